This is an optimization exercise on Yosys and OpenROAD, whose aim is small area, not a production implementation.
The RTL was checked by simulation tests, not by an equivalence proof against the original design.
Order is by start time. A run may have started before the one above it ended, and the first run may already hold edits.
Not every run is shown, and edits may drop behaviour that the tests do not exercise.
Power and IR drop assume default switching activity.

### flow/design.v
module PC (
    input wire clk,              
    input wire rst,               
    input wire hold,              
    input wire [31:0] next_pc,    
    input wire pc_sel,            
    output reg [31:0] pc          
);
    always @(posedge clk or posedge rst) begin
        if (rst) begin
            pc <= 32'b0;                      
        end 
        else if (!hold) begin                 
            if (pc_sel)
                pc <= next_pc;                
            else if (pc == 32'hFFFFFFFC)      
                pc <= 32'b0;                  
            else
                pc <= pc + 4;                 
        end
    end
endmodule
`timescale 1ns/1ps
module decoder (
    input  wire [31:0] instr,
    output wire [6:0]  opcode,
    output wire [4:0]  rd,
    output wire [2:0]  funct3,
    output wire [4:0]  rs1,
    output wire [4:0]  rs2,
    output wire [6:0]  funct7
);
    assign opcode = instr[6:0];
    assign rd     = instr[11:7];
    assign funct3 = instr[14:12];
    assign rs1    = instr[19:15];
    assign rs2    = instr[24:20];
    assign funct7 = instr[31:25];
endmodule
`timescale 1ns / 1ps
module imgen (
    input  [31:0] instr,       
    output reg [31:0] imm_out  
);
    wire [6:0] opcode = instr[6:0];
    always @(*) begin
        case (opcode)
            7'b0000011,  
            7'b0010011,  
            7'b1100111:  
                imm_out = {{20{instr[31]}}, instr[31:20]};
            7'b0100011:  
                imm_out = {{20{instr[31]}}, instr[31:25], instr[11:7]};
            7'b1100011:  
                imm_out = {{19{instr[31]}}, instr[31], instr[7],
                           instr[30:25], instr[11:8], 1'b0};
            7'b0110111,  
            7'b0010111:  
                imm_out = {instr[31:12], 12'b0};
            7'b1101111:  
                imm_out = {{11{instr[31]}}, instr[31],
                           instr[19:12], instr[20], instr[30:21], 1'b0};
            default:
                imm_out = 32'b0;
        endcase
    end
endmodule
`timescale 1ns / 1ps
module control (
    input  [6:0] opcode,      
    output reg Branch,
    output reg MemRead,
    output reg MemtoReg,
    output reg [1:0] ALUOp,
    output reg MemWrite,
    output reg ALUSrc,
    output reg RegWrite
);
    always @(*) begin
        Branch   = 0;
        MemRead  = 0;
        MemtoReg = 0;
        ALUOp    = 2'b00;
        MemWrite = 0;
        ALUSrc   = 0;
        RegWrite = 0;
        case (opcode)
            7'b0110011: begin  
                RegWrite = 1;
                ALUSrc   = 0;
                ALUOp    = 2'b10;
            end
            7'b0010011: begin  
                RegWrite = 1;
                ALUSrc   = 1;
                ALUOp    = 2'b11;
            end
            7'b0000011: begin  
                RegWrite = 1;
                ALUSrc   = 1;
                MemRead  = 1;
                MemtoReg = 1;
                ALUOp    = 2'b00;
            end
            7'b0100011: begin  
                ALUSrc   = 1;
                MemWrite = 1;
                ALUOp    = 2'b00;
            end
            7'b1100011: begin  
                Branch   = 1;
                ALUOp    = 2'b01;
            end
            7'b1101111: begin  
                RegWrite = 1;
                Branch   = 1;
                ALUOp    = 2'b00;
            end
            7'b0110111: begin  
                RegWrite = 1;
                ALUSrc   = 1;
                ALUOp    = 2'b00;
            end
            default: begin
                Branch   = 0;
                MemRead  = 0;
                MemtoReg = 0;
                ALUOp    = 2'b00;
                MemWrite = 0;
                ALUSrc   = 0;
                RegWrite = 0;
            end
        endcase
    end
endmodule
`timescale 1ns / 1ps
module register (
    input wire clk,
    input wire rst,
    input wire RegWrite,            
    input wire [4:0] rs1,           
    input wire [4:0] rs2,           
    input wire [4:0] rd,            
    input wire [31:0] write_data,   
    output wire [31:0] rdata1,      
    output wire [31:0] rdata2       
);
    reg [31:0] registers [31:0];
    integer i;
    always @(posedge clk or posedge rst) begin
        if (rst) begin
            for (i = 0; i < 32; i = i + 1)
                registers[i] <= 32'b0;
        end
        else if (RegWrite && rd != 0) begin
            registers[rd] <= write_data;
        end
    end
    assign rdata1 = (rs1 == 0) ? 32'b0 : registers[rs1];
    assign rdata2 = (rs2 == 0) ? 32'b0 : registers[rs2];
endmodule
`timescale 1ns / 1ps
module ID_stage (
    input wire clk,
    input wire rst,
    input wire [31:0] instr,         
    input wire [31:0] write_data,    
    output wire [31:0] rdata1,       
    output wire [31:0] rdata2,       
    output wire [31:0] imm_out,      
    output wire RegWrite,            
    output wire MemRead,
    output wire MemWrite,
    output wire Branch,
    output wire MemtoReg,
    output wire ALUSrc,
    output wire [1:0] ALUOp,         
    output wire [6:0] opcode,
    output wire [2:0] funct3,
    output wire [6:0] funct7,
    output wire [4:0] rs1,
    output wire [4:0] rs2,
    output wire [4:0] rd
);
    wire [6:0] opcode_w;
    wire [2:0] funct3_w;
    wire [6:0] funct7_w;
    wire [4:0] rs1_w, rs2_w, rd_w;
    decoder dec_inst (
        .instr(instr),
        .opcode(opcode_w),
        .funct3(funct3_w),
        .funct7(funct7_w),
        .rs1(rs1_w),
        .rs2(rs2_w),
        .rd(rd_w)
    );
    imgen imm_inst (
        .instr(instr),
        .imm_out(imm_out)
    );
    control ctrl_inst (
        .opcode(opcode),
        .Branch(Branch),
        .MemRead(MemRead),
        .MemtoReg(MemtoReg),
        .ALUOp(ALUOp),
        .MemWrite(MemWrite),
        .ALUSrc(ALUSrc),
        .RegWrite(RegWrite)
    );
    register reg_inst (
            .clk(clk),
            .rst(rst),
            .RegWrite(RegWrite),
            .rs1(rs1_w),
            .rs2(rs2_w),
            .rd(rd_w),
            .write_data(write_data),
            .rdata1(rdata1),
            .rdata2(rdata2)
        );
    assign opcode = opcode_w;
    assign funct3 = funct3_w;
    assign funct7 = funct7_w;
    assign rs1 = rs1_w;
    assign rs2 = rs2_w;
    assign rd  = rd_w;
endmodule
`timescale 1ns / 1ps
module ALU_control (
    input wire [1:0] ALUOp,      
    input wire [2:0] funct3,     
    input wire [6:0] funct7,     
    output reg [3:0] alu_ctrl    
);
    always @(*) begin
        case (ALUOp)
            2'b00: alu_ctrl = 4'b0010;  
            2'b01: alu_ctrl = 4'b0110;  
            2'b10: begin                
                case (funct3)
                    3'b000: alu_ctrl = (funct7[5]) ? 4'b0110 : 4'b0010;  
                    3'b111: alu_ctrl = 4'b0000;  
                    3'b110: alu_ctrl = 4'b0001;  
                    3'b010: alu_ctrl = 4'b0111;  
                    default: alu_ctrl = 4'b1111;  
                endcase
            end
            2'b11: begin                
                case (funct3)
                    3'b000: alu_ctrl = 4'b0010;  
                    3'b111: alu_ctrl = 4'b0000;  
                    3'b110: alu_ctrl = 4'b0001;  
                    3'b010: alu_ctrl = 4'b0111;  
                    default: alu_ctrl = 4'b1111;  
                endcase
            end
            default: alu_ctrl = 4'b1111;
        endcase
    end
endmodule
`timescale 1ns / 1ps
module alu (
    input  wire [31:0] A,           
    input  wire [31:0] B,           
    input  wire [3:0]  ALU_Ctrl,    
    output reg  [31:0] ALU_Result,  
    output wire Zero                 
);
    always @(*) begin
        case (ALU_Ctrl)
            4'b0010: ALU_Result = A + B;       
            4'b0110: ALU_Result = A - B;       
            4'b0000: ALU_Result = A & B;       
            4'b0001: ALU_Result = A | B;       
            4'b0111: ALU_Result = (A < B) ? 32'b1 : 32'b0;  
            4'b0011: ALU_Result = A ^ B;       
            4'b0100: ALU_Result = A << B[4:0];  
            4'b0101: ALU_Result = A >> B[4:0];  
            default: ALU_Result = 32'b0;
        endcase
    end
    assign Zero = (ALU_Result == 32'b0) ? 1'b1 : 1'b0;
endmodule
`timescale 1ns / 1ps
module Branch_unit (
    input wire [31:0] PC,           
    input wire [31:0] imm,          
    input wire Branch,              
    input wire Zero,                
    output reg [31:0] PC_next,      
    output reg branch_taken         
);
always @(*) begin
    if (Branch && Zero) begin
        branch_taken = 1'b1;
        PC_next = PC + imm;         
    end
    else begin
        branch_taken = 1'b0;
        PC_next = PC + 4;           
    end
end
endmodule
`timescale 1ns / 1ps
module EX_stage (
    input  wire [31:0] pc_in,           
    input  wire [31:0] rdata1,          
    input  wire [31:0] rdata2,          
    input  wire [31:0] imm_out,         
    input  wire [6:0] funct7,           
    input  wire [2:0] funct3,           
    input  wire [1:0] ALUOp,            
    input  wire        ALUSrc,          
    input  wire        Branch,          
    output wire [31:0] ALU_result,      
    output wire        Zero,            
    output wire [31:0] PC_next,         
    output wire        branch_taken     
);
    wire [3:0] ALU_Ctrl;
    wire [31:0] ALU_input2;
    ALU_control alu_ctrl_inst (
        .ALUOp(ALUOp),
        .funct3(funct3),
        .funct7(funct7),
        .alu_ctrl(ALU_Ctrl)
    );
    assign ALU_input2 = (ALUSrc) ? imm_out : rdata2;
    alu alu_inst (
        .A(rdata1),
        .B(ALU_input2),
        .ALU_Ctrl(ALU_Ctrl),
        .ALU_Result(ALU_result),
        .Zero(Zero)
    );
    Branch_unit branch_inst (
        .PC(pc_in),
        .imm(imm_out),
        .Branch(Branch),
        .Zero(Zero),
        .PC_next(PC_next),
        .branch_taken(branch_taken)
    );
endmodule
`timescale 1ns / 1ps
module WB_stage (
    input  wire [31:0] read_data,      
    input  wire [31:0] ALU_result,     
    input  wire        MemtoReg,       
    output wire [31:0] write_data      
);
    assign write_data = (MemtoReg) ? read_data : ALU_result;
endmodule
module riscv_core (
    input  wire        clk,
    input  wire        rst,           
    output wire [31:0] imem_addr,     
    input  wire [31:0] imem_rdata,    
    output wire [31:0] dmem_addr,     
    output wire [31:0] dmem_wdata,    
    output wire        dmem_we,       
    output wire        dmem_re,       
    input  wire [31:0] dmem_rdata     
);
    wire [31:0] pc;
    wire [31:0] rdata1, rdata2, imm;
    wire        RegWrite, MemRead, MemWrite, Branch, MemtoReg, ALUSrc;
    wire [1:0]  ALUOp;
    wire [6:0]  opcode, funct7;
    wire [2:0]  funct3;
    wire [4:0]  rs1, rs2, rd;
    wire [31:0] alu_result, pc_next;
    wire        zero, branch_taken;
    wire [31:0] wb_data;
    wire is_jal = (opcode == 7'b1101111);
    wire is_lui = (opcode == 7'b0110111);
    PC pc_inst (
        .clk(clk),
        .rst(rst),
        .hold(1'b0),
        .next_pc(pc_next),
        .pc_sel(branch_taken),
        .pc(pc)
    );
    ID_stage id_inst (
        .clk(clk),
        .rst(rst),
        .instr(imem_rdata),
        .write_data(wb_data),
        .rdata1(rdata1),
        .rdata2(rdata2),
        .imm_out(imm),
        .RegWrite(RegWrite),
        .MemRead(MemRead),
        .MemWrite(MemWrite),
        .Branch(Branch),
        .MemtoReg(MemtoReg),
        .ALUSrc(ALUSrc),
        .ALUOp(ALUOp),
        .opcode(opcode),
        .funct3(funct3),
        .funct7(funct7),
        .rs1(rs1),
        .rs2(rs2),
        .rd(rd)
    );
    EX_stage ex_inst (
        .pc_in(pc),
        .rdata1(rdata1),
        .rdata2(rdata2),
        .imm_out(imm),
        .funct7(funct7),
        .funct3(funct3),
        .ALUOp(ALUOp),
        .ALUSrc(ALUSrc),
        .Branch(Branch),
        .ALU_result(alu_result),
        .Zero(zero),
        .PC_next(),
        .branch_taken()
    );
    Branch_unit br_inst (
        .PC(pc),
        .imm(imm),
        .Branch(Branch),
        .Zero(zero | is_jal),
        .PC_next(pc_next),
        .branch_taken(branch_taken)
    );
    wire [31:0] ex_result = is_jal ? (pc + 32'd4) :
                            is_lui ? imm : alu_result;
    WB_stage wb_inst (
        .read_data(MemRead ? dmem_rdata : 32'b0),
        .ALU_result(ex_result),
        .MemtoReg(MemtoReg),
        .write_data(wb_data)
    );
    assign imem_addr  = pc;
    assign dmem_addr  = alu_result;
    assign dmem_wdata = rdata2;
    assign dmem_we    = MemWrite;
    assign dmem_re    = MemRead;
endmodule
### flow/run.sh
#!/bin/bash
# synth_recipe.tcl (not shown) runs the flow's synth.tcl, then flattens the netlist and writes it again
# the make line also repeats each setting of config.mk as NAME=value (left out here)
make -C /OpenROAD-flow-scripts/flow DESIGN_CONFIG=/design/flow/config.mk WORK_HOME=/design/flow/orfs CLKGATE_MAP_FILE= SYNTH_SCRIPT=/design/flow/synth_recipe.tcl finish
### flow/config.mk
export PLATFORM = sky130hd
export DESIGN_NAME = riscv_core
export DESIGN_NICKNAME = riscv_core
export VERILOG_FILES = /design/flow/design.v
export SDC_FILE = /design/flow/constraint.sdc
export NUM_CORES = 8
export LEC_CHECK = 0
export CAP_MARGIN = 20
export CORE_MARGIN = 2
export CORE_UTILIZATION = 35
export PLACE_DENSITY = 0.6
export SETUP_SLACK_MARGIN = 0.5
export SLEW_MARGIN = 20
### flow/constraint.sdc
create_clock -name core_clock -period 11.0 [get_ports {clk}]
set_input_delay 2.2000 -clock core_clock [delete_from_list [all_inputs] [get_ports {clk}]]
set_output_delay 2.2000 -clock core_clock [all_outputs]
set_load 0.01 [all_outputs]
==> run notes, run 1 <==
final std cells w/o fill between 8000 and 9000; max_slew headroom 18.1%; dpl cell area around 0.062 mm2; DRT iter0 DRCs about 9800; number of global-route vias before repair roughly 55000; TritonCTS Sinks 1024; WL final 315000 um; worst reg2reg startpoint id_inst.reg_inst.registers[16][0]; first-pass GRT wire length 436000 um; critical path launch point type input port; Synth Warn # 8; total grt overflow 0; Row Count approximately 150; CTS tree done; complex-gate fraction of the synthesized area between 20% and 30%; worst r2r path cells 29; Pre-antenna DRT Iters 13; H-tree level count 3; number of synthesized flops with an enable pin 0; Ports ~160; share of layout cells above drive strength 1 between 10% and 20%; Synth Net Count 6667; Leak ~29 nW; CTS Root Cell clkbuf_16; clk_skew between 40 and 50 ps; hold slack ~510 ps; post-synthesis mux area share 0.768%; r2r endpoint pc_inst.pc[13]; Final Max Slew Viols 0; simple-gate portion of the synthesized area approximately 16%; Vias roughly 59000; Worst-path clk slew approximately 60 ps; Slew @ Worst Pin 1230 ps; antenna violations before repair 18; die area 0.163 mm2; # port buffers around 160; maximum vdd drop about 0.13 mV; dpl ws 214 ps; Post-Synth XOR/XNOR Area less than 1%; Via density between 6 and 7; sequential area share after synthesis a little under half; commonest non-fill, non-tap cell in the layout nand2_1; post-detail-place hpwl between 150000 and 200000 um; most frequent cells in the layout nand2_1 (1229), o21ai_0 (1054), dfrtp_1 (1024), a22oi_1 (481), buf_4 (384); Residual DRC 0; setup slack, reg-to-reg between 4000 and 5000 ps; drt wl/cell 35.8 um; RSZ-0062 raised after global routing yes; WP data arrival 8250 ps; Avg Cell Area, Syn roughly 8.6 um2; min Tclk post-route roughly 10000 ps; Hold Path Sink id_inst.reg_inst.registers[1][21]; dpl cells 8533; Syn Inst Count 6468; Worst Setup Slack, final roughly 550 ps; Tot Pwr between 0.009 and 0.01 W; Tot GR Track Use 37.7%; Yosys cell types between 80 and 90; pin count of the biggest net entering global routing 170; post-route cell area about 0.067 mm2; adder-cell area share of the yosys netlist around 3.0%; period utilisation layout 95.0%; Hold Crit Depth 2; Main synth FF type dfrtp_1; max-cap viol count 0; ys async rst share between 90% and 100%; crit end category output pin; routability cong. ~1.0; CORE AREA approximately 0.16 mm2; Worst Path Required ~9000 ps; Final ANT Viol Nets 0; die height a little over 400 um; worst hold path startpoint id_inst.reg_inst.registers[1][21]; area grow syn2layout 19.6%; Clock Path Buffers 3; hold crit path type reg -> reg; Nets just under 7000; Final Setup Violations 0; largest family of logic cells by synthesized area compound AO/OA/AOI/OAI gates; WS Path Type in -> out; Num CTS Buffers between 100 and 150; crit-path max FO 13; Fmax achieved approximately 0.096 GHz; Final Hold Fails 0; power per cell area about 140 mW/mm2; #FFs+latches synth approximately 1000; Clock Latency Late Sink 800 ps; Die W slightly above 400 um; Initial Utilization around a third; status finished clean; synthesized cell area 0.0559 mm2
==> cell families after synthesis <==
| kind of cell | Yosys count |
|---|---|
| adder cells (fa/ha/maj) | 133 |
| XOR/XNOR | 63 |
| multiplexers | 42 |
| flip-flops | 1024 |
| buffers and inverters | 696 |
| AND/OR/NAND/NOR | 2030 |
| AO/OA/AOI/OAI | 2480 |
==> sequential cells by signal (all words and copies together) (netlist names) <==
| name | cells |
|---|---|
| id_inst.reg_inst.registers | 992 |
| pc_inst.pc | 32 |
==> synth_stat cells (all sizes together), types with 20 or more instances <==
master	n	share of area [%]
inv	113	0.76
a22oi	484	6.5
a222oi	66	1.2
a21oi	205	1.8
a21o	44	0.59
nand2	1253	8.4
and2	20	0.22
xnor2	38	0.60
o22ai	21	0.24
a221oi	214	3.4
nor2	269	1.8
ha	130	2.9
and3	24	0.27
nand3	169	1.5
nor3	70	0.63
xor2	25	0.39
dfrtp	1024	46
nand4	109	1.2
a22o	198	3.1
nand2b	27	0.30
clkbuf	536	3.6
o211ai	23	0.32
nor2b	20	0.22
mux2i	35	0.63
o21ai	1086	9.8
buf	46	0.39
==> through the flow <==
| stage | utilization (%) | setup TNS, ps |
|---|---|---|
| detailed placement | 39.3 | 0 |
| floorplan | - | -5441470 |
| global route | 42.1 | 0 |
| global placement | 39.3 | 0 |
| finish | 42.2 | 0 |
| CTS | 42.0 | 0 |
==> where the power goes <==
group          internal, W  leakage [nW]  total [W]  switching (W)
combinational     0.000405          12.7    0.00121       0.000808
sequential         0.00385          14.2    0.00398       0.000128
clock              0.00230          1.91    0.00406        0.00176
==> metal layers <==
layer | track usage, % | share of wire (%) | wire [um] | vias to the layer above
met2 | 54.1 | 41 | 127000 | 5198
met4 | 24.4 | 8.5 | 26800 | 16
met1 | 46.1 | 36 | 113000 | 28600
met3 | 16.0 | 15 | 46500 | 1661
li1 | - | - | - | 24000
met5 | 0.684 | 0.16 | 503 | -
==> critical path, stage by stage <==
cell	delay [ps]
clkdlybuf4s50_1	450
nand2b_2	280
buf_4	250
nor2_4	70
buf_4	280
buf_4	310
a22o_1	270
a221oi_1	220
nand4_1	130
nor3_1	300
a21oi_1	100
buf_4	200
nand2_1	60
o21ai_0	160
ha_2	470
inv_1	150
o41ai_4	440
nand2_1	100
a31oi_1	180
a21oi_2	90
a21oi_2	280
a21boi_2	120
o21ai_1	150
a2bb2oi_1	340
clkdlybuf4s50_1	610
==> layout make-up <==
class	instances	area (um2)
fill	15600	91700
multi-input combinational	4748	28700
sequential	1024	25600
timing repair buffer	601	5560
clock buffer	145	3130
tap	2072	2590
clock inverter	61	776
inverter	114	432
antenna	24	60.1
==> worst max path at each step <==
stage | from | endpoint | slack [ps]
after detailed placement | imem_rdata[23] | dmem_addr[30] | 210
final | imem_rdata[24] | dmem_addr[29] | 550
after floorplan | rst | id_inst.reg_inst.registers[10][0] | -5310
after CTS | imem_rdata[24] | dmem_addr[30] | 510
after global routing | imem_rdata[24] | dmem_addr[29] | 370
after global placement | imem_rdata[23] | dmem_addr[30] | 180
==> repair_timing <==
item,4_1_cts,5_1_grt
endpoints found under the hold margin,0,0
pin swaps,8,4
hold buffers,0,0
cloned,1,0
buffers inserted,17,6
setup endpoints to repair,13,14
gates resized for setup,15,33
==> inputs of run 2 (changes only) <==
==> flow/design.v (replaced) <==
module control (
    input  wire [31:0] ins,
    output wire        is_load,
    output wire        is_store,
    output wire        is_br,
    output wire        is_jal,
    output wire        reg_write,
    output wire        en1,         
    output wire        selR,        
    output wire        isI,
    output wire        isS,
    output wire        isIS,
    output wire        isU,
    output wire        isISU,
    output wire        sub,
    output wire        s_sum,
    output wire        s_or,
    output wire        s_ao,
    output wire        s_slt,
    output wire        s_ld
);
    wire [6:0] op = ins[6:0];
    wire [2:0] f3 = ins[14:12];
    wire is_op  = (op == 7'b0110011);
    wire is_opi = (op == 7'b0010011);
    wire is_lui = (op == 7'b0110111);
    wire is_alu = is_op | is_opi;
    assign is_load   = (op == 7'b0000011);
    assign is_store  = (op == 7'b0100011);
    assign is_br     = (op == 7'b1100011);
    assign is_jal    = (op == 7'b1101111);
    assign reg_write = is_alu | is_load | is_jal | is_lui;
    assign en1       = ~(is_jal | is_lui);
    assign selR  = is_op | is_br;
    assign isI   = is_opi | is_load;
    assign isS   = is_store;
    assign isIS  = isI | isS;
    assign isU   = is_lui;
    assign isISU = isIS | isU;
    assign sub   = is_br | (is_op & (f3 == 3'b000) & ins[30]) | (is_alu & (f3 == 3'b010));
    assign s_sum = (is_alu & (f3 == 3'b000)) | is_jal | is_lui;
    assign s_or  = is_alu & (f3 == 3'b110);
    assign s_ao  = is_alu & (f3[2:1] == 2'b11);
    assign s_slt = is_alu & (f3 == 3'b010);
    assign s_ld  = is_load;
endmodule
module rf_rbit #(
    parameter N = 31
) (
    input  wire [N-1:0] d,
    input  wire [N-1:0] s,
    output wire         y
);
    localparam NA = N / 3;           
    localparam NR = N - 3 * NA;      
    wire [NA+NR-1:0] t;              
    genvar k;
    generate
        for (k = 0; k < NA; k = k + 1) begin : a
            g_a222oi u (.a1(d[3*k]), .a2(s[3*k]), .b1(d[3*k+1]), .b2(s[3*k+1]),
                        .c1(d[3*k+2]), .c2(s[3*k+2]), .y(t[k]));
        end
        for (k = 0; k < NR; k = k + 1) begin : r
            g_nand2 u (.a(d[3*NA+k]), .b(s[3*NA+k]), .y(t[NA+k]));
        end
    endgenerate
    localparam NT = NA + NR;
    wire o0, o1, o2;
    g_nand4 n0 (.a(t[0]), .b(t[1]), .c(t[2]), .d(t[3]), .y(o0));
    g_nand4 n1 (.a(t[4]), .b(t[5]), .c(t[6]), .d(t[7]), .y(o1));
    generate
        if (NT == 12) begin : c12
            g_nand4 n2 (.a(t[8]), .b(t[9]), .c(t[10]), .d(t[11]), .y(o2));
        end else if (NT == 11) begin : c11
            g_nand3 n2 (.a(t[8]), .b(t[9]), .c(t[10]), .y(o2));
        end else begin : c10
            g_nand2 n2 (.a(t[8]), .b(t[9]), .y(o2));
        end
    endgenerate
    g_or3 o (.a(o0), .b(o1), .c(o2), .y(y));
endmodule
module rf_pre2 (
    input  wire [1:0] a,
    output wire [3:0] y
);
    assign y[0] = ~a[1] & ~a[0];
    assign y[1] = ~a[1] &  a[0];
    assign y[2] =  a[1] & ~a[0];
    assign y[3] =  a[1] &  a[0];
endmodule
module rf_pre3 (
    input  wire [2:0] a,
    output wire [7:0] y
);
    genvar k;
    generate
        for (k = 0; k < 8; k = k + 1) begin : g
            assign y[k] = (a == k);
        end
    endgenerate
endmodule
module rf_pre3e (
    input  wire [2:0] a,
    input  wire       en,
    output wire [7:0] y
);
    genvar k;
    generate
        for (k = 0; k < 8; k = k + 1) begin : g
            assign y[k] = en & (a == k);
        end
    endgenerate
endmodule
module rf_rdec #(
    parameter EN = 1     
) (
    input  wire [4:0]  rs,
    input  wire        en,
    input  wire [31:1] valid,
    output wire [31:1] sel,
    output wire [31:1] sel_b
);
    wire [3:0] lo;
    wire [7:0] hi;
    rf_pre2 p2 (.a(rs[1:0]), .y(lo));
    generate
        if (EN) begin : e
            rf_pre3e p3 (.a(rs[4:2]), .en(en), .y(hi));
        end else begin : n
            rf_pre3  p3 (.a(rs[4:2]), .y(hi));
        end
    endgenerate
    genvar i;
    generate
        for (i = 1; i < 32; i = i + 1) begin : g
            g_and3 u (.a(lo[i % 4]), .b(hi[i / 4]), .c(valid[i]), .y(sel[i]));
            g_and3 v (.a(lo[i % 4]), .b(hi[i / 4]), .c(valid[i]), .y(sel_b[i]));
        end
    endgenerate
endmodule
module rf_wdec (
    input  wire [4:0]  rd,
    input  wire        en,
    output wire [31:1] we,
    output wire [31:1] hold,
    output wire [31:1] we_b,
    output wire [31:1] hold_b
);
    wire [3:0] lo;
    wire [7:0] hi;
    rf_pre2  p2 (.a(rd[1:0]), .y(lo));
    rf_pre3e p3 (.a(rd[4:2]), .en(en), .y(hi));
    genvar i;
    generate
        for (i = 1; i < 32; i = i + 1) begin : g
            g_and2  a (.a(lo[i % 4]), .b(hi[i / 4]), .y(we[i]));
            g_nand2 n (.a(lo[i % 4]), .b(hi[i / 4]), .y(hold[i]));
            g_and2  c (.a(lo[i % 4]), .b(hi[i / 4]), .y(we_b[i]));
            g_nand2 m (.a(lo[i % 4]), .b(hi[i / 4]), .y(hold_b[i]));
        end
    endgenerate
endmodule
module g_inv   (input a, output y);                   assign y = ~a;                                  endmodule
module g_nand2 (input a, b, output y);                assign y = ~(a & b);                            endmodule
module g_nor2  (input a, b, output y);                assign y = ~(a | b);                            endmodule
module g_and2  (input a, b, output y);                assign y = a & b;                               endmodule
module g_or2   (input a, b, output y);                assign y = a | b;                               endmodule
module g_and3  (input a, b, c, output y);             assign y = a & b & c;                           endmodule
module g_or3   (input a, b, c, output y);             assign y = a | b | c;                           endmodule
module g_nand3 (input a, b, c, output y);             assign y = ~(a & b & c);                        endmodule
module g_nand4 (input a, b, c, d, output y);          assign y = ~(a & b & c & d);                    endmodule
module g_and4  (input a, b, c, d, output y);          assign y = a & b & c & d;                       endmodule
module g_or4   (input a, b, c, d, output y);          assign y = a | b | c | d;                       endmodule
module g_xor2  (input a, b, output y);                assign y = a ^ b;                               endmodule
module g_xnor2 (input a, b, output y);                assign y = ~(a ^ b);                            endmodule
module g_nand2b(input an, b, output y);               assign y = ~(~an & b);                          endmodule
module g_a21o  (input a1, a2, b1, output y);          assign y = (a1 & a2) | b1;                      endmodule
module g_a22o  (input a1, a2, b1, b2, output y);      assign y = (a1 & a2) | (b1 & b2);               endmodule
module g_a222oi(input a1, a2, b1, b2, c1, c2, output y);
    assign y = ~((a1 & a2) | (b1 & b2) | (c1 & c2));
endmodule
module g_ha    (input a, b, output s, output c);     assign s = a ^ b; assign c = a & b;            endmodule
module add_cla #(
    parameter N    = 32,
    parameter CIN  = 1,      
    parameter COUT = 1       
) (
    input  wire [N-1:0] a,
    input  wire [N-1:0] b,
    input  wire         ci,
    output wire [N-1:0] s,
    output wire [N-1:0] p,
    output wire [N-1:0] g,
    output wire         co
);
    localparam NB = (N + 3) / 4;
    wire [N:0] c;
    genvar i, k;
    generate
        for (i = 0; i < N; i = i + 1) begin : pg
            g_ha h (.a(a[i]), .b(b[i]), .s(p[i]), .c(g[i]));
        end
        if (CIN) begin : with_cin
            assign c[0] = ci;
            g_a21o c1 (.a1(p[0]), .a2(c[0]), .b1(g[0]), .y(c[1]));
            g_xor2 s0 (.a(p[0]), .b(c[0]), .y(s[0]));
        end else begin : no_cin
            assign c[0] = 1'b0;
            assign c[1] = g[0];
            assign s[0] = p[0];
        end
        for (i = 1; i < N; i = i + 1) begin : sx
            g_xor2 u (.a(p[i]), .b(c[i]), .y(s[i]));
        end
        for (k = 0; k < NB; k = k + 1) begin : blk
            localparam LO = 4 * k;
            localparam HI = (4 * k + 3 < N - 1) ? 4 * k + 3 : N - 1;
            for (i = LO + 1; i <= HI; i = i + 1) begin : rip
                if (i > 1) begin : r
                    g_a21o u (.a1(p[i-1]), .a2(c[i-1]), .b1(g[i-1]), .y(c[i]));
                end
            end
            if (k == 0 && NB > 1) begin : first
                g_a21o u (.a1(p[HI]), .a2(c[HI]), .b1(g[HI]), .y(c[HI+1]));
            end else if (k == NB - 1) begin : last
                if (COUT) begin : co_g
                    g_a21o u (.a1(p[HI]), .a2(c[HI]), .b1(g[HI]), .y(c[HI+1]));
                end else begin : co_n
                    assign c[HI+1] = 1'b0;
                end
            end else begin : mid
                wire G1, G2, G3, P;
                g_a21o x1 (.a1(p[LO+1]), .a2(g[LO]),   .b1(g[LO+1]), .y(G1));
                g_a21o x2 (.a1(p[LO+2]), .a2(G1),      .b1(g[LO+2]), .y(G2));
                g_a21o x3 (.a1(p[LO+3]), .a2(G2),      .b1(g[LO+3]), .y(G3));
                g_and4 pp (.a(p[LO]), .b(p[LO+1]), .c(p[LO+2]), .d(p[LO+3]), .y(P));
                g_a21o cc (.a1(P), .a2(c[LO]), .b1(G3), .y(c[HI+1]));
            end
        end
    endgenerate
    assign co = c[N];
endmodule
module alu (
    input  wire [31:0] A,           
    input  wire [31:0] r2,          
    input  wire [31:0] ins,
    input  wire [31:0] dmem_rdata,
    input  wire        selR,        
    input  wire        isI,         
    input  wire        isS,         
    input  wire        isIS,        
    input  wire        isU,         
    input  wire        isISU,       
    input  wire        is_jal,      
    input  wire        sub,
    input  wire        s_sum,
    input  wire        s_or,
    input  wire        s_ao,
    input  wire        s_slt,
    input  wire        s_ld,
    output wire [31:0] sum,
    output wire [31:0] wb,
    output wire [31:0] wb_b,        
    output wire        eq           
);
    wire [31:0] Bx;    
    genvar b;
    generate
        for (b = 0; b < 32; b = b + 1) begin : bs
            if (b < 5) begin : lo
                wire bn;
                g_a222oi m (.a1(r2[b]), .a2(selR), .b1(ins[20+b]), .b2(isI),
                            .c1(ins[7+b]), .c2(isS), .y(bn));
                if (b == 2) begin : four
                    wire bp;
                    g_nand2b j (.an(is_jal), .b(bn), .y(bp));
                    g_xor2   x (.a(bp), .b(sub), .y(Bx[b]));
                end else begin : n
                    g_xnor2  x (.a(bn), .b(sub), .y(Bx[b]));
                end
            end else if (b < 11) begin : mid
                wire bp;
                g_a22o  m (.a1(r2[b]), .a2(selR), .b1(ins[20+b]), .b2(isIS), .y(bp));
                g_xor2  x (.a(bp), .b(sub), .y(Bx[b]));
            end else if (b == 11) begin : b11
                wire bp;
                g_a22o  m (.a1(r2[b]), .a2(selR), .b1(ins[31]), .b2(isIS), .y(bp));
                g_xor2  x (.a(bp), .b(sub), .y(Bx[b]));
            end else if (b < 31) begin : up
                wire bn;
                g_a222oi m (.a1(r2[b]), .a2(selR), .b1(ins[31]), .b2(isIS),
                            .c1(ins[b]), .c2(isU), .y(bn));
                g_xnor2  x (.a(bn), .b(sub), .y(Bx[b]));
            end else begin : top
                wire bp;
                g_a22o  m (.a1(r2[b]), .a2(selR), .b1(ins[31]), .b2(isISU), .y(bp));
                g_xor2  x (.a(bp), .b(sub), .y(Bx[b]));
            end
        end
    endgenerate
    wire [31:0] p, g;
    wire        co;
    add_cla #(.N(32), .CIN(1), .COUT(1)) add (
        .a(A), .b(Bx), .ci(sub), .s(sum), .p(p), .g(g), .co(co)
    );
    wire [7:0] ne;
    wire [1:0] ne2;
    genvar k;
    generate
        for (k = 0; k < 8; k = k + 1) begin : e
            g_nand4 u (.a(p[4*k]), .b(p[4*k+1]), .c(p[4*k+2]), .d(p[4*k+3]), .y(ne[k]));
        end
    endgenerate
    g_or4 e0 (.a(ne[0]), .b(ne[1]), .c(ne[2]), .d(ne[3]), .y(ne2[0]));
    g_or4 e1 (.a(ne[4]), .b(ne[5]), .c(ne[6]), .d(ne[7]), .y(ne2[1]));
    g_nor2 e2 (.a(ne2[0]), .b(ne2[1]), .y(eq));
    generate
        for (b = 0; b < 32; b = b + 1) begin : w
            wire y1, y2;
            g_a222oi r (.a1(sum[b]), .a2(s_sum), .b1(p[b]), .b2(s_or), .c1(g[b]), .c2(s_ao), .y(y1));
            g_nand2  l (.a(dmem_rdata[b]), .b(s_ld), .y(y2));
            if (b == 0) begin : slt
                wire y3;
                g_nand2b t (.an(co), .b(s_slt), .y(y3));    
                g_nand3  o (.a(y1), .b(y2), .c(y3), .y(wb[b]));
                g_nand3  c (.a(y1), .b(y2), .c(y3), .y(wb_b[b]));
            end else begin : n
                g_nand2  o (.a(y1), .b(y2), .y(wb[b]));
                g_nand2  c (.a(y1), .b(y2), .y(wb_b[b]));
            end
        end
    endgenerate
endmodule
module pcu (
    input  wire [31:1] pc,
    input  wire [31:0] ins,
    input  wire        is_br,
    input  wire        is_jal,
    input  wire        eq,
    output wire [31:1] npc
);
    wire bt, taken, ntaken;
    g_and2 t0 (.a(is_br), .b(eq), .y(bt));           
    g_or2  t1 (.a(bt), .b(is_jal), .y(taken));
    g_inv  t2 (.a(taken), .y(ntaken));
    wire [31:1] off;
    genvar b;
    generate
        for (b = 1; b < 32; b = b + 1) begin : o
            if (b < 5) begin : lo           
                if (b == 2) begin : four
                    wire x;
                    g_a22o m (.a1(bt), .a2(ins[7+b]), .b1(is_jal), .b2(ins[20+b]), .y(x));
                    g_or2  f (.a(x), .b(ntaken), .y(off[b]));
                end else begin : n
                    g_a22o m (.a1(bt), .a2(ins[7+b]), .b1(is_jal), .b2(ins[20+b]), .y(off[b]));
                end
            end else if (b < 11) begin : mid    
                g_and2 m (.a(taken), .b(ins[20+b]), .y(off[b]));
            end else if (b == 11) begin : b11    
                g_a22o m (.a1(bt), .a2(ins[7]), .b1(is_jal), .b2(ins[20]), .y(off[b]));
            end else if (b < 20) begin : j       
                g_a22o m (.a1(bt), .a2(ins[31]), .b1(is_jal), .b2(ins[b]), .y(off[b]));
            end else begin : sgn                 
                g_and2 m (.a(taken), .b(ins[31]), .y(off[b]));
            end
        end
    endgenerate
    wire [30:0] s, p, g;
    wire        co;
    add_cla #(.N(31), .CIN(0), .COUT(0)) add (
        .a(pc), .b(off), .ci(1'b0), .s(s), .p(p), .g(g), .co(co)
    );
    assign npc = s;
endmodule
module riscv_core (
    input  wire        clk,
    input  wire        rst,           
    output wire [31:0] imem_addr,     
    input  wire [31:0] imem_rdata,    
    output wire [31:0] dmem_addr,     
    output wire [31:0] dmem_wdata,    
    output wire        dmem_we,       
    output wire        dmem_re,       
    input  wire [31:0] dmem_rdata     
);
    wire [31:0] ins = imem_rdata;
    reg  [31:1] pc_q;         
    reg  [31:1] valid;
    wire [31:1] npc;
    wire [31:0] wb, wb_b;
    wire [31:1] we, hold, we_b, hold_b, valid_n;
    wire [31:0] q [1:31];
    genvar i, b;
    generate
        for (i = 1; i < 32; i = i + 1) begin : r
            reg  [31:0] x;
            wire [31:0] xn;
            for (b = 0; b < 32; b = b + 1) begin : w
                if (b < 16) begin : a
                    g_a22o u (.a1(wb[b]),   .a2(we[i]),   .b1(x[b]), .b2(hold[i]),   .y(xn[b]));
                end else begin : c
                    g_a22o u (.a1(wb_b[b]), .a2(we_b[i]), .b1(x[b]), .b2(hold_b[i]), .y(xn[b]));
                end
            end
            always @(posedge clk)
                x <= xn;
            assign q[i] = x;
            g_or2 v (.a(valid[i]), .b(we[i]), .y(valid_n[i]));
        end
    endgenerate
    always @(posedge clk or posedge rst)
        if (rst)
            valid <= 31'b0;
        else
            valid <= valid_n;
    always @(posedge clk or posedge rst)
        if (rst)
            pc_q <= 31'b0;
        else
            pc_q <= npc;
    wire is_load, is_store, is_br, is_jal, reg_write, en1;
    wire selR, isI, isS, isIS, isU, isISU, sub, s_sum, s_or, s_ao, s_slt, s_ld;
    control ctl (
        .ins(ins), .is_load(is_load), .is_store(is_store), .is_br(is_br), .is_jal(is_jal),
        .reg_write(reg_write), .en1(en1), .selR(selR), .isI(isI), .isS(isS), .isIS(isIS),
        .isU(isU), .isISU(isISU), .sub(sub), .s_sum(s_sum), .s_or(s_or), .s_ao(s_ao),
        .s_slt(s_slt), .s_ld(s_ld)
    );
    wire [31:1] sel1, sel2, sel1_b, sel2_b;
    rf_rdec d1 (.rs(ins[19:15]), .en(en1),  .valid(valid), .sel(sel1), .sel_b(sel1_b));
    rf_rdec #(.EN(0)) d2 (.rs(ins[24:20]), .en(1'b0), .valid(valid), .sel(sel2), .sel_b(sel2_b));
    rf_wdec dw (.rd(ins[11:7]), .en(reg_write), .we(we), .hold(hold), .we_b(we_b), .hold_b(hold_b));
    wire [31:0] pc = {pc_q, 1'b0};
    wire [31:0] A, r2;
    generate
        for (b = 0; b < 32; b = b + 1) begin : rp
            wire [30:0] col;
            for (i = 1; i < 32; i = i + 1) begin : c
                assign col[i-1] = q[i][b];
            end
            wire [31:1] s1 = (b < 16) ? sel1 : sel1_b;
            wire [31:1] s2 = (b < 16) ? sel2 : sel2_b;
            if (b == 0) begin : b0       
                rf_rbit #(.N(31)) p1 (.d(col), .s(s1), .y(A[b]));
            end else begin : bn
                rf_rbit #(.N(32)) p1 (.d({pc[b], col}), .s({is_jal, s1}), .y(A[b]));
            end
            rf_rbit #(.N(31)) p2 (.d(col), .s(s2), .y(r2[b]));
        end
    endgenerate
    wire eq;
    alu ex (
        .A(A), .r2(r2), .ins(ins), .dmem_rdata(dmem_rdata),
        .selR(selR), .isI(isI), .isS(isS), .isIS(isIS), .isU(isU), .isISU(isISU),
        .is_jal(is_jal), .sub(sub), .s_sum(s_sum), .s_or(s_or), .s_ao(s_ao),
        .s_slt(s_slt), .s_ld(s_ld), .sum(dmem_addr), .wb(wb), .wb_b(wb_b), .eq(eq)
    );
    pcu nx (.pc(pc_q), .ins(ins), .is_br(is_br), .is_jal(is_jal), .eq(eq), .npc(npc));
    assign imem_addr  = pc;
    assign dmem_wdata = r2;
    assign dmem_we    = is_store;
    assign dmem_re    = is_load;
endmodule
==> flow/flow/run.sh (new file) <==
#!/bin/bash
# Layout flow: the standard synthesis and layout (standard.sh), with
# these changes to how the layout is made:
#   - the port buffers are the smallest buffer cell (sky130 buf_1)
#     instead of the flow's default pick;
#   - clock tree: sinks clustered by 25 within 70 um, and no dummy
#     loads added to the clock tree;
#   - after global routing, gates with timing slack to spare are sized
#     down (ORFS RECOVER_POWER).
# Each step's full output goes to its own log file here; ORFS writes
# its per-stage logs under orfs/logs/.
set -euo pipefail

bash standard.sh synth > synth.log 2>&1

bash standard.sh \
    "BUFFER_PORTS_ARGS=-buffer_cell sky130_fd_sc_hd__buf_1" \
    "CTS_ARGS=-sink_clustering_enable -repair_clock_nets -dont_use_dummy_load -sink_clustering_size 25 -sink_clustering_max_diameter 70" \
    "RECOVER_POWER=100" \
    finish > layout.log 2>&1
==> flow/standard.sh (new file) <==
#!/bin/bash
# synth_recipe.tcl (not shown) runs the flow's synth.tcl, then flattens the netlist and writes it again
# the make line also repeats each setting of config.mk as NAME=value (left out here)
make -C /OpenROAD-flow-scripts/flow DESIGN_CONFIG=/design/flow/config.mk WORK_HOME=/design/flow/orfs CLKGATE_MAP_FILE= SYNTH_SCRIPT=/design/flow/synth_recipe.tcl "${@:-finish}"
--- a/flow/config.mk
+++ b/flow/config.mk
@@ -7,7 +7,9 @@
 export LEC_CHECK = 0
 export CAP_MARGIN = 20
 export CORE_MARGIN = 2
-export CORE_UTILIZATION = 35
+export CORE_UTILIZATION = 55
 export PLACE_DENSITY = 0.6
-export SETUP_SLACK_MARGIN = 0.5
+export SETUP_SLACK_MARGIN = 0.2
 export SLEW_MARGIN = 20
+export SYNTH_HIERARCHICAL = 1
+export SYNTH_MINIMUM_KEEP_SIZE = 0
removed: flow/run.sh
==> run 2 against run 1 <==
Compared with the run above: now fails the layout checks on max-capacitance violations, max-slew violations; synthesized cell count shrank 41%; fmax shrank 3.6%; register-to-register slack worse by 2100 ps; combinational power is 79% lower.
==> run notes, run 2 <==
period utilisation layout 98.5% (+3.5 points); hold crit path type reg -> reg; Tot GR Track Use 47.0% (+9.3 points); area grow syn2layout 9.58%; crit-path max FO 16 (+3); number of global-route vias before repair 40300 (-27%); max_slew headroom -157% (-180 points); clk_skew 65.0 ps (+15.8 ps); power per cell area 130 mW/mm2 (-6.1%); setup slack, reg-to-reg 2390 ps (-2110 ps); Leak 19.5 nW (-32%); Initial Utilization 55.3% (+20 points); max-cap viol count 30 (+30); Clock Latency Late Sink 680 ps (-120 ps); Avg Cell Area, Syn 11.5 um2 (+34%); Final Max Slew Viols 949 (+949); die height 288 um (-29%); setup_tns 0 ps (unchanged); CP peak stage delay 720 ps (+110 ps); worst reg2reg startpoint valid[19]; Cell Chain, Critical Path clkbuf_1, and2_2, and3_1, a222oi_1, nand4_1, or3_1, a22o_1, xor2_1, ha_1, and4_1, a21o_1, a21o_1, a21o_1, a21o_1, a21o_1, a21o_1, a21o_1, a21o_1, a21o_1, xor2_1, buf_1; Pre-antenna DRT Iters 15 (+2); Synth Net Count 3969 (-40%); met3 usage 21.0% (+5.0 points); r2r endpoint pc_q[28]; TritonCTS Sinks 1054 (+2.9%); Final ANT Viol Nets 0 (unchanged); Num CTS Buffers 54 (-50%); commonest non-fill, non-tap cell in the layout a22o_1; Slew @ Worst Pin 3860 ps (+2630 ps); Ports 164 (unchanged); Fmax achieved 0.0922 GHz (-3.6%); worst r2r path cells 28 (-3.4%); Fill cells 6799 (-56%); RSZ-0062 raised after global routing no; CTS tree done; WP data arrival 8640 ps (+390 ps); crit end category output pin; WL final 205000 um (-35%); met1 usage 62.0% (+16 points); most frequent cells in the layout a22o_1 (1013), dfxtp_1 (992), a222oi_1 (696), nand2_1 (224), nand4_1 (167); Worst Path Required 8800 ps (about the same); Clock Path Buffers 3 (unchanged); critical path launch point type input port; min Tclk post-route 10840 ps (+386 ps); layout check failures max-capacitance violations, max-slew violations; maximum vdd drop 0.155 mV (+20%); synthesized cell area 0.0443 mm2 (-21%); Via density 8.53 (+26%); routability cong. 1.04 (+1.7%); Largest regs r.x: 992 flops, pc_q: 31 flops, valid: 31 flops; first-pass GRT wire length 288000 um (-34%); post-detail-place hpwl 139000 um (-30%); CTS Root Cell clkbuf_16; CORE AREA 0.0802 mm2 (-49%); dpl cells 5194 (-39%); # port buffers 162 (-0.61%); Most flops, register r.x; H-tree level count 2 (-1); Largest register FFs 992 (unchanged); Row Count 104 (-29%); die area 0.0828 mm2 (-49%); DRT iter0 DRCs 12000 (+23%); Worst path slowest cell a222oi_1; pin count of the biggest net entering global routing 63 (-63%); final std cells w/o fill 5257 (-40%); crit path launch imem_rdata[20]; Vias 44800 (-25%); status complete, but fails checks; Syn Inst Count 3840 (-41%); Worst-path clk slew 80 ps (+20 ps); total grt overflow 0 (unchanged); met2 usage 66.6% (+13 points); Final Setup Violations 0 (unchanged); Final Hold Fails 0 (unchanged); share of layout cells above drive strength 1 4.91% (-7.5 points); drt wl/cell 39.1 um (+9.1%); WS Path Type in -> out; Synth Warn # 7 (-1); Residual DRC 0 (unchanged); antenna violations before repair 16 (-2); Worst Setup EP dmem_addr[31]; CTS Hold Bufs 0 (unchanged); grt peak-use layer met2; Nets 4323 (-36%); Die W 288 um (-29%); most frequent CP cell a21o_1
run 2: changes by cell type in the layout (fill, tap and decap cells not counted), moves of 151 or more:
cell and change:
a221oi_1 -211, dfrtp_1 -962, a222oi_1 +630, buf_4 -280, nand2_1 -1005, o21ai_0 -1054, a21oi_1 -202, a22oi_1 -481
dfxtp_1 +992, nor2_1 -198, a22o_1 +815, clkdlybuf4s50_1 -151
run 2: critical path: cells and delay by family:
family	cells	cell delay [ps]
XOR/XNOR	2	440
AO/OA/AOI/OAI	11	2970
buffers and inverters	2	410
adder cells (fa/ha/maj)	1	330
AND/OR/NAND/NOR	5	2270
run 2: worst min-delay path by stage:
stage           startpoint           to  slack [ps]  cells past startpoint
2_1_floorplan   r[10].x[0]   r[10].x[0]         460                      1
3_3_place_gp   r[19].x[15]  r[19].x[15]         480                      1
3_5_place_dp    r[1].x[18]   r[1].x[18]         480                      1
4_1_cts        r[25].x[30]  r[25].x[30]         500                      1
5_1_grt        r[24].x[18]  r[24].x[18]         510                      1
6_report       r[28].x[21]  r[28].x[21]         510                      1
run 2: cell type report:
class	instances	area, um2	share of cell area [%]
Multi-Input combinational cell	2777	22900	47.2
Sequential cell	1054	21400	44.1
Timing Repair Buffer	304	1540	3.16
Clock buffer	54	1350	2.78
Tap cell	1060	1330	2.73
Antenna cell	5	12.5	0.0258
Inverter	3	11.3	0.0232
run 2: timing repair:
item,in CTS,in global routing
setup buffers,0,3
setup endpoints to repair,0,3
resized for setup,0,6
run 2: layer usage:
metal / routed length, um / vias to the layer above
met5: 250 / -
met3: 36500 / 755
met2: 82200 / 4244
met1: 75000 / 21800
li1: - / 18000
met4: 11400 / 20
run 2: through the flow:
step                      power [W]  utilization, %  hold WS (ps)  setup WS (ps)  cell area [um2]
final                       0.00631            60.6           505            160            48600
after global routing        0.00645            60.6           515            143            48500
after CTS                   0.00629            60.7           503            350            48600
after detailed placement    0.00425            59.0           477            373            47300
after global placement      0.00425            59.0           478            472            47300
after floorplan             0.00411               -           464            485            44300
run 2: report_power, final:
group | switching [W] | total (W) | internal [W]
sequential | 0.0000634 | 0.00392 | 0.00386
clock | 0.00126 | 0.00213 | 0.000873
combinational | 0.000181 | 0.000258 | 0.0000777
==> inputs of run 3 (changes only) <==
--- a/flow/flow/run.sh
+++ b/flow/flow/run.sh
@@ -5,8 +5,6 @@
 #     instead of the flow's default pick;
 #   - clock tree: sinks clustered by 25 within 70 um, and no dummy
 #     loads added to the clock tree;
-#   - after global routing, gates with timing slack to spare are sized
-#     down (ORFS RECOVER_POWER).
 # Each step's full output goes to its own log file here; ORFS writes
 # its per-stage logs under orfs/logs/.
 set -euo pipefail
@@ -16,5 +14,4 @@
 bash standard.sh \
     "BUFFER_PORTS_ARGS=-buffer_cell sky130_fd_sc_hd__buf_1" \
     "CTS_ARGS=-sink_clustering_enable -repair_clock_nets -dont_use_dummy_load -sink_clustering_size 25 -sink_clustering_max_diameter 70" \
-    "RECOVER_POWER=100" \
     finish > layout.log 2>&1
==> run 3 against run 2 <==
Compared with the run above: the run now finishes clean; area after synthesis unchanged; routed wire length about the same; cell count about the same; sequential share of layout area down 0.14 points; clock skew up 5.3 ps; hold slack worse by 1.4 ps; critical endpoint unchanged; largest cell class unchanged; largest power group unchanged.
==> run notes, run 3 <==
status finished clean; Largest register FFs 992 (unchanged); Comb pwr share 4.1% (about the same); Final Setup Violations 0 (unchanged); number of global-route vias before repair 40300 (unchanged); crit-path leading delay family compound AO/OA/AOI/OAI gates; most frequent cells in the layout a22o_1 (1013), dfxtp_1 (992), a222oi_1 (696), nand2_1 (224), nand4_1 (167); Synth Net Count 3969 (unchanged); Cell Chain, Critical Path clkbuf_2, and2_2, and3_1, a222oi_1, nand4_1, or3_1, a22o_1, xor2_1, ha_1, and4_1, a21o_1, a21o_1, a21o_1, a21o_1, a21o_1, a21o_1, a21o_1, a21o_1, a21o_1, xor2_1, buf_1; RSZ-0062 raised after global routing no; # port buffers 162 (unchanged); Tot Pwr 0.00632 W (about the same); Avg Cell Area, Syn 11.5 um2 (unchanged); Die W 288 um (unchanged); Clock power frac 33.8% (about the same); Sw Pwr 0.00151 W (+0.26%); Pint 0.00481 W (about the same); Worst Path Required 8800 ps (about the same); Pre-antenna DRT Iters 19 (+4); Clock Path Buffers 3 (unchanged); hold crit path type reg -> reg; Vias 44800 (-0.11%); max-cap viol count 0 (-100%); area grow syn2layout 9.94%; sw frac 23.9% (+0.043 points); post-detail-place hpwl 139000 um (unchanged); min Tclk post-route 10790 ps (-50.5 ps); most frequent CP cell a21o_1; routability cong. 1.04 (unchanged); dpl ws 373 ps (unchanged); drt wl/cell 39.0 um (about the same); Num CTS Buffers 54 (unchanged); WL final 205000 um (about the same); first-pass GRT wire length 288000 um (unchanged); pin count of the biggest net entering global routing 63 (unchanged); WP data arrival 8590 ps (-50 ps); synthesized cell area 0.0443 mm2 (unchanged); Clock Latency Late Sink 680 ps (about the same); Tot GR Track Use 47.0% (unchanged); Final Max Slew Viols 0 (-100%); Worst path slowest cell a222oi_1; CORE AREA 0.0802 mm2 (unchanged); hold slack 504 ps (-1.39 ps); Largest regs r.x: 992 flops, pc_q: 31 flops, valid: 31 flops; Worst Setup Slack, final 210 ps (+50.5 ps); Row Count 104 (unchanged); critical path launch point type input port; Nets 4323 (unchanged); Initial Utilization 55.3% (unchanged); Leak 19.7 nW (+1.1%); Fill cells 6758 (-0.60%); share of layout cells above drive strength 1 5.92% (+1.0 points); DRT iter0 DRCs 12100 (+0.96%); die height 288 um (unchanged); Worst Path Buf+Inv 2 (unchanged); period utilisation layout 98.1% (-0.46 points); CTS Root Cell clkbuf_16; power per cell area 130 mW/mm2 (-0.25%); Final Hold Fails 0 (unchanged); clk_skew 70.3 ps (+5.27 ps); CTS tree done; H-tree level count 2 (unchanged); TritonCTS Sinks 1054 (unchanged); total grt overflow 0 (unchanged); setup_tns 0 ps (unchanged); Fmax achieved 0.0927 GHz (+0.47%); max_slew headroom 22.6% (+180 points); crit end category output pin; sequential power share 62.1% (about the same); Worst-path clk slew 70 ps (about the same); Most flops, register r.x; antenna violations before repair 16 (unchanged); Slew @ Worst Pin 1160 ps (-2700 ps); Residual DRC 0 (unchanged); Via density 8.51 (-0.17%); Syn Inst Count 3840 (unchanged); Synth Warn # 7 (unchanged); CP peak stage delay 730 ps (about the same); Ports 164 (unchanged); die area 0.0828 mm2 (unchanged); maximum vdd drop 0.156 mV (+0.62%); Final ANT Viol Nets 0 (unchanged); WS Path Type in -> out; commonest non-fill, non-tap cell in the layout a22o_1; crit-path max FO 16 (unchanged)
-- run 3: repair_timing --
action                     4_1_cts  5_1_grt
hold buffers                     0        0
buffers inserted                 0        3
setup endpoints to repair        0        3
resized for setup                0        6
-- run 3: path summary, 6_finish.rpt --
| kind | end | slack [ps] | start | cells past startpoint |
|---|---|---|---|---|
| setup reg to reg | pc_q[28] | 2580 | valid[19] | 28 |
| min in group asynchronous | pc_q[8] | 1780 | rst | 3 |
| setup / recovery | dmem_addr[31] | 210 | imem_rdata[21] | 21 |
| max in group asynchronous | valid[27] | 8580 | rst | 3 |
| hold reg to reg | r[19].x[10] | 500 | r[19].x[10] | 1 |
| hold / removal | r[19].x[10] | 500 | r[19].x[10] | 1 |
-- run 3: through the flow --
step / util, % / instances / cell area (um2)
6_report: 60.8 / 5260 / 48700
4_1_cts: 60.7 / 5248 / 48600
3_5_place_dp: 59.0 / 5194 / 47300
3_3_place_gp: 59.0 / 5194 / 47300
2_1_floorplan: - / 3840 / 44300
5_1_grt: 60.7 / 5252 / 48700
-- run 3: cell type report --
cell class / count / area [um2] / area share, %
Timing Repair Buffer: 304 / 1680 / 3.45
Sequential cell: 1054 / 21400 / 44.0
Antenna cell: 8 / 20.0 / 0.0411
Tap cell: 1060 / 1330 / 2.72
Inverter: 3 / 11.3 / 0.0231
Clock buffer: 54 / 1350 / 2.77
Multi-Input combinational cell: 2777 / 22900 / 47.0
-- run 3: metal layers --
| metal | GRT usage, % | wire [um] | up-vias | part of all wire (%) |
|---|---|---|---|---|
| met5 | 1.05 | 241 | - | 0.12 |
| met4 | 18.7 | 10700 | 18 | 5.2 |
| met3 | 21.0 | 36300 | 693 | 18 |
| met2 | 66.6 | 82800 | 4304 | 40 |
| met1 | 62.0 | 75400 | 21800 | 37 |
| li1 | - | - | 18000 | - |
-- run 3: power groups by stage --
stage | Sequential [W] | Clock (W) | Combinational (W)
CTS | 0.00392 | 0.00213 | 0.000247
finish | 0.00392 | 0.00214 | 0.000259
global placement | 0.00401 | 0 | 0.000242
global route | 0.00392 | 0.00226 | 0.000271
detailed placement | 0.00401 | 0 | 0.000246
floorplan | 0.00399 | 0 | 0.000117
==> inputs of run 4 (changes only) <==
--- a/flow/design.v
+++ b/flow/design.v
@@ -117,8 +117,7 @@
     input  wire [4:0]  rs,
     input  wire        en,
     input  wire [31:1] valid,
-    output wire [31:1] sel,
-    output wire [31:1] sel_b
+    output wire [31:1] sel
 );
     wire [3:0] lo;
     wire [7:0] hi;
@@ -134,7 +133,6 @@
     generate
         for (i = 1; i < 32; i = i + 1) begin : g
             g_and3 u (.a(lo[i % 4]), .b(hi[i / 4]), .c(valid[i]), .y(sel[i]));
-            g_and3 v (.a(lo[i % 4]), .b(hi[i / 4]), .c(valid[i]), .y(sel_b[i]));
         end
     endgenerate
 endmodule
@@ -142,9 +140,7 @@
     input  wire [4:0]  rd,
     input  wire        en,
     output wire [31:1] we,
-    output wire [31:1] hold,
-    output wire [31:1] we_b,
-    output wire [31:1] hold_b
+    output wire [31:1] hold
 );
     wire [3:0] lo;
     wire [7:0] hi;
@@ -155,8 +151,6 @@
         for (i = 1; i < 32; i = i + 1) begin : g
             g_and2  a (.a(lo[i % 4]), .b(hi[i / 4]), .y(we[i]));
             g_nand2 n (.a(lo[i % 4]), .b(hi[i / 4]), .y(hold[i]));
-            g_and2  c (.a(lo[i % 4]), .b(hi[i / 4]), .y(we_b[i]));
-            g_nand2 m (.a(lo[i % 4]), .b(hi[i / 4]), .y(hold_b[i]));
         end
     endgenerate
 endmodule
@@ -260,7 +254,6 @@
     input  wire        s_ld,
     output wire [31:0] sum,
     output wire [31:0] wb,
-    output wire [31:0] wb_b,        
     output wire        eq           
 );
     wire [31:0] Bx;    
@@ -323,10 +316,8 @@
                 wire y3;
                 g_nand2b t (.an(co), .b(s_slt), .y(y3));    
                 g_nand3  o (.a(y1), .b(y2), .c(y3), .y(wb[b]));
-                g_nand3  c (.a(y1), .b(y2), .c(y3), .y(wb_b[b]));
             end else begin : n
                 g_nand2  o (.a(y1), .b(y2), .y(wb[b]));
-                g_nand2  c (.a(y1), .b(y2), .y(wb_b[b]));
             end
         end
     endgenerate
@@ -388,8 +379,8 @@
     reg  [31:1] pc_q;         
     reg  [31:1] valid;
     wire [31:1] npc;
-    wire [31:0] wb, wb_b;
-    wire [31:1] we, hold, we_b, hold_b, valid_n;
+    wire [31:0] wb;
+    wire [31:1] we, hold, valid_n;
     wire [31:0] q [1:31];
     genvar i, b;
     generate
@@ -397,11 +388,7 @@
             reg  [31:0] x;
             wire [31:0] xn;
             for (b = 0; b < 32; b = b + 1) begin : w
-                if (b < 16) begin : a
-                    g_a22o u (.a1(wb[b]),   .a2(we[i]),   .b1(x[b]), .b2(hold[i]),   .y(xn[b]));
-                end else begin : c
-                    g_a22o u (.a1(wb_b[b]), .a2(we_b[i]), .b1(x[b]), .b2(hold_b[i]), .y(xn[b]));
-                end
+                g_a22o u (.a1(wb[b]), .a2(we[i]), .b1(x[b]), .b2(hold[i]), .y(xn[b]));
             end
             always @(posedge clk)
                 x <= xn;
@@ -427,10 +414,10 @@
         .isU(isU), .isISU(isISU), .sub(sub), .s_sum(s_sum), .s_or(s_or), .s_ao(s_ao),
         .s_slt(s_slt), .s_ld(s_ld)
     );
-    wire [31:1] sel1, sel2, sel1_b, sel2_b;
-    rf_rdec d1 (.rs(ins[19:15]), .en(en1),  .valid(valid), .sel(sel1), .sel_b(sel1_b));
-    rf_rdec #(.EN(0)) d2 (.rs(ins[24:20]), .en(1'b0), .valid(valid), .sel(sel2), .sel_b(sel2_b));
-    rf_wdec dw (.rd(ins[11:7]), .en(reg_write), .we(we), .hold(hold), .we_b(we_b), .hold_b(hold_b));
+    wire [31:1] sel1, sel2;
+    rf_rdec d1 (.rs(ins[19:15]), .en(en1),  .valid(valid), .sel(sel1));
+    rf_rdec #(.EN(0)) d2 (.rs(ins[24:20]), .en(1'b0), .valid(valid), .sel(sel2));
+    rf_wdec dw (.rd(ins[11:7]), .en(reg_write), .we(we), .hold(hold));
     wire [31:0] pc = {pc_q, 1'b0};
     wire [31:0] A, r2;
     generate
@@ -439,14 +426,12 @@
             for (i = 1; i < 32; i = i + 1) begin : c
                 assign col[i-1] = q[i][b];
             end
-            wire [31:1] s1 = (b < 16) ? sel1 : sel1_b;
-            wire [31:1] s2 = (b < 16) ? sel2 : sel2_b;
             if (b == 0) begin : b0       
-                rf_rbit #(.N(31)) p1 (.d(col), .s(s1), .y(A[b]));
+                rf_rbit #(.N(31)) p1 (.d(col), .s(sel1), .y(A[b]));
             end else begin : bn
-                rf_rbit #(.N(32)) p1 (.d({pc[b], col}), .s({is_jal, s1}), .y(A[b]));
+                rf_rbit #(.N(32)) p1 (.d({pc[b], col}), .s({is_jal, sel1}), .y(A[b]));
             end
-            rf_rbit #(.N(31)) p2 (.d(col), .s(s2), .y(r2[b]));
+            rf_rbit #(.N(31)) p2 (.d(col), .s(sel2), .y(r2[b]));
         end
     endgenerate
     wire eq;
@@ -454,7 +439,7 @@
         .A(A), .r2(r2), .ins(ins), .dmem_rdata(dmem_rdata),
         .selR(selR), .isI(isI), .isS(isS), .isIS(isIS), .isU(isU), .isISU(isISU),
         .is_jal(is_jal), .sub(sub), .s_sum(s_sum), .s_or(s_or), .s_ao(s_ao),
-        .s_slt(s_slt), .s_ld(s_ld), .sum(dmem_addr), .wb(wb), .wb_b(wb_b), .eq(eq)
+        .s_slt(s_slt), .s_ld(s_ld), .sum(dmem_addr), .wb(wb), .eq(eq)
     );
     pcu nx (.pc(pc_q), .ins(ins), .is_br(is_br), .is_jal(is_jal), .eq(eq), .npc(npc));
     assign imem_addr  = pc;
--- a/flow/flow/run.sh
+++ b/flow/flow/run.sh
@@ -5,6 +5,7 @@
 #     instead of the flow's default pick;
 #   - clock tree: sinks clustered by 25 within 70 um, and no dummy
 #     loads added to the clock tree;
+
 # Each step's full output goes to its own log file here; ORFS writes
 # its per-stage logs under orfs/logs/.
 set -euo pipefail
==> run 4 against run 3 <==
Compared with the run above: still clean; final area is essentially flat; register-to-register slack better by 80 ps; worst setup slack gained 110 ps; non-clock buffer count rose by 89; sequential cell count stayed put.
==> run notes, run 4 <==
status finished clean; hold crit path type reg -> reg; area grow syn2layout 11.8%; r2r endpoint pc_q[28]; H-tree level count 2 (unchanged); setup slack, reg-to-reg 2660 ps (+80 ps); power per cell area 130 mW/mm2 (about the same); post-detail-place hpwl 139000 um (-0.18%); Slew @ Worst Pin 1190 ps (+30.6 ps); CORE AREA 0.0787 mm2 (-1.8%); Largest register FFs 992 (unchanged); maximum vdd drop 0.108 mV (-31%); setup_tns 0 ps (unchanged); total grt overflow 0 (unchanged); commonest non-fill, non-tap cell in the layout a22o_1; Fmax achieved 0.0936 GHz (+0.99%); CTS Root Cell clkbuf_16; Avg Cell Area, Syn 11.7 um2 (+1.7%); Final Max Slew Viols 0 (unchanged); post-route cell area 0.0487 mm2 (about the same); Row Count 103 (-0.96%); Num CTS Buffers 55 (+1.9%); TritonCTS Sinks 1054 (unchanged); Synth Warn # 7 (unchanged); first-pass GRT wire length 308000 um (+6.8%); CTS tree done; Via density 8.91 (+4.7%); Multi-input gate area 0.0222 mm2 (-3.0%); drt wl/cell 42.0 um (+7.6%); Vias 46500 (+3.8%); critical path launch point type input port; Most flops, register r.x; number of global-route vias before repair 43000 (+6.8%); Final Setup Violations 0 (unchanged); Worst-path clk slew 80 ps (about the same); crit path launch imem_rdata[6]; WS Path Type in -> out; RSZ-0062 raised after global routing no; Nets 4289 (-0.79%); min Tclk post-route 10680 ps (-106 ps); period utilisation layout 97.1% (-0.96 points); Clock power frac 34.1% (+0.3 points); dpl cell area 0.0473 mm2 (about the same); Register Area 0.0214 mm2 (unchanged); antenna violations before repair 20 (+4); Fill cells 6382 (-5.6%); Pre-antenna DRT Iters 22 (+3); die area 0.0816 mm2 (-1.6%); WL final 219000 um (+6.8%); max_slew headroom 20.6% (-2.0 points); worst r2r path cells 28 (unchanged); synthesized cell area 0.0436 mm2 (-1.6%); crit-path max FO 18 (+2); Post-CTS Setup Inserts 0 (unchanged); Syn Inst Count 3716 (-3.2%); Final ANT Viol Nets 0 (unchanged); Largest regs r.x: 992 flops, pc_q: 31 flops, valid: 31 flops; max-cap viol count 0 (unchanged); routability cong. 1.06 (+1.9%); Sw Pwr 0.00150 W (-0.39%); Final Hold Fails 0 (unchanged); DRT iter0 DRCs 14700 (+21%); most frequent cells in the layout a22o_1 (1013), dfxtp_1 (992), a222oi_1 (696), buf_4 (229), nand2_1 (182); Final Core Density 61.9% (+1.1 points); worst reg2reg startpoint valid[3]; pin count of the biggest net entering global routing 63 (unchanged); share of layout cells above drive strength 1 8.32% (+2.4 points); Worst Setup EP dmem_addr[31]; Leak 19.7 nW (about the same); Clock Latency Late Sink 680 ps (about the same); # port buffers 162 (unchanged); Synth Net Count 3845 (-3.1%); Worst Path Required 8800 ps (about the same); Die W 286 um (-0.78%); Ports 164 (unchanged); Tot GR Track Use 50.9% (+3.9 points); Clock Path Buffers 3 (unchanged); crit end category output pin; die height 286 um (-0.78%); Residual DRC 0 (unchanged); sw frac 23.7% (-0.12 points); clk_skew 59.5 ps (-10.8 ps); WP data arrival 8480 ps (-110 ps); Initial Utilization 55.4% (+0.11 points); Comb pwr share 4.0% (about the same); Pint 0.00482 W (+0.29%); sequential power share 62.0% (about the same)
==> run 4: cell count changes in the layout (fill, tap and decap cells not counted), moves of 2 or more <==
cell	change
buf_4	+88
and3_1	-60
nand2_1	-42
and2_1	-31
nand2_2	+11
diode_2	+3
and3_2	-2
buf_1	-2
buf_12	+2
clkbuf_2	+2
==> run 4: routing by layer <==
layer  GRT usage [%]  up-vias  wire [um]
li1                -    17700          -
met1            63.6    22400      73800
met2            68.9     5227      84700
met3            23.9     1184      40600
met4            35.2       14      20000
met5           0.233        -        213
==> run 4: timing repair <==
action / CTS / global route
endpoints found under the setup margin: 0 / 1
gates resized for setup: 0 / 5
hold buffers: 0 / 0
==> run 4: power by group through the flow <==
stage               sequential [W]  combinational [W]  clock (W)
global route               0.00392           0.000262    0.00228
global placement           0.00400           0.000233          0
floorplan                  0.00399           0.000112          0
detailed placement         0.00400           0.000239          0
CTS                        0.00392           0.000240    0.00214
finish                     0.00392           0.000250    0.00216
==> run 4: worst min path at each step <==
stage / start / to / slack [ps] / depth (start not counted)
after floorplan: valid[10] / valid[10] / 440 / 1
after global placement: valid[27] / valid[27] / 460 / 1
after detailed placement: valid[10] / valid[10] / 460 / 1
after CTS: valid[21] / valid[21] / 480 / 1
after global routing: valid[17] / valid[17] / 510 / 1
final: valid[21] / valid[21] / 480 / 1
==> run 4: per-stage QoR <==
stage	hold WS [ps]	power [W]	cells	setup slack, ps
2_1_floorplan	439	0.00410	3716	485
3_3_place_gp	459	0.00424	5153	568
3_5_place_dp	464	0.00424	5153	483
4_1_cts	483	0.00629	5208	465
5_1_grt	510	0.00646	5210	239
6_report	485	0.00632	5219	316
==> run 4: layout make-up <==
class / count / share of cell area [%]
Timing Repair Buffer: 393 / 4.87
Clock buffer: 55 / 2.82
Multi-Input combinational cell: 2653 / 45.6
Antenna cell: 11 / 0.0565
Tap cell: 1050 / 2.70
Inverter: 3 / 0.0231
Sequential cell: 1054 / 43.9
==> run 4: worst max-delay path: stages <==
cell and delay [ps]:
buf_1 290, and3b_2 240, o211ai_1 80, buf_4 210
and4bb_2 270, and3_1 540, buf_4 420, a222oi_1 350
nand4_1 500, or3_1 540, ha_1 390, and4_1 220
a21o_1 210, a21o_1 210, a21o_1 190, a21o_1 240
a21o_1 230, a21o_1 190, a21o_1 180, a21o_1 180
a21o_1 190, xor2_1 220, buf_1 180
==> inputs of run 5 (changes only) <==
--- a/flow/design.v
+++ b/flow/design.v
@@ -117,7 +117,8 @@
     input  wire [4:0]  rs,
     input  wire        en,
     input  wire [31:1] valid,
-    output wire [31:1] sel
+    output wire [31:1] sel,
+    output wire [31:1] sel_b
 );
     wire [3:0] lo;
     wire [7:0] hi;
@@ -133,6 +134,7 @@
     generate
         for (i = 1; i < 32; i = i + 1) begin : g
             g_and3 u (.a(lo[i % 4]), .b(hi[i / 4]), .c(valid[i]), .y(sel[i]));
+            g_and3 v (.a(lo[i % 4]), .b(hi[i / 4]), .c(valid[i]), .y(sel_b[i]));
         end
     endgenerate
 endmodule
@@ -140,7 +142,9 @@
     input  wire [4:0]  rd,
     input  wire        en,
     output wire [31:1] we,
-    output wire [31:1] hold
+    output wire [31:1] hold,
+    output wire [31:1] we_b,
+    output wire [31:1] hold_b
 );
     wire [3:0] lo;
     wire [7:0] hi;
@@ -151,6 +155,8 @@
         for (i = 1; i < 32; i = i + 1) begin : g
             g_and2  a (.a(lo[i % 4]), .b(hi[i / 4]), .y(we[i]));
             g_nand2 n (.a(lo[i % 4]), .b(hi[i / 4]), .y(hold[i]));
+            g_and2  c (.a(lo[i % 4]), .b(hi[i / 4]), .y(we_b[i]));
+            g_nand2 m (.a(lo[i % 4]), .b(hi[i / 4]), .y(hold_b[i]));
         end
     endgenerate
 endmodule
@@ -254,6 +260,7 @@
     input  wire        s_ld,
     output wire [31:0] sum,
     output wire [31:0] wb,
+    output wire [31:0] wb_b,        
     output wire        eq           
 );
     wire [31:0] Bx;    
@@ -316,8 +323,10 @@
                 wire y3;
                 g_nand2b t (.an(co), .b(s_slt), .y(y3));    
                 g_nand3  o (.a(y1), .b(y2), .c(y3), .y(wb[b]));
+                g_nand3  c (.a(y1), .b(y2), .c(y3), .y(wb_b[b]));
             end else begin : n
                 g_nand2  o (.a(y1), .b(y2), .y(wb[b]));
+                g_nand2  c (.a(y1), .b(y2), .y(wb_b[b]));
             end
         end
     endgenerate
@@ -379,8 +388,8 @@
     reg  [31:1] pc_q;         
     reg  [31:1] valid;
     wire [31:1] npc;
-    wire [31:0] wb;
-    wire [31:1] we, hold, valid_n;
+    wire [31:0] wb, wb_b;
+    wire [31:1] we, hold, we_b, hold_b, valid_n;
     wire [31:0] q [1:31];
     genvar i, b;
     generate
@@ -388,7 +397,12 @@
             reg  [31:0] x;
             wire [31:0] xn;
             for (b = 0; b < 32; b = b + 1) begin : w
-                g_a22o u (.a1(wb[b]), .a2(we[i]), .b1(x[b]), .b2(hold[i]), .y(xn[b]));
+                wire wd = (i < 16) ? wb[b] : wb_b[b];
+                if (b < 16) begin : a
+                    g_a22o u (.a1(wd), .a2(we[i]),   .b1(x[b]), .b2(hold[i]),   .y(xn[b]));
+                end else begin : c
+                    g_a22o u (.a1(wd), .a2(we_b[i]), .b1(x[b]), .b2(hold_b[i]), .y(xn[b]));
+                end
             end
             always @(posedge clk)
                 x <= xn;
@@ -414,10 +428,10 @@
         .isU(isU), .isISU(isISU), .sub(sub), .s_sum(s_sum), .s_or(s_or), .s_ao(s_ao),
         .s_slt(s_slt), .s_ld(s_ld)
     );
-    wire [31:1] sel1, sel2;
-    rf_rdec d1 (.rs(ins[19:15]), .en(en1),  .valid(valid), .sel(sel1));
-    rf_rdec #(.EN(0)) d2 (.rs(ins[24:20]), .en(1'b0), .valid(valid), .sel(sel2));
-    rf_wdec dw (.rd(ins[11:7]), .en(reg_write), .we(we), .hold(hold));
+    wire [31:1] sel1, sel2, sel1_b, sel2_b;
+    rf_rdec d1 (.rs(ins[19:15]), .en(en1),  .valid(valid), .sel(sel1), .sel_b(sel1_b));
+    rf_rdec #(.EN(0)) d2 (.rs(ins[24:20]), .en(1'b0), .valid(valid), .sel(sel2), .sel_b(sel2_b));
+    rf_wdec dw (.rd(ins[11:7]), .en(reg_write), .we(we), .hold(hold), .we_b(we_b), .hold_b(hold_b));
     wire [31:0] pc = {pc_q, 1'b0};
     wire [31:0] A, r2;
     generate
@@ -426,12 +440,14 @@
             for (i = 1; i < 32; i = i + 1) begin : c
                 assign col[i-1] = q[i][b];
             end
+            wire [31:1] s1 = (b < 16) ? sel1 : sel1_b;
+            wire [31:1] s2 = (b < 16) ? sel2 : sel2_b;
             if (b == 0) begin : b0       
-                rf_rbit #(.N(31)) p1 (.d(col), .s(sel1), .y(A[b]));
+                rf_rbit #(.N(31)) p1 (.d(col), .s(s1), .y(A[b]));
             end else begin : bn
-                rf_rbit #(.N(32)) p1 (.d({pc[b], col}), .s({is_jal, sel1}), .y(A[b]));
+                rf_rbit #(.N(32)) p1 (.d({pc[b], col}), .s({is_jal, s1}), .y(A[b]));
             end
-            rf_rbit #(.N(31)) p2 (.d(col), .s(sel2), .y(r2[b]));
+            rf_rbit #(.N(31)) p2 (.d(col), .s(s2), .y(r2[b]));
         end
     endgenerate
     wire eq;
@@ -439,7 +455,7 @@
         .A(A), .r2(r2), .ins(ins), .dmem_rdata(dmem_rdata),
         .selR(selR), .isI(isI), .isS(isS), .isIS(isIS), .isU(isU), .isISU(isISU),
         .is_jal(is_jal), .sub(sub), .s_sum(s_sum), .s_or(s_or), .s_ao(s_ao),
-        .s_slt(s_slt), .s_ld(s_ld), .sum(dmem_addr), .wb(wb), .eq(eq)
+        .s_slt(s_slt), .s_ld(s_ld), .sum(dmem_addr), .wb(wb), .wb_b(wb_b), .eq(eq)
     );
     pcu nx (.pc(pc_q), .ins(ins), .is_br(is_br), .is_jal(is_jal), .eq(eq), .npc(npc));
     assign imem_addr  = pc;
--- a/flow/flow/run.sh
+++ b/flow/flow/run.sh
@@ -5,7 +5,6 @@
 #     instead of the flow's default pick;
 #   - clock tree: sinks clustered by 25 within 70 um, and no dummy
 #     loads added to the clock tree;
-
 # Each step's full output goes to its own log file here; ORFS writes
 # its per-stage logs under orfs/logs/.
 set -euo pipefail
==> run 5 against run 4 <==
Compared with the run above: non-clock buffer count shrank 91; cell count increased by 1.3%; via count down 8.5%; core utilization down 1.1 points; sequential power barely moved; area after synthesis increased by 1.9%; worst setup slack gained 29 ps; largest cell class unchanged; synthesized cell count grew 4.2%; highest routed layer unchanged; fmax rose by 0.27%; first-iteration DRC count fell by 39%; still clean; routed wire length fell by 18%; die area grew 1.9%.
==> run notes, run 5 <==
status finished clean; commonest non-fill, non-tap cell in the layout a22o_1; post-route cell area 0.0488 mm2 (+0.13%); max-cap viol count 0 (unchanged); met3 usage 13.3% (-11 points); clk_skew 62.3 ps (+2.81 ps); die height 288 um (+0.92%); sw frac 23.2% (-0.48 points); Final Max Slew Viols 0 (unchanged); final std cells w/o fill 5287 (+1.3%); Ports 164 (unchanged); Clock power frac 33.5% (-0.6 points); synthesized cell area 0.0444 mm2 (+1.9%); sequential power share 62.3% (+0.3 points); Worst Path Required 8800 ps (about the same); Hold Path Sink r[19].x[26]; crit-path max FO 16 (-2); Leak 19.9 nW (+1.2%); Most flops, register r.x; share of layout cells above drive strength 1 5.80% (-2.5 points); Clock Path Buffers 3 (unchanged); Fill cells 6748 (+5.7%); Sw Pwr 0.00146 W (-2.9%); first-pass GRT wire length 260000 um (-15%); setup_tns 0 ps (unchanged); die area 0.0831 mm2 (+1.9%); maximum vdd drop 0.140 mV (+30%); most frequent cells in the layout a22o_1 (1013), dfxtp_1 (992), a222oi_1 (696), nand2_1 (255), nand4_1 (167); Vias 42500 (-8.5%); Clock Latency Late Sink 670 ps (about the same); number of global-route vias before repair 38500 (-11%); met1 usage 57.4% (-6.2 points); pin count of the biggest net entering global routing 63 (unchanged); Comb pwr share 4.1% (about the same); Row Count 104 (+0.97%); # port buffers 162 (unchanged); drt wl/cell 34.1 um (-19%); Final Setup Violations 0 (unchanged); critical path launch point type input port; WP data arrival 8450 ps (-30 ps); Final Hold Fails 0 (unchanged); worst hold path startpoint r[19].x[26]; crit end category output pin; Synth Net Count 4001 (+4.1%); CTS Root Cell clkbuf_16; Largest register FFs 992 (unchanged); Nets 4353 (+1.5%); period utilisation layout 96.9% (-0.26 points); grt peak-use layer met2; Fmax achieved 0.0939 GHz (+0.27%); DRT iter0 DRCs 9018 (-39%); met2 usage 59.4% (-9.5 points); area grow syn2layout 9.84%; r2r endpoint pc_q[31]; Initial Utilization 55.3% (about the same); Worst-path clk slew 90 ps (about the same); WS Path Type in -> out; Residual DRC 0 (unchanged); Die W 288 um (+0.92%); H-tree level count 2 (unchanged); Via density 8.04 (-9.7%); power per cell area 128 mW/mm2 (-1.0%); Hold Crit Depth 1 (unchanged); CORE AREA 0.0803 mm2 (+2.0%); Syn Inst Count 3872 (+4.2%); post-detail-place hpwl 131000 um (-6.0%); TritonCTS Sinks 1054 (unchanged); Num CTS Buffers 54 (-1.8%); antenna violations before repair 11 (-45%); setup slack, reg-to-reg 3000 ps (+340 ps); Slew @ Worst Pin 1210 ps (+22.8 ps); routability cong. 1.08 (+1.8%); hold crit path type reg -> reg; Pint 0.00481 W (-0.27%); WL final 180000 um (-18%); CTS tree done; Tot GR Track Use 41.2% (-9.7 points); worst r2r path cells 28 (unchanged); Final ANT Viol Nets 0 (unchanged); RSZ-0062 raised after global routing no; worst reg2reg startpoint valid[1]; Largest regs r.x: 992 flops, pc_q: 31 flops, valid: 31 flops; dpl cells 5226 (+1.4%); min Tclk post-route 10650 ps (-28.7 ps); total grt overflow 0 (unchanged); Synth Warn # 7 (unchanged); Pre-antenna DRT Iters 17 (-23%); dpl cell area 0.0474 mm2 (+0.17%); max_slew headroom 19.0% (-1.5 points); Avg Cell Area, Syn 11.5 um2 (-2.2%)
## run 5: repair_timing
item	4_1_cts	5_1_grt
hold buffers	0	0
buffers inserted	0	2
gates resized for setup	1	4
endpoints found under the setup margin	1	4
hold endpoints to repair	0	0
pin swaps	0	2
## run 5: worst max path at each step
stage / startpoint / to / slack (ps)
6_report: imem_rdata[16] / dmem_addr[31] / 350
5_1_grt: imem_rdata[20] / dmem_addr[31] / 210
3_5_place_dp: imem_rdata[21] / dmem_addr[31] / 220
4_1_cts: imem_rdata[6] / dmem_addr[31] / 210
2_1_floorplan: imem_rdata[12] / dmem_addr[31] / 480
3_3_place_gp: imem_rdata[6] / dmem_addr[31] / 300
## run 5: routing by layer
metal | wire (um) | up-vias
met5 | 132 | -
met4 | 7940 | 8
met3 | 26600 | 403
met2 | 74100 | 3199
met1 | 71300 | 20800
li1 | - | 18100
## run 5: power groups by stage
stage | Combinational [W] | Sequential [W] | Clock, W
after floorplan | 0.000117 | 0.00399 | 0
after global placement | 0.000245 | 0.00399 | 0
after detailed placement | 0.000248 | 0.00399 | 0
after CTS | 0.000249 | 0.00390 | 0.00212
after global routing | 0.000276 | 0.00391 | 0.00224
final | 0.000259 | 0.00391 | 0.00210
## run 5: area by class of cell
type	count	area (um2)	area share (%)
diodes	5	12.5	0.0256
multi-input cells	2809	23000	47.2
clock buffers	54	1350	2.77
well taps	1060	1330	2.72
inverters	3	11.3	0.0231
flip-flops and latches	1054	21400	43.9
repair buffers	302	1660	3.41
## run 5: stage by stage
step	power (W)	setup slack, ps	utilization, %	hold WS, ps
2_1_floorplan	0.00411	485	-	464
3_3_place_gp	0.00424	296	59.0	477
3_5_place_dp	0.00424	216	59.0	478
4_1_cts	0.00628	207	60.7	503
5_1_grt	0.00643	214	60.8	518
6_report	0.00627	345	60.8	508
## run 5: critical path, cell delays in order
cell and delay (ps):
buf_1 570, and2b_2 490, and3_1 480, a222oi_1 520
nand4_1 290, or3_1 420, ha_1 320, a21o_1 220
a21o_1 190, a21o_1 180, a21o_1 200, a21o_1 200
a21o_1 210, a21o_1 280, a21o_1 230, a21o_1 200
a21o_1 200, a21o_1 180, a21o_1 180, a21o_1 200
xor2_2 280, buf_1 190
==> inputs of run 6 (changes only) <==
--- a/flow/config.mk
+++ b/flow/config.mk
@@ -8,8 +8,9 @@
 export CAP_MARGIN = 20
 export CORE_MARGIN = 2
 export CORE_UTILIZATION = 55
+export GPL_TIMING_DRIVEN = 0
 export PLACE_DENSITY = 0.6
-export SETUP_SLACK_MARGIN = 0.2
+export SETUP_SLACK_MARGIN = 0.6
 export SLEW_MARGIN = 20
 export SYNTH_HIERARCHICAL = 1
 export SYNTH_MINIMUM_KEEP_SIZE = 0
==> run 6 against run 5 <==
Compared with the run above: sequential power barely moved; cell count is 1.6% lower; count of clock-buffer cells in the layout rose by 1; total power grew 0.39%; synthesized cell count unchanged; critical path depth grew 2; critical path type unchanged; register-to-register slack got worse by 400 ps; non-clock buffer count decreased by 88; critical endpoint unchanged; sequential cell count did not move.
==> run notes, run 6 <==
Worst Path Buf+Inv 2 (unchanged); Pre-antenna DRT Iters 14 (-3); crit-path max FO 16 (unchanged); Largest regs r.x: 992 flops, pc_q: 31 flops, valid: 31 flops; Num CTS Buffers 55 (+1.9%); Ports 164 (unchanged); pin count of the biggest net entering global routing 48 (-24%); TritonCTS Sinks 1054 (unchanged); Syn Inst Count 3872 (unchanged); worst hold path startpoint r[16].x[18]; Largest register FFs 992 (unchanged); Vias 41100 (-3.3%); CTS tree done; die height 288 um (unchanged); max_slew headroom 20.2% (+1.2 points); Clock Path Buffers 3 (unchanged); synthesized cell area 0.0444 mm2 (unchanged); critical path launch point type input port; hold crit path type reg -> reg; max-cap viol count 0 (unchanged); maximum vdd drop 0.125 mV (-11%); Synth Net Count 4001 (unchanged); worst r2r path cells 28 (unchanged); Tot GR Track Use 38.5% (-2.7 points); dpl ws -938 ps (-1150 ps); most frequent cells in the layout a22o_1 (1013), dfxtp_1 (992), a222oi_1 (696), nand2_1 (255), nand4_1 (167); WL final 169000 um (-6.1%); Worst Path Required 8800 ps (about the same); status finished clean; Via density 7.90 (-1.8%); Row Count 104 (unchanged); r2r endpoint pc_q[31]; first-pass GRT wire length 245000 um (-5.9%); CORE AREA 0.0803 mm2 (unchanged); Slew @ Worst Pin 1190 ps (-26.8 ps); CP peak stage delay 630 ps (+60 ps); routability cong. 0.995 (-7.8%); worst reg2reg startpoint valid[4]; DRT iter0 DRCs 7974 (-12%); post-detail-place hpwl 120000 um (-7.9%); Final Hold Fails 0 (unchanged); RSZ-0062 raised after global routing no; Final ANT Viol Nets 0 (unchanged); Most flops, register r.x; Initial Utilization 55.3% (unchanged); Nets 4268 (-2.0%); Worst Setup Slack, final 518 ps (+173 ps); setup_tns 0 ps (unchanged); Final Max Slew Viols 0 (unchanged); Fmax achieved 0.0954 GHz (+1.7%); die area 0.0831 mm2 (unchanged); Cell Chain, Critical Path buf_8, and3b_2, and3_4, a222oi_1, nand4_1, or3_4, a222oi_1, xnor2_1, ha_1, a21o_1, a21o_1, a21o_1, a21o_1, a21o_1, a21o_4, a21o_4, a21o_1, a21o_1, a21o_1, a21o_1, a21o_1, a21o_1, xor2_4, buf_6; number of global-route vias before repair 37000 (-3.9%); setup slack, reg-to-reg 2600 ps (-400 ps); clk_skew 50.6 ps (-11.7 ps); commonest non-fill, non-tap cell in the layout a22o_1; Worst-path clk slew 50 ps (-40 ps); # port buffers 160 (-1.2%); hold slack 504 ps (-3.80 ps); WS Path Type in -> out; Leak 19.5 nW (-2.0%); Final Setup Violations 0 (unchanged); Clock Latency Late Sink 670 ps (about the same); Die W 288 um (unchanged); area grow syn2layout 9.48%; crit-path leading delay family compound AO/OA/AOI/OAI gates; Hold Path Sink r[16].x[18]; Avg Cell Area, Syn 11.5 um2 (unchanged); CTS Root Cell clkbuf_16; crit end category output pin; period utilisation layout 95.3% (-1.6 points); Tot Pwr 0.00629 W (+0.39%); H-tree level count 2 (unchanged); most frequent CP cell a21o_1; Synth Warn # 7 (unchanged); CTS Hold Bufs 0 (unchanged); min Tclk post-route 10480 ps (-173 ps); Fill cells 6744 (-0.059%); antenna violations before repair 23 (+12); Worst path slowest cell a222oi_1; power per cell area 129 mW/mm2 (+0.72%); Residual DRC 0 (unchanged); Final Core Density 60.6% (-0.20 points); WP data arrival 8280 ps (-170 ps); total grt overflow 0 (unchanged); share of layout cells above drive strength 1 5.32% (-0.49 points); drt wl/cell 32.5 um (-4.6%); Hold Crit Depth 1 (unchanged)
==> run 6: worst max-delay path by stage <==
stage | from | endpoint | cells after the start
6_report | imem_rdata[24] | dmem_addr[31] | 24
5_1_grt | imem_rdata[6] | dmem_addr[31] | 25
4_1_cts | imem_rdata[22] | dmem_addr[31] | 24
3_5_place_dp | imem_rdata[24] | dmem_addr[31] | 24
3_3_place_gp | imem_rdata[2] | pc_q[31] | 26
2_1_floorplan | imem_rdata[12] | dmem_addr[31] | 19
==> run 6: power by group <==
part,total (W),switching [W],internal (W)
Clock,0.00212,0.00123,0.000887
Combinational,0.000265,0.000182,0.0000831
Sequential,0.00391,0.0000489,0.00386
Total,0.00629,0.00146,0.00483
==> run 6: worst register-to-register path, delay by kind of cell, from the launching register on <==
family | cells | cell delay [ps]
compound gates | 13 | 3480
simple gates | 9 | 3150
fa+ha+maj | 2 | 700
flops | 1 | 420
xor+xnor | 2 | 290
buf+inv | 2 | 260
==> run 6: cell type report <==
cell class / instances / area [um2] / area share (%)
sequential: 1054 / 21400 / 44.0
buffer: 6 / 46.3 / 0.0952
tap: 1060 / 1330 / 2.73
antenna: 7 / 17.5 / 0.0360
timing repair buffer: 208 / 1150 / 2.37
multi-input combinational: 2811 / 23300 / 47.9
clock buffer: 55 / 1380 / 2.83
inverter: 3 / 13.8 / 0.0283
==> run 6: what timing repair did <==
action                     CTS  global route
setup endpoints to repair   35            16
setup buffers               22            11
gates resized for setup     91            26
pin swaps                   27            24
cloned                       2             0
==> run 6: per-stage QoR <==
step           area, um2  std cells
2_1_floorplan      44400       3872
6_report           48600       5204
5_1_grt            48600       5198
3_3_place_gp       46400       5092
4_1_cts            48500       5186
3_5_place_dp       46700       5107
==> run 6: routing by layer <==
layer	routed length, um	GRT usage (%)
met5	312	2.16
met1	70100	54.9
met4	5460	11.7
met3	22900	11.6
met2	70400	55.7
==> inputs of run 7 (changes only) <==
==> flow/flow/run.sh (replaced) <==
#!/bin/bash
# Layout flow: the standard synthesis and layout (standard.sh), with
# these changes to how the layout is made:
#   - the port buffers are a small buffer cell (sky130 buf_2)
#     instead of the flow's default pick;
#   - clock tree: sinks clustered by 25 within 70 um, and no dummy
#     loads added to the clock tree;
# Each step's full output goes to its own log file here; ORFS writes
# its per-stage logs under orfs/logs/.
set -euo pipefail

bash standard.sh synth > synth.log 2>&1

bash standard.sh \
    "BUFFER_PORTS_ARGS=-buffer_cell sky130_fd_sc_hd__buf_2" \
    "CTS_ARGS=-sink_clustering_enable -repair_clock_nets -dont_use_dummy_load -sink_clustering_size 25 -sink_clustering_max_diameter 70" \
    finish > layout.log 2>&1
--- a/flow/config.mk
+++ b/flow/config.mk
@@ -10,7 +10,7 @@
 export CORE_UTILIZATION = 55
 export GPL_TIMING_DRIVEN = 0
 export PLACE_DENSITY = 0.6
-export SETUP_SLACK_MARGIN = 0.6
+export SETUP_SLACK_MARGIN = 0.4
 export SLEW_MARGIN = 20
 export SYNTH_HIERARCHICAL = 1
 export SYNTH_MINIMUM_KEEP_SIZE = 0
==> run 7 against run 6 <==
Compared with the run above: still clean; core utilization grew 0.19 points; area after synthesis is the same; first-iteration DRC count grew 3.9%; worst setup slack lost 200 ps; critical path depth is the same; hold slack lost 2.4 ps; final area grew 0.32%; sequential cell count is the same; register-to-register slack lost 290 ps; highest routed layer unchanged.
==> run notes, run 7 <==
Final Max Slew Viols 0 (unchanged); Avg Cell Area, Syn 11.5 um2 (unchanged); dpl cell area 0.0468 mm2 (+0.39%); met1 usage 55.7% (+0.84 points); Final ANT Viol Nets 0 (unchanged); H-tree level count 2 (unchanged); first-pass GRT wire length 244000 um (about the same); # port buffers 160 (unchanged); Row Count 104 (unchanged); crit-path max FO 16 (unchanged); Worst path slowest cell a222oi_1; routability cong. 0.979 (-1.6%); post-route cell area 0.0488 mm2 (+0.32%); period utilisation layout 97.1% (+1.9 points); dpl cells 5106 (-0.020%); Synth Net Count 4001 (unchanged); most frequent cells in the layout a22o_1 (1013), dfxtp_1 (992), a222oi_1 (696), nand2_1 (255), nand4_1 (167); Syn Inst Count 3872 (unchanged); crit path launch imem_rdata[1]; Worst Path Buf+Inv 4 (+2); Final Hold Fails 0 (unchanged); Ports 164 (unchanged); met2 usage 54.7% (-1.0 points); crit end category output pin; min Tclk post-route 10690 ps (+204 ps); antenna violations before repair 17 (-26%); setup_tns 0 ps (unchanged); CP peak stage delay 570 ps (-60 ps); max_slew headroom 28.6% (+8.4 points); met3 usage 11.6% (-0.016 points); hold slack 502 ps (-2.41 ps); # diodes 0 (-7); Largest regs r.x: 992 flops, pc_q: 31 flops, valid: 31 flops; commonest non-fill, non-tap cell in the layout a22o_1; Clock Path Buffers 3 (unchanged); Clock Latency Late Sink 670 ps (about the same); DRT iter0 DRCs 8284 (+3.9%); Leak 20.1 nW (+2.9%); critical path launch point type input port; WS Path Type in -> out; Most flops, register r.x; share of layout cells above drive strength 1 8.87% (+3.6 points); TritonCTS Sinks 1054 (unchanged); Vias 41300 (+0.54%); drt wl/cell 32.8 um (+0.97%); worst hold path startpoint r[16].x[19]; Via density 7.95 (+0.67%); status finished clean; WL final 171000 um (+0.83%); power per cell area 129 mW/mm2 (about the same); CTS tree done; Num CTS Buffers 55 (unchanged); maximum vdd drop 0.126 mV (+1.1%); clk_skew 63.9 ps (+13.3 ps); Tot GR Track Use 38.5% (about the same); synthesized cell area 0.0444 mm2 (unchanged); Nets 4268 (unchanged); Residual DRC 0 (unchanged); Slew @ Worst Pin 1070 ps (-121 ps); total grt overflow 0 (unchanged); area grow syn2layout 9.83%; Worst-path clk slew 70 ps (+20 ps); Fmax achieved 0.0936 GHz (-1.9%); crit-path leading delay family compound AO/OA/AOI/OAI gates; die area 0.0831 mm2 (unchanged); Largest register FFs 992 (unchanged); worst reg2reg startpoint valid[4]; Synth Warn # 7 (unchanged); Final Setup Violations 0 (unchanged); post-detail-place hpwl 121000 um (+0.59%); grt peak-use layer met1; Worst Path Required 8800 ps (about the same); CTS Root Cell clkbuf_16; max-cap viol count 0 (unchanged); die height 288 um (unchanged); most frequent CP cell a21o_1; final std cells w/o fill 5197 (-0.13%); hold crit path type reg -> reg; RSZ-0062 raised after global routing yes; Pre-antenna DRT Iters 14 (unchanged); pin count of the biggest net entering global routing 48 (unchanged); Initial Utilization 55.3% (unchanged); CORE AREA 0.0803 mm2 (unchanged); Cell Chain, Critical Path buf_2, and3_1, o211ai_1, buf_4, and4b_2, and3_1, a222oi_1, nand4_1, or3_1, ha_1, a21o_1, a21o_1, a21o_1, a21o_1, a21o_4, a21o_4, a21o_4, a21o_4, a21o_1, a21o_1, a21o_1, buf_4, xor2_1, buf_2; WP data arrival 8490 ps (+210 ps); Die W 288 um (unchanged); number of global-route vias before repair 36900 (-0.11%)
[run 7: layout make-up]
class	instances	area, um2
fill	6654	31500
multi-input combinational	2810	23300
sequential	1054	21400
clock buffer	55	1380
timing repair buffer	209	1370
tap	1060	1330
buffer	6	46.3
inverter	3	13.8
[run 7: timing repair]
action / in CTS / in global routing
gates cloned: 1 / 1
endpoints found under the hold margin: 0 / 0
pin swaps: 11 / 31
buffers inserted: 5 / 28
setup endpoints to repair: 9 / 10
resized for setup: 38 / 47
hold buffers: 0 / 0
[run 7: worst paths after layout]
path | slack, ps | cells after the start | end
worst max-delay path | 310 | 24 | dmem_addr[29]
worst min register to register | 500 | 1 | r[16].x[19]
max in group asynchronous | 8900 | 3 | valid[5]
min in group asynchronous | 1500 | 2 | pc_q[27]
worst min-delay path | 500 | 1 | r[16].x[19]
worst max register to register | 2310 | 28 | pc_q[31]
[run 7: where the power goes]
group	leakage [nW]	switching [W]	internal [W]
Combinational	10.6	0.000181	0.0000957
Sequential	8.81	0.0000458	0.00386
Clock	0.678	0.00124	0.000888
Total	20.1	0.00147	0.00484
[run 7: layer usage]
| layer | vias up | part of all wire (%) |
|---|---|---|
| li1 | 17900 | - |
| met1 | 20400 | 41 |
| met2 | 2802 | 41 |
| met3 | 255 | 14 |
| met4 | 14 | 3.2 |
| met5 | - | 0.062 |
[run 7: worst reg2reg max path, delay by kind of cell (launching register included)]
kind | cells | cell delay (ps)
xor+xnor | 2 | 380
buf+inv | 2 | 270
compound gates | 13 | 3310
fa+ha+maj | 2 | 730
simple gates | 9 | 3460
flops | 1 | 450
[run 7: through the flow]
stage | setup slack (ps) | total power, W | utilization, %
CTS | 403 | 0.00631 | 60.3
detailed placement | -435 | 0.00425 | 58.4
global route | 274 | 0.00648 | 60.8
floorplan | 485 | 0.00411 | -
global placement | -1830 | 0.00424 | 58.0
finish | 314 | 0.00631 | 60.8
==> inputs of run 8 (changes only) <==
==> flow/flow/run.sh (replaced) <==
#!/bin/bash
# Layout flow: the standard synthesis and layout (standard.sh), with
# these changes to how the layout is made:
#   - the port buffers are the smallest buffer cell (sky130 buf_1)
#     instead of the flow's default pick;
#   - clock tree: sinks clustered by 30 within 75 um, and no dummy
#     loads added to the clock tree;
# Each step's full output goes to its own log file here; ORFS writes
# its per-stage logs under orfs/logs/.
set -euo pipefail

bash standard.sh synth > synth.log 2>&1

bash standard.sh \
    "BUFFER_PORTS_ARGS=-buffer_cell sky130_fd_sc_hd__buf_1" \
    "CTS_ARGS=-sink_clustering_enable -repair_clock_nets -dont_use_dummy_load -sink_clustering_size 30 -sink_clustering_max_diameter 75" \
    finish > layout.log 2>&1
--- a/flow/config.mk
+++ b/flow/config.mk
@@ -10,7 +10,7 @@
 export CORE_UTILIZATION = 55
 export GPL_TIMING_DRIVEN = 0
 export PLACE_DENSITY = 0.6
-export SETUP_SLACK_MARGIN = 0.4
+export SETUP_SLACK_MARGIN = 0.6
 export SLEW_MARGIN = 20
 export SYNTH_HIERARCHICAL = 1
 export SYNTH_MINIMUM_KEEP_SIZE = 0
==> run 8 against run 7 <==
Compared with the run above: combinational power is 4% lower; sequential cell count stayed put; still clean on timing, DRC and antenna; register-to-register slack better by 340 ps; largest cell class unchanged; hold slack worse by 3.0 ps; final area is 0.58% lower; cell count hardly changed.
==> run notes, run 8 <==
Fill cells 6772 (+1.8%); Final Max Slew Viols 0 (unchanged); # port buffers 160 (unchanged); Fmax achieved 0.0955 GHz (+2.1%); setup slack, reg-to-reg 2650 ps (+340 ps); maximum vdd drop 0.135 mV (+6.9%); TritonCTS Sinks 1054 (unchanged); CP peak stage delay 640 ps (+70 ps); Syn Inst Count 3872 (unchanged); Clock Latency Late Sink 680 ps (about the same); Worst Path Buf+Inv 2 (-2); total grt overflow 0 (unchanged); dpl ws -938 ps (-504 ps); synthesized cell area 0.0444 mm2 (unchanged); Synth Warn # 7 (unchanged); Via density 7.91 (-0.53%); Row Count 104 (unchanged); WL final 169000 um (-0.84%); Worst-path clk slew 60 ps (about the same); critical path launch point type input port; min Tclk post-route 10470 ps (-215 ps); antenna violations before repair 24 (+7); worst hold path startpoint r[16].x[22]; Die W 288 um (unchanged); Tot Pwr 0.00620 W (-1.7%); hold slack 499 ps (-2.95 ps); CTS Root Cell clkbuf_16; crit end category output pin; Worst Setup Slack, final 530 ps (+215 ps); period utilisation layout 95.2% (-2.0 points); routability cong. 0.995 (+1.6%); hold crit path type reg -> reg; crit-path leading delay family compound AO/OA/AOI/OAI gates; crit-path max FO 16 (unchanged); worst reg2reg startpoint valid[6]; Vias 41100 (-0.47%); die height 288 um (unchanged); Tot GR Track Use 38.4% (about the same); share of layout cells above drive strength 1 5.30% (-3.6 points); Pre-antenna DRT Iters 14 (unchanged); worst r2r path cells 28 (unchanged); Slew @ Worst Pin 1160 ps (+96.5 ps); clk_skew 91.2 ps (+27.3 ps); Final ANT Viol Nets 0 (unchanged); Cell Chain, Critical Path buf_6, and2_4, and3_4, a222oi_1, nand4_1, or3_4, a222oi_1, xnor2_1, ha_1, a21o_1, a21o_1, a21o_1, a21o_1, a21o_1, a21o_4, a21o_4, a21o_1, a21o_1, a21o_1, a21o_1, a21o_1, a21o_1, xor2_4, buf_6; H-tree level count 2 (unchanged); post-route cell area 0.0485 mm2 (-0.58%); most frequent cells in the layout a22o_1 (1013), dfxtp_1 (992), a222oi_1 (696), nand2_1 (255), nand4_1 (167); power per cell area 128 mW/mm2 (-1.1%); Ports 164 (unchanged); number of global-route vias before repair 37000 (+0.27%); CTS Hold Bufs 0 (unchanged); Most flops, register r.x; Clock Path Buffers 3 (unchanged); CTS tree done; Nets 4265 (-0.070%); dpl cell area 0.0467 mm2 (-0.39%); Avg Cell Area, Syn 11.5 um2 (unchanged); WP data arrival 8270 ps (-220 ps); pin count of the biggest net entering global routing 48 (unchanged); CORE AREA 0.0803 mm2 (unchanged); Num CTS Buffers 50 (-9.1%); Worst Path Required 8800 ps (about the same); Final Setup Violations 0 (unchanged); status finished clean; first-pass GRT wire length 244000 um (about the same); max-cap viol count 0 (unchanged); Largest regs r.x: 992 flops, pc_q: 31 flops, valid: 31 flops; RSZ-0062 raised after global routing no; r2r endpoint pc_q[31]; most frequent CP cell a21o_1; Final Core Density 60.4% (-0.35 points); max_slew headroom 21.9% (-6.7 points); commonest non-fill, non-tap cell in the layout a22o_1; area grow syn2layout 9.19%; Largest register FFs 992 (unchanged); die area 0.0831 mm2 (unchanged); Leak 19.5 nW (-3.0%); drt wl/cell 32.5 um (-0.90%); Hold Crit Depth 1 (unchanged); Initial Utilization 55.3% (unchanged); Worst path slowest cell a222oi_1; post-detail-place hpwl 120000 um (-0.59%); Hold Path Sink r[16].x[22]; DRT iter0 DRCs 7757 (-6.4%); Residual DRC 0 (unchanged); Final Hold Fails 0 (unchanged); WS Path Type in -> out; Synth Net Count 4001 (unchanged)
## run 8: final cells by class
| class | instances | area (um2) | area share [%] |
|---|---|---|---|
| Multi-Input combinational cell | 2811 | 23300 | 48.0 |
| Sequential cell | 1054 | 21400 | 44.1 |
| Tap cell | 1060 | 1330 | 2.73 |
| Clock buffer | 50 | 1250 | 2.58 |
| Timing Repair Buffer | 210 | 1170 | 2.41 |
| Buffer | 6 | 46.3 | 0.0954 |
| Antenna cell | 6 | 15.0 | 0.0310 |
| Inverter | 3 | 13.8 | 0.0284 |
## run 8: power breakdown
group / switching [W] / leakage [nW] / total, W / internal (W)
Sequential: 0.0000490 / 8.81 / 0.00391 / 0.00386
Clock: 0.00122 / 0.616 / 0.00203 / 0.000813
Combinational: 0.000182 / 10.0 / 0.000266 / 0.0000834
## run 8: through the flow
stage | TNS, ps | instances
final | 0 | 5200
after global routing | 0 | 5195
after global placement | -16390 | 5092
after floorplan | 0 | 3872
after detailed placement | -9730 | 5107
after CTS | 0 | 5181
## run 8: how the worst max path moves through the flow
stage | from | end | depth (start not counted)
after floorplan | imem_rdata[12] | dmem_addr[31] | 19
after global placement | imem_rdata[2] | pc_q[31] | 26
after detailed placement | imem_rdata[24] | dmem_addr[31] | 24
after CTS | imem_rdata[22] | dmem_addr[31] | 24
after global routing | imem_rdata[24] | dmem_addr[31] | 23
final | imem_rdata[20] | dmem_addr[31] | 24
## run 8: routing by layer
layer,wire [um],GRT usage [%],share of wire [%]
met5,373,2.16,0.22
met3,23400,11.6,14
met4,5290,11.7,3.1
met1,69400,54.5,41
met2,70600,55.8,42
## run 8: repair_timing
action	CTS	global route
gates cloned	2	0
pin swaps	28	25
resized for setup	90	25
endpoints found under the setup margin	35	13
setup buffers	22	13
==> inputs of run 9 (changes only) <==
==> flow/flow/run.sh (replaced) <==
#!/bin/bash
# Layout flow: the standard synthesis and layout (standard.sh), with
# these changes to how the layout is made:
#   - the port buffers are the smallest buffer cell (sky130 buf_1)
#     instead of the flow's default pick;
#   - clock tree: sinks clustered by 25 within 70 um, and no dummy
#     loads added to the clock tree;
# Each step's full output goes to its own log file here; ORFS writes
# its per-stage logs under orfs/logs/.
set -euo pipefail

bash standard.sh synth > synth.log 2>&1

bash standard.sh \
    "BUFFER_PORTS_ARGS=-buffer_cell sky130_fd_sc_hd__buf_1" \
    "CTS_ARGS=-sink_clustering_enable -repair_clock_nets -dont_use_dummy_load -sink_clustering_size 25 -sink_clustering_max_diameter 70" \
    finish > layout.log 2>&1
--- a/flow/config.mk
+++ b/flow/config.mk
@@ -7,9 +7,9 @@
 export LEC_CHECK = 0
 export CAP_MARGIN = 20
 export CORE_MARGIN = 2
-export CORE_UTILIZATION = 55
+export CORE_UTILIZATION = 58
 export GPL_TIMING_DRIVEN = 0
-export PLACE_DENSITY = 0.6
+export PLACE_DENSITY = 0.65
 export SETUP_SLACK_MARGIN = 0.6
 export SLEW_MARGIN = 20
 export SYNTH_HIERARCHICAL = 1
==> run 9 against run 8 <==
Compared with the run above: total power rose by 1.5%; final area rose by 0.61%; area after synthesis did not move; largest cell class unchanged; largest power group unchanged; sequential cell count did not move; first-iteration DRC count rose by 14%; sequential share of layout area fell by 0.27 points.
==> run notes, run 9 <==
clk_skew 57.4 ps (-33.8 ps); Synth Warn # 7 (unchanged); post-detail-place hpwl 118000 um (-1.6%); Via density 8.00 (+1.1%); Worst Setup Slack, final 503 ps (-26.7 ps); Residual DRC 0 (unchanged); DRT iter0 DRCs 8815 (+14%); min Tclk post-route 10500 ps (+26.7 ps); commonest non-fill, non-tap cell in the layout a22o_1; Largest register FFs 992 (unchanged); die area 0.0788 mm2 (-5.1%); CTS tree done; max-cap viol count 0 (unchanged); hold crit path type reg -> reg; antenna violations before repair 18 (-25%); Slew @ Worst Pin 1180 ps (+16.2 ps); Nets 4277 (+0.28%); power per cell area 129 mW/mm2 (+0.90%); Syn Inst Count 3872 (unchanged); Worst-path clk slew 70 ps (about the same); Final Max Slew Viols 0 (unchanged); Clock Latency Late Sink 670 ps (about the same); max_slew headroom 21.2% (-0.69 points); CTS Root Cell clkbuf_16; pin count of the biggest net entering global routing 48 (unchanged); period utilisation layout 95.4% (+0.24 points); die height 281 um (-2.6%); Final Hold Fails 0 (unchanged); Vias 41400 (+0.74%); synthesized cell area 0.0444 mm2 (unchanged); Synth Net Count 4001 (unchanged); crit end category output pin; Worst Path Required 8800 ps (about the same); routability cong. 0.985 (-1.1%); Initial Utilization 58.5% (+3.2 points); # port buffers 160 (unchanged); Ports 164 (unchanged); Avg Cell Area, Syn 11.5 um2 (unchanged); WP data arrival 8300 ps (+30 ps); dpl ws -987 ps (-49.1 ps); share of layout cells above drive strength 1 5.96% (+0.66 points); critical path launch point type input port; post-route cell area 0.0488 mm2 (+0.61%); first-pass GRT wire length 244000 um (-0.12%); number of global-route vias before repair 37500 (+1.3%); Final ANT Viol Nets 0 (unchanged); Die W 281 um (-2.6%); Register Area 0.0214 mm2 (unchanged); RSZ-0062 raised after global routing yes; CTS Hold Bufs 0 (unchanged); dpl cell area 0.0467 mm2 (about the same); maximum vdd drop 0.133 mV (-1.8%); H-tree level count 2 (unchanged); total grt overflow 0 (unchanged); area grow syn2layout 9.86%; Leak 19.6 nW (+0.65%); Tot GR Track Use 40.3% (+1.9 points); crit-path max FO 16 (unchanged); Most flops, register r.x; WS Path Type in -> out; Final Setup Violations 0 (unchanged); status finished clean; CORE AREA 0.0759 mm2 (-5.4%); TritonCTS Sinks 1054 (unchanged); setup_tns 0 ps (unchanged); Largest regs r.x: 992 flops, pc_q: 31 flops, valid: 31 flops; Clock Path Buffers 3 (unchanged); Multi-input gate area 0.0233 mm2 (+0.21%); drt wl/cell 32.3 um (-0.81%); Row Count 101 (-2.9%); Num CTS Buffers 55 (+10%); Fill cells 6232 (-8.0%); WL final 167000 um (-1.2%); most frequent cells in the layout a22o_1 (1013), dfxtp_1 (992), a222oi_1 (696), nand2_1 (255), nand4_1 (167); Fmax achieved 0.0953 GHz (-0.25%); Pre-antenna DRT Iters 14 (unchanged)
[run 9: stage by stage]
| step | util (%) | power (W) | instances | hold WS, ps |
|---|---|---|---|---|
| floorplan | - | 0.00411 | 3872 | 464 |
| finish | 64.3 | 0.00630 | 5182 | 505 |
| global route | 64.2 | 0.00646 | 5177 | 515 |
| detailed placement | 61.5 | 0.00424 | 5078 | 477 |
| global placement | 61.0 | 0.00423 | 5062 | 477 |
| CTS | 63.8 | 0.00628 | 5148 | 504 |
[run 9: layer usage]
metal  up-vias  routed length (um)  GRT usage (%)
met5         -                 112              0
met4        16                4940           10.6
met3       324               24900           12.9
met2      3070               69800           59.3
met1     20100               67400           56.7
li1      17900                   -              -
[run 9: timing repair]
item / 4_1_cts / 5_1_grt
pin swaps: 19 / 29
gates resized for setup: 114 / 32
endpoints found under the setup margin: 36 / 16
gates cloned: 1 / 0
setup buffers: 14 / 28
[run 9: layout make-up]
class                      count  area share [%]
antenna                        6          0.0308
tap                         1030            2.64
multi-input combinational   2810            47.8
timing repair buffer         218            2.72
sequential                  1054            43.9
clock buffer                  55            2.82
buffer                         6          0.0948
inverter                       3          0.0282
[run 9: where the power goes]
part / switching, W / internal (W)
Combinational: 0.000181 / 0.0000840
Sequential: 0.0000512 / 0.00386
Clock: 0.00123 / 0.000889
[run 9: worst max-delay path, cell delays in order]
cell and delay [ps]:
buf_8 150, and2_4 270, and3_4 240, buf_4 180, a222oi_1 440, nand4_1 360, or3_1 530, a222oi_1 410
xnor2_1 190, ha_1 310, a21o_1 220, a21o_1 190, a21o_1 210, a21o_1 200, a21o_4 230, a21o_4 230
a21o_4 210, a21o_1 210, a21o_1 230, a21o_1 170, a21o_1 200, a21o_1 240, xor2_4 290, buf_6 150
[run 9: worst paths after layout]
check,startpoint,end,slack (ps),cells after the start
min in group asynchronous,rst,pc_q[30],1460,2
max reg2reg,valid[4],pc_q[31],2530,27
max in group asynchronous,rst,valid[4],8960,3
min,r[14].x[6],r[14].x[6],510,1
max,imem_rdata[21],dmem_addr[31],500,24
min reg2reg,r[14].x[6],r[14].x[6],510,1
==> inputs of run 10 (changes only) <==
==> flow/flow/run.sh (replaced) <==
#!/bin/bash
# Layout flow: the standard synthesis and layout (standard.sh), with
# these changes to how the layout is made:
#   - the port buffers are small buffer cells instead of the flow's
#     default pick: buf_2 on inputs, buf_1 on outputs (flow/out_buffers.tcl);
#   - clock tree: sinks clustered by 30 within 75 um, and no dummy
#     loads added to the clock tree;
# Each step's full output goes to its own log file here; ORFS writes
# its per-stage logs under orfs/logs/.
set -euo pipefail

bash standard.sh synth > synth.log 2>&1

bash standard.sh \
    "BUFFER_PORTS_ARGS=-inputs -buffer_cell sky130_fd_sc_hd__buf_2" \
    "PRE_GLOBAL_PLACE_TCL=$PWD/flow/out_buffers.tcl" \
    "CTS_ARGS=-sink_clustering_enable -repair_clock_nets -dont_use_dummy_load -sink_clustering_size 30 -sink_clustering_max_diameter 75" \
    finish > layout.log 2>&1
==> flow/flow/out_buffers.tcl (new file) <==
# Run by ORFS before global placement (PRE_GLOBAL_PLACE_TCL): buffer the
# output ports with sky130 buf_1 (the input ports get buf_2 through
# BUFFER_PORTS_ARGS in run.sh).
buffer_ports -outputs -buffer_cell sky130_fd_sc_hd__buf_1
--- a/flow/config.mk
+++ b/flow/config.mk
@@ -7,10 +7,10 @@
 export LEC_CHECK = 0
 export CAP_MARGIN = 20
 export CORE_MARGIN = 2
-export CORE_UTILIZATION = 58
+export CORE_UTILIZATION = 55
 export GPL_TIMING_DRIVEN = 0
-export PLACE_DENSITY = 0.65
-export SETUP_SLACK_MARGIN = 0.6
+export PLACE_DENSITY = 0.6
+export SETUP_SLACK_MARGIN = 0.4
 export SLEW_MARGIN = 20
 export SYNTH_HIERARCHICAL = 1
 export SYNTH_MINIMUM_KEEP_SIZE = 0
==> run 10 against run 9 <==
Compared with the run above: still clean on timing, DRC and antenna; critical path depth did not move; register-to-register slack got worse by 210 ps; global-route usage fell by 1.5 points; sequential cell count did not move; final area fell by 1.0%; combinational power fell by 2%; largest power group unchanged.
==> run notes, run 10 <==
Clock Path Buffers 3 (unchanged); status finished clean; dpl cell area 0.0468 mm2 (+0.20%); critical path launch point type input port; Synth Net Count 4001 (unchanged); commonest non-fill, non-tap cell in the layout a22o_1; worst hold path startpoint r[27].x[9]; final std cells w/o fill 5170 (-0.23%); first-pass GRT wire length 247000 um (+1.1%); clk_skew 82.4 ps (+25.0 ps); Largest regs r.x: 992 flops, pc_q: 31 flops, valid: 31 flops; crit end category output pin; Final Setup Violations 0 (unchanged); Worst-path clk slew 50 ps (-20 ps); WP data arrival 8600 ps (+300 ps); Via density 7.97 (-0.32%); Avg Cell Area, Syn 11.5 um2 (unchanged); hold slack 505 ps (-0.457 ps); CTS Root Cell clkbuf_16; die height 288 um (+2.7%); crit-path leading delay family compound AO/OA/AOI/OAI gates; worst r2r path cells 28 (+3.7%); Final Hold Fails 0 (unchanged); Num CTS Buffers 51 (-7.3%); min Tclk post-route 10800 ps (+300 ps); total grt overflow 0 (unchanged); Tot Pwr 0.00621 W (-1.4%); Row Count 104 (+3.0%); CTS tree done; power per cell area 129 mW/mm2 (-0.35%); Fmax achieved 0.0926 GHz (-2.8%); Hold Crit Depth 1 (unchanged); routability cong. 0.999 (+1.4%); r2r endpoint pc_q[31]; share of layout cells above drive strength 1 5.53% (-0.43 points); Most flops, register r.x; post-detail-place hpwl 121000 um (+2.2%); crit-path max FO 16 (unchanged); H-tree level count 2 (unchanged); post-route cell area 0.0483 mm2 (-1.0%); Syn Inst Count 3872 (unchanged); most frequent CP cell a21o_1; Largest register FFs 992 (unchanged); pin count of the biggest net entering global routing 48 (unchanged); max_slew headroom 30.8% (+9.6 points); CP peak stage delay 540 ps (about the same); Nets 4239 (-0.89%); DRT iter0 DRCs 7683 (-13%); WL final 170000 um (+1.9%); Final ANT Viol Nets 0 (unchanged); Clock Latency Late Sink 670 ps (about the same); setup slack, reg-to-reg 2320 ps (-210 ps); Pre-antenna DRT Iters 14 (unchanged); Leak 19.5 nW (-0.52%); max-cap viol count 0 (unchanged); Hold Path Sink r[27].x[9]; most frequent cells in the layout a22o_1 (1013), dfxtp_1 (992), a222oi_1 (696), nand2_1 (255), nand4_1 (167); Synth Warn # 7 (unchanged); Final Max Slew Viols 0 (unchanged); # port buffers 160 (unchanged); Initial Utilization 55.3% (-3.2 points); CORE AREA 0.0803 mm2 (+5.7%); maximum vdd drop 0.126 mV (-4.9%); die area 0.0831 mm2 (+5.4%); Cell Chain, Critical Path buf_4, and2b_4, buf_4, and3_2, a222oi_1, nand3_1, or3_1, a222oi_1, xnor2_1, ha_1, a21o_1, a21o_1, a21o_1, a21o_1, a21o_4, a21o_4, a21o_1, a21o_1, a21o_1, a21o_1, a21o_1, a21o_1, xor2_4, buf_2; Slew @ Worst Pin 1040 ps (-140 ps); Tot GR Track Use 38.8% (-1.5 points); Worst Path Buf+Inv 3 (unchanged); CTS Hold Bufs 0 (unchanged); hold crit path type reg -> reg; TritonCTS Sinks 1054 (unchanged); drt wl/cell 32.9 um (+2.1%); Worst path slowest cell or3_1; setup_tns 0 ps (unchanged); WS Path Type in -> out; Vias 41200 (-0.55%); Worst Path Required 8800 ps (about the same); Residual DRC 0 (unchanged); antenna violations before repair 19 (+1); Ports 164 (unchanged); dpl cells 5107 (+0.57%); area grow syn2layout 8.73%; Die W 288 um (+2.7%); RSZ-0062 raised after global routing yes; period utilisation layout 98.2% (+2.7 points); number of global-route vias before repair 37200 (-0.76%); worst reg2reg startpoint valid[4]; synthesized cell area 0.0444 mm2 (unchanged)
==> run 10: cell count changes in the layout (fill, tap and decap cells not counted), moves of 4 or more <==
cell       previous run  this run
diode_2               6         2
and3_1               76       100
and3_4               23        11
clkbuf_16            55        51
buf_4                42        16
and3_2               27        15
buf_2                10        67
buf_12                7         1
buf_1               144        95
==> run 10: area by class of cell <==
| type | instances | area (um2) |
|---|---|---|
| Antenna cell | 2 | 5.00 |
| Buffer | 6 | 46.3 |
| Clock buffer | 51 | 1280 |
| Fill cell | 6631 | 32000 |
| Inverter | 3 | 13.8 |
| Multi-Input combinational cell | 2810 | 23200 |
| Sequential cell | 1054 | 21400 |
| Tap cell | 1060 | 1330 |
| Timing Repair Buffer | 184 | 1010 |
==> run 10: per-stage QoR <==
step / setup slack, ps / utilization, %
3_3_place_gp: -1930 / 57.8
5_1_grt: 226 / 60.2
4_1_cts: 417 / 60.0
6_report: 203 / 60.2
3_5_place_dp: -375 / 58.2
2_1_floorplan: 485 / -
==> run 10: how the worst max path moves through the flow <==
stage | depth (start not counted) | end | from | slack (ps)
2_1_floorplan | 19 | dmem_addr[31] | imem_rdata[12] | 480
3_3_place_gp | 26 | pc_q[31] | imem_rdata[12] | -1930
3_5_place_dp | 24 | dmem_addr[31] | imem_rdata[21] | -380
4_1_cts | 24 | dmem_addr[31] | imem_rdata[21] | 420
5_1_grt | 24 | dmem_addr[31] | imem_rdata[23] | 230
6_report | 24 | dmem_addr[31] | imem_rdata[20] | 200
==> run 10: per-layer routing <==
layer | GRT usage (%) | wire length (um)
met1 | 55.4 | 70200
met2 | 55.8 | 70300
met3 | 12.0 | 23700
met4 | 12.4 | 5950
met5 | 0.682 | 172
==> run 10: report_power, final <==
group / internal (W) / total, W / switching, W
sequential: 0.00386 / 0.00390 / 0.0000446
clock: 0.000828 / 0.00204 / 0.00122
combinational: 0.0000819 / 0.000261 / 0.000179
==> run 10: repair_timing <==
| item | in CTS | in global routing |
|---|---|---|
| setup buffers | 6 | 3 |
| cloned | 0 | 1 |
| endpoints found under the setup margin | 8 | 7 |
| pin swaps | 11 | 14 |
| gates resized for setup | 44 | 17 |
==> run 10: worst register-to-register path: cells and delay by family, from the launching register on <==
family                   cells  cell delay (ps)
AND/OR/NAND/NOR              9             3460
XOR/XNOR                     2              360
adder cells (fa/ha/maj)      2              720
flip-flops                   1              450
AO/OA/AOI/OAI               13             3340
buffers and inverters        2              270
==> inputs of run 11 (changes only) <==
--- a/flow/config.mk
+++ b/flow/config.mk
@@ -10,7 +10,7 @@
 export CORE_UTILIZATION = 55
 export GPL_TIMING_DRIVEN = 0
 export PLACE_DENSITY = 0.6
-export SETUP_SLACK_MARGIN = 0.4
+export SETUP_SLACK_MARGIN = 0.6
 export SLEW_MARGIN = 20
 export SYNTH_HIERARCHICAL = 1
 export SYNTH_MINIMUM_KEEP_SIZE = 0
==> run 11 against run 10 <==
Compared with the run above: first-iteration DRC count rose by 5.1%; total power rose by 0.30%; fmax rose by 3.6%; global-route usage shrank 0.29 points; highest routed layer unchanged; still clean on timing, DRC and antenna; register-to-register slack better by 230 ps; count of clock-buffer cells in the layout stayed put; sequential power is essentially flat.
==> run notes, run 11 <==
status finished clean; Avg Cell Area, Syn 11.5 um2 (unchanged); power per cell area 128 mW/mm2 (-0.74%); Fmax achieved 0.0959 GHz (+3.6%); Ports 164 (unchanged); crit end category output pin; WS Path Type in -> out; DRT iter0 DRCs 8077 (+5.1%); critical path launch point type input port; period utilisation layout 94.8% (-3.4 points); drt wl/cell 32.6 um (-0.91%); min Tclk post-route 10430 ps (-370 ps); Pre-antenna DRT Iters 13 (-1); Slew @ Worst Pin 1200 ps (+165 ps); WP data arrival 8230 ps (-370 ps); antenna violations before repair 24 (+5); synthesized cell area 0.0444 mm2 (unchanged); Nets 4281 (+0.99%); Worst Setup Slack, final 574 ps (+370 ps); Worst Path Required 8800 ps (about the same); H-tree level count 2 (unchanged); Synth Net Count 4001 (unchanged); Final Core Density 60.8% (+0.63 points); Most flops, register r.x; Met3 Wirelength 24300 um (+2.6%); Leak 19.7 nW (+1.0%); maximum vdd drop 0.130 mV (+3.0%); Final Hold Fails 0 (unchanged); die height 288 um (unchanged); WL final 170000 um (about the same); max-cap viol count 0 (unchanged); Worst-path clk slew 50 ps (about the same); post-detail-place hpwl 120000 um (-0.53%); Syn Inst Count 3872 (unchanged); CTS Hold Bufs 0 (unchanged); Synth Warn # 7 (unchanged); share of layout cells above drive strength 1 7.25% (+1.7 points); TritonCTS Sinks 1054 (unchanged); Fill cells 6695 (+0.97%); Vias 41200 (-0.11%); Final Max Slew Viols 0 (unchanged); clk_skew 96.2 ps (+13.8 ps); Num CTS Buffers 51 (unchanged); # port buffers 160 (unchanged); RSZ-0062 raised after global routing no; die area 0.0831 mm2 (unchanged); Die W 288 um (unchanged); post-route met1 wirelength 69400 um (-1.1%); Clock Latency Late Sink 680 ps (about the same); Top Metal Used met5; most frequent cells in the layout a22o_1 (1013), dfxtp_1 (992), a222oi_1 (696), nand2_1 (255), nand4_1 (167); area grow syn2layout 9.88%; total grt overflow 0 (unchanged); crit-path max FO 16 (unchanged); CTS Root Cell clkbuf_16; commonest non-fill, non-tap cell in the layout a22o_1; CTS tree done; Largest regs r.x: 992 flops, pc_q: 31 flops, valid: 31 flops; setup slack, reg-to-reg 2550 ps (+230 ps); Final ANT Viol Nets 0 (unchanged); Residual DRC 0 (unchanged); number of global-route vias before repair 36900 (-0.83%); Largest register FFs 992 (unchanged); hold crit path type reg -> reg; first-pass GRT wire length 245000 um (-0.75%); CORE AREA 0.0803 mm2 (unchanged); met2 wire len 70600 um (+0.40%); Row Count 104 (unchanged); Final Setup Violations 0 (unchanged); pin count of the biggest net entering global routing 48 (unchanged); routability cong. 1.01 (+0.99%); Tot GR Track Use 38.5% (-0.29 points); Via density 7.89 (-0.96%); Initial Utilization 55.3% (unchanged); max_slew headroom 19.2% (-12 points); dpl ws -375 ps (+0.0870 ps); Clock Path Buffers 3 (unchanged)
run 11: final timing paths:
path	start	endpoint	depth (start not counted)
max	imem_rdata[16]	dmem_addr[31]	22
min	r[14].x[20]	r[14].x[20]	1
max reg2reg	valid[4]	pc_q[31]	28
min reg2reg	r[14].x[20]	r[14].x[20]	1
max in group asynchronous	rst	valid[5]	3
min in group asynchronous	rst	pc_q[15]	2
run 11: area by class of cell:
cell class	count	area [um2]	area share [%]
Antenna cell	4	10.0	0.0205
Timing Repair Buffer	225	1380	2.82
Tap cell	1060	1330	2.72
Buffer	6	46.3	0.0948
Sequential cell	1054	21400	43.9
Multi-Input combinational cell	2811	23400	47.8
Inverter	3	13.8	0.0282
Clock buffer	51	1280	2.61
run 11: stage by stage:
step	instance area (um2)	TNS (ps)	cells	power (W)	hold WS, ps
after global placement	46400	-17210	5092	0.00423	477
after floorplan	44400	0	3872	0.00411	464
after detailed placement	46700	-1070	5106	0.00424	477
after global routing	48800	0	5211	0.00640	519
final	48800	0	5214	0.00623	504
after CTS	48500	0	5191	0.00624	502
run 11: what timing repair did:
item | in CTS | in global routing
cloned | 2 | 1
gates resized for setup | 70 | 53
setup buffers | 32 | 18
pin swaps | 30 | 37
endpoints found under the hold margin | 0 | 0
endpoints found under the setup margin | 14 | 14
run 11: routing by layer:
layer / up-vias / track usage (%)
li1: 17900 / -
met1: 20200 / 53.9
met2: 2732 / 55.7
met3: 285 / 13.4
met4: 14 / 12.0
met5: - / 0.114
run 11: power by group:
| group | internal (W) | switching [W] |
|---|---|---|
| Sequential | 0.00386 | 0.0000487 |
| Clock | 0.000829 | 0.00122 |
| Combinational | 0.0000887 | 0.000183 |
run 11: worst max-delay path: stages:
cell and delay [ps]:
buf_2 270, nor2b_2 930, and3_1 910, a222oi_1 210
nand3_1 290, or3_1 150, ha_1 240, a21o_1 200
a21o_1 180, a21o_1 200, a21o_1 180, a21o_1 190
a21o_4 230, a21o_4 230, a21o_1 180, a21o_1 210
a21o_1 200, a21o_1 200, a21o_1 200, a21o_1 230
xor2_4 260, buf_6 140
==> inputs of run 12 (changes only) <==
--- a/flow/config.mk
+++ b/flow/config.mk
@@ -10,7 +10,7 @@
 export CORE_UTILIZATION = 55
 export GPL_TIMING_DRIVEN = 0
 export PLACE_DENSITY = 0.6
-export SETUP_SLACK_MARGIN = 0.6
+export SETUP_SLACK_MARGIN = 0.2
 export SLEW_MARGIN = 20
 export SYNTH_HIERARCHICAL = 1
 export SYNTH_MINIMUM_KEEP_SIZE = 0
==> run 12 against run 11 <==
Compared with the run above: count of clock-buffer cells in the layout did not move; synthesized cell count is the same; sequential power is essentially flat; core utilization fell by 0.73 points; worst setup slack lost 430 ps; critical path type unchanged.
==> run notes, run 12 <==
status finished clean; Largest register FFs 992 (unchanged); Final ANT Viol Nets 0 (unchanged); Final Hold Fails 0 (unchanged); die area 0.0831 mm2 (unchanged); Worst Setup Slack, final 143 ps (-430 ps); post-detail-place hpwl 121000 um (+0.53%); H-tree level count 2 (unchanged); Via density 7.99 (+1.2%); Clock power frac 32.9% (about the same); WS Path Type in -> out; crit end category output pin; clk_skew 83.6 ps (-12.6 ps); Most flops, register r.x; DRT iter0 DRCs 7726 (-4.3%); most frequent cells in the layout a22o_1 (1013), dfxtp_1 (992), a222oi_1 (696), nand2_1 (255), nand4_1 (167); Comb pwr share 4.2% (-0.2 points); max_slew headroom 30.2% (+11 points); CTS tree done; post-route cell area 0.0482 mm2 (-1.2%); Initial Utilization 55.3% (unchanged); area grow syn2layout 8.56%; Sw Pwr 0.00144 W (-0.93%); Vias 41300 (+0.27%); Worst path slowest cell or3_4; Pint 0.00477 W (-0.16%); Synth Net Count 4001 (unchanged); max-cap viol count 0 (unchanged); CTS Root Cell clkbuf_16; CORE AREA 0.0803 mm2 (unchanged); sequential power share 62.9% (+0.2 points); Clock Path Buffers 3 (unchanged); critical path launch point type input port; Worst Path Required 8800 ps (about the same); min Tclk post-route 10860 ps (+430 ps); crit-path max FO 16 (unchanged); Largest regs r.x: 992 flops, pc_q: 31 flops, valid: 31 flops; Num CTS Buffers 51 (unchanged); RSZ-0062 raised after global routing no; commonest non-fill, non-tap cell in the layout a22o_1; Fill cells 6634 (-0.91%); Leak 19.4 nW (-1.2%); maximum vdd drop 0.126 mV (-3.0%); Final Setup Violations 0 (unchanged); setup_tns 0 ps (unchanged); Clock Latency Late Sink 670 ps (about the same); Nets 4235 (-1.1%); Tot GR Track Use 38.8% (+0.27 points); Final Core Density 60.1% (-0.73 points); number of global-route vias before repair 37200 (+0.85%); pin count of the biggest net entering global routing 48 (unchanged); antenna violations before repair 20 (-17%); Synth Warn # 7 (unchanged); Ports 164 (unchanged); Worst-path clk slew 70 ps (+20 ps); first-pass GRT wire length 247000 um (+0.72%); most frequent CP cell a21o_1; # port buffers 160 (unchanged); total grt overflow 0 (unchanged); Die W 288 um (unchanged); Slew @ Worst Pin 1050 ps (-156 ps); die height 288 um (unchanged); share of layout cells above drive strength 1 5.34% (-1.9 points); Avg Cell Area, Syn 11.5 um2 (unchanged); period utilisation layout 98.7% (+3.9 points); power per cell area 129 mW/mm2 (+0.87%); Syn Inst Count 3872 (unchanged); sw frac 23.2% (-0.14 points); hold crit path type reg -> reg; routability cong. 0.999 (-0.98%); TritonCTS Sinks 1054 (unchanged); synthesized cell area 0.0444 mm2 (unchanged); Residual DRC 0 (unchanged); WL final 170000 um (about the same); Final Max Slew Viols 0 (unchanged); Pre-antenna DRT Iters 11 (-2); drt wl/cell 32.9 um (+0.87%); Fmax achieved 0.0921 GHz (-4.0%); Cell Chain, Critical Path buf_4, and3b_2, and3_2, a222oi_1, nand4_1, or3_4, a222oi_1, xnor2_1, ha_1, a21o_1, a21o_1, a21o_1, a21o_1, a21o_1, a21o_4, a21o_4, a21o_1, a21o_1, a21o_1, a21o_1, a21o_1, xor2_1, buf_1; CP peak stage delay 520 ps (-410 ps); dpl cell area 0.0468 mm2 (about the same); dpl ws -375 ps (-0.0870 ps); WP data arrival 8660 ps (+430 ps); Row Count 104 (unchanged)
## run 12: cell types whose count changed in the layout (fill, tap and decap cells not counted), moves of 3 or more
cell / delta
buf_4: -40
and3_1: +27
or3_4: -3
and3_4: -22
and3_2: -5
or3_1: +3
## run 12: power by group through the flow
stage	combinational [W]	clock (W)	sequential [W]
2_1_floorplan	0.000117	0	0.00399
3_3_place_gp	0.000239	0	0.00399
3_5_place_dp	0.000247	0	0.00399
4_1_cts	0.000250	0.00207	0.00390
5_1_grt	0.000276	0.00219	0.00391
6_report	0.000259	0.00204	0.00390
## run 12: what timing repair did
item	in CTS	in global routing
endpoints found under the setup margin	6	3
gates cloned	0	0
pin swaps	8	10
buffers inserted	3	3
hold buffers	0	0
gates resized for setup	35	14
## run 12: per-stage QoR
step	power (W)	cells	hold WS [ps]
after floorplan	0.00411	3872	464
after global placement	0.00423	5092	477
after detailed placement	0.00424	5107	478
after CTS	0.00622	5161	502
after global routing	0.00638	5164	515
final	0.00621	5166	502
## run 12: layout make-up
type	count	area (um2)	area share, %
clock buffer	51	1280	2.65
tap	1060	1330	2.75
inverter	3	13.8	0.0285
antenna	2	5.00	0.0104
sequential	1054	21400	44.4
multi-input combinational	2809	23200	48.0
buffer	6	46.3	0.0960
timing repair buffer	181	983	2.04
## run 12: path summary, 6_finish.rpt
kind,startpoint,endpoint,slack (ps),cells past startpoint
setup / recovery,imem_rdata[24],dmem_addr[30],140,23
hold / removal,r[16].x[23],r[16].x[23],500,1
setup reg to reg,valid[1],pc_q[31],1980,27
hold reg to reg,r[16].x[23],r[16].x[23],500,1
max in group asynchronous,rst,valid[6],8860,3
min in group asynchronous,rst,pc_q[12],1540,2
## run 12: routing by layer
layer / global-route usage [%] / part of all wire (%) / vias up
met1: 55.4 / 41 / 20300
met3: 11.9 / 14 / 280
met5: 0.682 / 0.12 / -
li1: - / - / 17800
met2: 55.7 / 41 / 2856
met4: 12.4 / 3.5 / 22
## run 12: critical path, delay by kind of cell
family                   cells  cell delay [ps]
buffers and inverters        2              460
AO/OA/AOI/OAI               14             3450
AND/OR/NAND/NOR              4             1560
adder cells (fa/ha/maj)      1              320
XOR/XNOR                     2              650
==> inputs of run 13 (changes only) <==
--- a/flow/config.mk
+++ b/flow/config.mk
@@ -10,7 +10,7 @@
 export CORE_UTILIZATION = 55
 export GPL_TIMING_DRIVEN = 0
 export PLACE_DENSITY = 0.6
-export SETUP_SLACK_MARGIN = 0.2
+export SETUP_SLACK_MARGIN = 0.3
 export SLEW_MARGIN = 20
 export SYNTH_HIERARCHICAL = 1
 export SYNTH_MINIMUM_KEEP_SIZE = 0
==> run 13 against run 12 <==
Compared with the run above: still clean; sequential share of layout area about the same; global-route usage about the same; final area up 0.11%; hold slack better by 0.88 ps; largest cell class unchanged; largest power group unchanged.
==> run notes, run 13 <==
first-pass GRT wire length 247000 um (about the same); Final ANT Viol Nets 0 (unchanged); Slew @ Worst Pin 1030 ps (-18.4 ps); share of layout cells above drive strength 1 5.48% (+0.14 points); max_slew headroom 31.4% (+1.2 points); Initial Utilization 55.3% (unchanged); Tot GR Track Use 38.8% (about the same); period utilisation layout 98.7% (about the same); Final Setup Violations 0 (unchanged); pin count of the biggest net entering global routing 48 (unchanged); die area 0.0831 mm2 (unchanged); worst hold path startpoint r[16].x[23]; Cell Chain, Critical Path buf_4, nor3b_4, and3_4, buf_4, a222oi_1, nand4_1, or3_1, a222oi_1, xnor2_1, ha_1, a21o_1, a21o_1, a21o_1, a21o_1, a21o_4, a21o_4, a21o_1, a21o_1, a21o_1, a21o_1, a21o_1, a21o_1, xor2_4, clkbuf_2; setup slack, reg-to-reg 2330 ps (+350 ps); Worst path slowest cell or3_1; synthesized cell area 0.0444 mm2 (unchanged); Final Max Slew Viols 0 (unchanged); dpl cell area 0.0468 mm2 (unchanged); Fmax achieved 0.0921 GHz (about the same); post-detail-place hpwl 121000 um (unchanged); # port buffers 160 (unchanged); Synth Warn # 7 (unchanged); r2r endpoint pc_q[31]; critical path launch point type input port; Avg Cell Area, Syn 11.5 um2 (unchanged); CTS Root Cell clkbuf_16; area grow syn2layout 8.68%; max-cap viol count 0 (unchanged); Final Hold Fails 0 (unchanged); Nets 4237 (+0.047%); Residual DRC 0 (unchanged); H-tree level count 2 (unchanged); Leak 19.5 nW (about the same); RSZ-0062 raised after global routing yes; Row Count 104 (unchanged); hold crit path type reg -> reg; crit-path max FO 11 (-5); Syn Inst Count 3872 (unchanged); Vias 41200 (-0.22%); total grt overflow 0 (unchanged); most frequent CP cell a21o_1; worst r2r path cells 27 (unchanged); Worst-path clk slew 70 ps (about the same); dpl cells 5107 (unchanged); worst reg2reg startpoint valid[28]; Via density 7.97 (-0.24%); min Tclk post-route 10850 ps (-2.50 ps); status finished clean; WL final 170000 um (+0.11%); most frequent cells in the layout a22o_1 (1013), dfxtp_1 (992), a222oi_1 (696), nand2_1 (255), nand4_1 (167); Final Core Density 60.1% (+0.067 points); commonest non-fill, non-tap cell in the layout a22o_1; final std cells w/o fill 5167 (+0.019%); Clock Path Buffers 3 (unchanged); routability cong. 0.999 (unchanged); WP data arrival 8650 ps (about the same); crit end category output pin; DRT iter0 DRCs 7914 (+2.4%); Worst Path Required 8800 ps (about the same); maximum vdd drop 0.126 mV (about the same); Num CTS Buffers 51 (unchanged); Tot Pwr 0.00621 W (about the same); power per cell area 129 mW/mm2 (about the same); Most flops, register r.x; clk_skew 85.2 ps (+1.64 ps); Synth Net Count 4001 (unchanged); antenna violations before repair 19 (-5.0%); CORE AREA 0.0803 mm2 (unchanged); dpl ws -375 ps (unchanged); Largest register FFs 992 (unchanged); post-route cell area 0.0483 mm2 (+0.11%); CTS tree done; TritonCTS Sinks 1054 (unchanged); CP peak stage delay 590 ps (+70 ps); Die W 288 um (unchanged); drt wl/cell 32.9 um (about the same); number of global-route vias before repair 37200 (-0.064%); Ports 164 (unchanged); Hold Path Sink r[16].x[23]; die height 288 um (unchanged); Worst Setup Slack, final 146 ps (+2.50 ps); Pre-antenna DRT Iters 14 (+3); Clock Latency Late Sink 670 ps (about the same); Largest regs r.x: 992 flops, pc_q: 31 flops, valid: 31 flops; WS Path Type in -> out; Hold Crit Depth 1 (unchanged)
## run 13: how the worst max path moves through the flow
stage                   startpoint            end  slack, ps
floorplan           imem_rdata[12]  dmem_addr[31]        480
global placement    imem_rdata[12]       pc_q[31]      -1930
detailed placement  imem_rdata[21]  dmem_addr[31]       -380
CTS                 imem_rdata[22]  dmem_addr[31]        320
global route        imem_rdata[24]  dmem_addr[31]        180
finish              imem_rdata[22]  dmem_addr[31]        150
## run 13: what timing repair did
action,CTS,global route
hold buffers,0,0
buffers inserted,3,5
gates resized for setup,40,16
endpoints found under the setup margin,8,6
pin swaps,8,13
## run 13: report_power, final
group	internal, W	switching (W)
Sequential	0.00386	0.0000444
Clock	0.000828	0.00122
Combinational	0.0000819	0.000179
## run 13: per-layer routing
metal	up-vias	GRT usage, %	share of wire [%]
met5	-	0.682	0.084
met4	14	12.3	3.5
met3	289	11.9	14
met2	2776	55.7	41
met1	20300	55.5	41
li1	17800	-	-
## run 13: area by class of cell
class	count	area [um2]
well taps	1060	1330
diodes	1	2.50
multi-input cells	2809	23200
flip-flops and latches	1054	21400
plain buffers	6	46.3
inverters	3	13.8
repair buffers	183	1010
fillers	6631	32000
clock buffers	51	1280
## run 13: critical path, delay by kind of cell
kind | cells | cell delay (ps)
AOI/OAI and AO/OA | 14 | 3630
adders and majority gates | 1 | 340
buffers and inverters | 3 | 560
and+or+nand+nor | 4 | 1430
xor gates and xnor gates | 2 | 480
## run 13: stage by stage
step	setup TNS, ps	hold slack, ps
global route	0	515
CTS	0	502
detailed placement	-1330	478
floorplan	0	464
global placement	-153510	477
finish	0	503

port drivers added, routing unchanged:
No port has a modelled driver above. Below, the same layouts with a new extraction and two added sets of constraints. Step 1 (the two cells are an assumption about what drives the block):
set clk [get_ports {clk}]
set_driving_cell -lib_cell sky130_fd_sc_hd__clkbuf_16 $clk
set_driving_cell -lib_cell sky130_fd_sc_hd__buf_2 [delete_from_list [all_inputs] $clk]
Step 2 also shifts input and output timing later by t, the mid clock arrival at the registers, as if the neighbouring blocks saw the same clock. a / b / c = no drivers / after step 1 / after step 2; a / b = the first two.
| run | t, ns | slack for setup (ns) | latest minus earliest clock arrival (ns) | worst data-port slew with drivers (ns) |
|---|---|---|---|---|
| run 1 | 0.855 | 0.546 / 0.460 / 0.460 | 0.050 / 0.049 | 0.30 |
| run 2 | 0.722 | 0.160 / 0.134 / -0.144 | 0.065 / 0.065 | 0.17 |
| run 3 | 0.721 | 0.210 / 0.167 / 0.021 | 0.071 / 0.070 | 0.18 |
| run 4 | 0.726 | 0.316 / 0.294 / 0.176 | 0.060 / 0.059 | 0.04 |
| run 5 | 0.720 | 0.345 / 0.260 / 0.260 | 0.063 / 0.062 | 0.16 |
| run 6 | 0.716 | 0.518 / 0.401 / 0.217 | 0.050 / 0.051 | 0.18 |
| run 7 | 0.716 | 0.314 / 0.244 / -0.006 | 0.064 / 0.064 | 0.23 |
| run 8 | 0.705 | 0.530 / 0.455 / 0.196 | 0.091 / 0.092 | 0.19 |
| run 9 | 0.709 | 0.503 / 0.455 / 0.184 | 0.057 / 0.058 | 0.12 |
| run 10 | 0.700 | 0.203 / 0.168 / -0.095 | 0.083 / 0.082 | 0.15 |
| run 11 | 0.700 | 0.574 / 0.413 / 0.138 | 0.096 / 0.096 | 0.21 |
| run 12 | 0.700 | 0.143 / 0.116 / -0.341 | 0.083 / 0.084 | 0.16 |
| run 13 | 0.703 | 0.146 / 0.123 / -0.138 | 0.085 / 0.085 | 0.15 |
For run 12, which loses most, drivers alone change the setup slack by -0.027 ns; drivers and shift together by -0.484 ns.
